Context: an optimization exercise on an open-source flow, tuned for small area. The choices shown serve that exercise and are no tape-out recipe. At most, simulation tests tie the RTL to the original design; equivalence was not proved. Order is by start time. A run may have started before the one above it ended, and the first run may already hold edits. Some runs may be left out. An edit can pass the tests and still lose a function that they never use. For runs 1, 2 and 6, only the layout was checked, not whether the RTL still works. Power and IR drop assume default switching activity.

File: run.sh
#!/bin/bash
# synth_recipe.tcl (not shown) runs the flow's synth.tcl, then flattens the netlist and writes it again
# the make line also repeats each setting of config.mk as NAME=value (left out here)
make -C /OpenROAD-flow-scripts/flow DESIGN_CONFIG=/design/flow/config.mk WORK_HOME=/design/flow/orfs CLKGATE_MAP_FILE= SYNTH_SCRIPT=/design/flow/synth_recipe.tcl finish
File: config.mk
export PLATFORM = sky130hd
export DESIGN_NAME = riscv32b
export DESIGN_NICKNAME = riscv32b
export VERILOG_FILES = /design/flow/design.v
export SDC_FILE = /design/flow/constraint.sdc
export NUM_CORES = 8
export LEC_CHECK = 0
export CAP_MARGIN = 20
export CORE_MARGIN = 2
export CORE_UTILIZATION = 40
export SLEW_MARGIN = 20
File: constraint.sdc
create_clock -name core_clock -period 10.0 [get_ports {clk}]
set_input_delay 2.0000 -clock core_clock [delete_from_list [all_inputs] [get_ports {clk}]]
set_output_delay 2.0000 -clock core_clock [all_outputs]
set_load 0.01 [all_outputs]
File: design.v
module alu #(parameter WIDTH=32)(
input          [3:0]    alu_cntr,
input signed   [WIDTH-1:0]    a, b,
output         o_flag,
output         z_flag,
output reg     [WIDTH-1:0] alu_result);
wire [WIDTH-1:0] unsigned_in_a = $unsigned(a);
wire [WIDTH-1:0] unsigned_in_b = $unsigned(b);
reg slt_reg;
assign z_flag = (alu_result == 0)? 1'b1:1'b0;
assign o_flag = (alu_cntr[2:0] == 3'b100)? slt_reg : 1'b0;
always@(*)
begin
alu_result <= 0;
slt_reg <= 0;
case(alu_cntr[3])
1'b0:  
   begin
   if (alu_cntr[2:0] == 3'b100)
   begin
      alu_result <= unsigned_in_a - unsigned_in_b;
      slt_reg <= (unsigned_in_a < unsigned_in_b);  
   end
   end
1'b1:  
   begin 
   case(alu_cntr[2:0])
      3'b000:  alu_result <= a + b;
      3'b001: alu_result <= a & b;
      3'b010:  alu_result <= a ^ b;
      3'b011:  alu_result <= a | b;
      3'b100:  begin 
         alu_result <= a - b;
         slt_reg <= (a < b);
         end
      3'b101:  alu_result <= a << unsigned_in_b;
      3'b110:  alu_result <= a >> unsigned_in_b;
      3'b111:  alu_result <= a >>> unsigned_in_b;
      default: alu_result <= 0;
   endcase
   end
default: alu_result <= 0;
endcase
end
endmodule
module exe #(parameter WIDTH=32)(
input wire clk,
input wire rstn,
input wire exe_wait,
input wire [31:0] imm,
input wire [1:0]  alu_b,
input wire [1:0]  alu_a,
input wire [3:0]  alu_cntr,
input wire [31:0] reg_source1,reg_source2,
input wire [31:0] pc_id2exe,
input wire [2:0]  branch_cntr,
input wire [1:0]  memtoreg_id2exe,
input wire [2:0]  ld_cntr_id2exe,
input wire [1:0]  st_cntr_id2exe,
input wire        reg_write_id2exe,
input wire [4:0]  wr_addr_id2exe,
input wire [6:0]  opcode_id2exe,
output reg [31:0] alu_result,
output reg [1:0]  memtoreg_exe2lsu,
output reg [2:0]  ld_cntr_exe2lsu,
output reg [1:0]  st_cntr_exe2lsu,
output reg [31:0] reg_source2_exe2lsu,
output reg [4:0]  wr_addr_exe2lsu,
output reg [6:0]  opcode_exe2lsu,
output reg reg_write_exe2lsu,
output reg ov_flag, 
output reg pcbranch,
output z_flag
);
reg  stall1;
reg  stall2;
wire overflow;
wire [31:0] result;
always@(posedge clk or negedge rstn)
begin
if(~rstn) begin
   stall1 <= 0;
   stall2 <= 0;
   memtoreg_exe2lsu <= 0;
   ld_cntr_exe2lsu <=  0;
   st_cntr_exe2lsu <= 0;
   ov_flag <= 0;
   alu_result <= 0;
   reg_source2_exe2lsu <= 0;
   reg_write_exe2lsu <= 0;
   wr_addr_exe2lsu <= 0;
   opcode_exe2lsu <= 0;
   reg_write_exe2lsu <= 0;
end
else begin
if (exe_wait|stall1)
  begin
   reg_write_exe2lsu <= 0;
   st_cntr_exe2lsu <= 0;
   if (stall1!=1) stall1 <= 1;
   else
   begin 
      if (stall2!=1) stall2 <= 1;
      else
      begin
         stall1 <= 0;
         stall2 <= 0;
      end
   end   
  end
else
  begin
   stall1 <= 0;
   stall2 <= 0;
   memtoreg_exe2lsu <= memtoreg_id2exe;
   ld_cntr_exe2lsu <=  ld_cntr_id2exe;
   st_cntr_exe2lsu <= st_cntr_id2exe;
   ov_flag <= overflow;
   alu_result <= result;
   reg_source2_exe2lsu <= reg_source2;
   reg_write_exe2lsu <= reg_write_id2exe;
   wr_addr_exe2lsu <= wr_addr_id2exe;
   opcode_exe2lsu <= opcode_id2exe;
  end
end
end
reg [31:0]b;
always@(*)
begin
if (~rstn) b <= 0;
else begin
case(alu_b)
   2'b00: b <= reg_source2;
   2'b01: b <= reg_source2 & 32'h0000001F;
   2'b10: b <= imm;
   2'b11: b <= 32'h00000004;
   default: b <= reg_source2;
endcase
end
end
reg [31:0]a;
always@(*)
begin
if (~rstn) a <= 0;
else begin
case(alu_a)
   2'b01: a <= 32'h00000000;
   2'b10: a <= pc_id2exe;
   2'b11: a <= reg_source1;
   default: a <= reg_source1;
endcase 
end
end
alu #(   .WIDTH(WIDTH)
) 
alu_inst(   .alu_cntr(alu_cntr),
      .a(a),
      .b(b),
      .o_flag(overflow),
      .z_flag(z_flag),
      .alu_result(result)
);
always@(posedge clk or negedge rstn)
begin
if (~rstn) pcbranch <= 0;
else begin
   case(branch_cntr)
   3'b001:     pcbranch <= ({overflow,z_flag}==2'b01)? 1'b1:1'b0;  
   3'b010:     pcbranch <= (z_flag == 1'b0)? 1'b1:1'b0;      
   3'b011:     pcbranch <= ({overflow,z_flag} == 2'b10)? 1'b1:1'b0;   
   3'b100:     pcbranch <= (overflow ==1'b0)? 1'b1:1'b0;     
   default: pcbranch <= 1'b0; 
   endcase
end
end
endmodule
module idecode(
input wire clk,
input wire rstn,
input wire ide_wait,
input wire [31:0] instr,
input wire [31:0] pc_if2id,
input wire [4:0]  wr_addr,
input wire [6:0]  opcode,
output reg [1:0]  memtoreg_id2exe,
output reg [1:0]  st_cntr_id2exe,
output reg [2:0]  ld_cntr_id2exe,
output reg [1:0]  alu_a,
output reg [1:0]  alu_b,
output reg [3:0]  alu_cntr,
output reg [31:0] imm,
output reg [2:0]  branch_cntr,
output reg [31:0] pc_id2exe,
output reg [4:0]  wr_addr_id2exe,
output reg [6:0]  opcode_id2exe,
output reg reg_write,
output reg jal, jalr
);
wire [31:0]Uimm = {instr[31:12],{12{1'b0}}};
wire [31:0]Iimm = {{20{instr[31]}},instr[31:20]};
wire [31:0]SBimm = {{20{instr[31]}},instr[7],instr[30:25],instr[11:8],1'b0};
wire [31:0]UJimm = {{12{instr[31]}},instr[19:12],instr[20],instr[30:25],instr[24:21],1'b0};
wire [31:0]Simm = {{20{instr[31]}}, instr[31:25],instr[11:7]};
wire [31:0]Shiftimm = {{27{1'b0}},Iimm[4:0]};
always@(posedge clk or negedge rstn)
begin
if(~rstn) begin
{reg_write,memtoreg_id2exe,st_cntr_id2exe,ld_cntr_id2exe,alu_a,alu_b,alu_cntr,imm,branch_cntr,jal,jalr} <= 52'd0;
pc_id2exe <= 32'h0;
wr_addr_id2exe <= 5'h0;
opcode_id2exe <= 7'h0;
end
else begin
if (ide_wait=== 1)  
begin
   jal<=0;
   jalr<=0;
   branch_cntr <= 3'b000;
end
else begin
case(instr[6:0])
   7'b0000011:  
         begin 
         {reg_write,memtoreg_id2exe,alu_a,alu_b,branch_cntr,jal,jalr,alu_cntr} <= 16'b1111110000001000;
         st_cntr_id2exe <= 2'b00;
         case(instr[14:12])
            3'b010:  ld_cntr_id2exe <= 3'b000;
            3'b001: ld_cntr_id2exe <= 3'b001;
            3'b000: ld_cntr_id2exe <= 3'b010;
            3'b101:  ld_cntr_id2exe <= 3'b011;
            3'b100:  ld_cntr_id2exe <= 3'b100;
         endcase
         imm <= Iimm;
         end
   7'b0100011:  
         begin
         {reg_write,memtoreg_id2exe,alu_a,alu_b,branch_cntr,jal,jalr,alu_cntr} <= 16'b0001110000001000;
         ld_cntr_id2exe <= 3'b000;
         case(instr[14:12])
            3'b010: st_cntr_id2exe <= 2'b01;
            3'b001: st_cntr_id2exe <= 2'b10;
            3'b000: st_cntr_id2exe <= 2'b11;
            default: st_cntr_id2exe <= 2'b00; 
         endcase
         imm <= Simm;   
         end
   7'b0110111:  
         begin
         {reg_write,memtoreg_id2exe,alu_a,alu_b,branch_cntr,jal,jalr,alu_cntr} <= 16'b1010110000001000;
         st_cntr_id2exe <= 2'b00;
         ld_cntr_id2exe <= 3'b000;
         imm <= Uimm; 
         end
   7'b0010111:  
         begin
         {reg_write,memtoreg_id2exe,alu_a,alu_b,branch_cntr,jal,jalr,alu_cntr} <= 16'b1011010000001000;
         st_cntr_id2exe <= 2'b00;
         ld_cntr_id2exe <= 3'b000; 
         imm <= Uimm;
         end
   7'b0110011:  
         begin
         {reg_write,branch_cntr,jal,jalr} <= 6'b100000;
         st_cntr_id2exe <= 2'b00;
         ld_cntr_id2exe <= 3'b000;
         case(instr[14:12])
            3'b111:   
               begin
               {memtoreg_id2exe,alu_a,alu_b,alu_cntr} <= 10'b0111001001;
               end
            3'b110:   
               begin
               {memtoreg_id2exe,alu_a,alu_b,alu_cntr} <= 10'b0111001011;
               end
            3'b100:   
               begin
               {memtoreg_id2exe,alu_a,alu_b,alu_cntr} <= 10'b0111001010;
               end 
            3'b000:   
               begin
               {memtoreg_id2exe,alu_a,alu_b} <= 6'b011100;
               case(instr[30])
                  1'b1: alu_cntr <= 4'b1100;
                  default: alu_cntr <= 4'b1000;
               endcase
               end
            3'b010:   
               begin
               {memtoreg_id2exe,alu_a,alu_b,alu_cntr} <= 10'b1011001100;
               end
            3'b011:   
               begin
               {memtoreg_id2exe,alu_a,alu_b,alu_cntr} <= 10'b1011000100;
               end
            3'b001:   
               begin
               {memtoreg_id2exe,alu_a,alu_b,alu_cntr} <= 10'b0111011101;
               end
            3'b101:   
               begin
               {memtoreg_id2exe,alu_a,alu_b} <= 6'b011101;
               case(instr[30])
                  1'b0: alu_cntr <= 4'b1110;
                  default: alu_cntr <= 4'b1111;
               endcase
               end
            default:begin
               {memtoreg_id2exe,alu_a,alu_b,alu_cntr} <= 10'b0111001000;
               end
         endcase
         end
   7'b0010011:  
         begin
            {reg_write,branch_cntr,jal,jalr} <= 6'b100000;
            st_cntr_id2exe <= 2'b00;
            ld_cntr_id2exe <= 3'b000;
            case(instr[14:12])
            3'b111:   
               begin
               {memtoreg_id2exe,alu_a,alu_b,alu_cntr} <= 10'b0111101001;
               imm <= Iimm;
               end
            3'b110:   
               begin
               {memtoreg_id2exe,alu_a,alu_b,alu_cntr} <= 10'b0111101011;
               imm <= Iimm;
               end
            3'b100:   
               begin
               {memtoreg_id2exe,alu_a,alu_b,alu_cntr} <= 10'b0111101010;
               imm <= Iimm;
               end 
            3'b000:   
               begin
               {memtoreg_id2exe,alu_a,alu_b,alu_cntr} <= 10'b0111101000;
               imm <= Iimm;
               end
            3'b010:   
               begin
               {memtoreg_id2exe,alu_a,alu_b,alu_cntr} <= 10'b1011101100;
               imm <= Iimm;
               end
            3'b011:   
               begin
               {memtoreg_id2exe,alu_a,alu_b,alu_cntr} <= 10'b1011100100;
               imm <= Iimm;
               end
            3'b001:   
               begin
               {memtoreg_id2exe,alu_a,alu_b,alu_cntr} <= 10'b0111101101;
               imm <= Shiftimm;
               end
            3'b101:   
               begin
               {memtoreg_id2exe,alu_a,alu_b} <= 6'b011110;
               case(instr[30])
                  1'b0: alu_cntr <= 4'b1110;
                  default: alu_cntr <= 4'b1111;
               endcase
               imm <= Shiftimm;
               end
            default:begin
               {memtoreg_id2exe,alu_a,alu_b,alu_cntr} <= 10'b0111101000;
               imm <= Iimm;
               end
            endcase
         end
   7'b1100011:  
         begin
         {reg_write,memtoreg_id2exe,jal,jalr,alu_a,alu_b} <= 9'b001001100;
         st_cntr_id2exe <= 2'b00;
         ld_cntr_id2exe <= 3'b000;
         imm <= SBimm;
         case(instr[14:12])
            3'b000:   
               begin
               alu_cntr <= 4'b1100;
               branch_cntr <= 3'b001;
               end
            3'b001:   
               begin
               alu_cntr <= 4'b1100;
               branch_cntr <= 3'b010;
               end
            3'b100:  
               begin
               alu_cntr <= 4'b1100;
               branch_cntr <= 3'b011;
               end
            3'b101:  
               begin
               alu_cntr <= 4'b1100;
               branch_cntr <= 3'b100;
               end
            3'b110:  
               begin
               alu_cntr <= 4'b0100;
               branch_cntr <= 3'b011;
               end
            3'b111:   
               begin
               alu_cntr <= 4'b0100;
               branch_cntr <= 3'b100;
               end
         endcase
         end
   7'b1101111:  
         begin
         {reg_write,memtoreg_id2exe,alu_a,alu_b,branch_cntr,jal,jalr,alu_cntr} <= 16'b1011011000101000;
         st_cntr_id2exe <= 2'b00;
         ld_cntr_id2exe <= 3'b000; 
         imm <= UJimm;
         end
   7'b1100111:  
         begin
         {reg_write,memtoreg_id2exe,alu_a,alu_b,branch_cntr,jal,jalr,alu_cntr} <= 16'b1011011000111000;
         st_cntr_id2exe <= 2'b00;
         ld_cntr_id2exe <= 3'b000; 
         imm <= Iimm;
         end
   default: {reg_write,memtoreg_id2exe,st_cntr_id2exe,ld_cntr_id2exe,alu_a,alu_b,alu_cntr,imm,branch_cntr,jal,jalr} <= 52'd0;
endcase
pc_id2exe <= pc_if2id;
wr_addr_id2exe <= wr_addr;
opcode_id2exe <= opcode;
end
end  
end
endmodule
module ifetch(
input wire clk,
input wire rstn,
input wire [31:0] rs1,
input wire [31:0] imm,
input wire [31:0] instr_in,
input wire [31:0] bpu_addr,
input wire [2:0]  branch_cntr,
input wire bpu_branch,
input wire jal,jalr,pcbranch, 
output ide_wait,
output exe_wait,
output [31:0] pc_if2bpu,
output [31:0] instr_addr_o,
output reg [31:0] instr_reg,
output reg [31:0] pc_if2id
);
reg branch_encountered;
reg cpu_wait;
reg branch_predicted;
reg branch_predicted_d1;
reg branch_predicted_d2;
reg [31:0] pc_prev1,pc_prev2,pc_prev3;
wire branchcnt = branch_cntr[0]| branch_cntr[1]|branch_cntr[2];
wire pc_error = jal|jalr|(pcbranch^branch_predicted_d2)|(branchcnt^branch_predicted_d1)|branch_encountered; 
assign exe_wait = (pcbranch==0 & branch_predicted_d2==1)? 1'b1:1'b0; 
wire [31:0] t1;
wire [31:0] t2;
wire [31:0] t3;
wire [31:0] t4;
wire [31:0] pc_nxt;
reg  [31:0] pc;
reg [31:0] pc_next1;
assign instr_addr_o = pc;
assign ide_wait = pc_error|cpu_wait;
assign pc_if2bpu = pc;
assign t1 = (jalr===1)? rs1 : pc-8;
assign t2 = t1 + imm;
assign t3 = (jalr===1)? t2 &(32'hFFFFFFFE) : t2;
assign t4 = pc+4;
assign pc_nxt = (pcbranch==1 && branch_predicted_d2==0 )? pc_next1 : (jal===1)? t3:t4 ;
always@(posedge clk or negedge rstn)
begin
if (~rstn)  
begin
 pc <= 0;
 pc_if2id <= 0;
 pc_next1 <= 0;
 instr_reg <= 0;
 cpu_wait <= 0;
 branch_encountered <= 0;
 branch_predicted <= 0;
 branch_predicted_d1 <= 0;
 branch_predicted_d2 <= 0;
end
else
begin
   if(branchcnt !=0 && branch_predicted_d1==0)
   begin
   pc_next1 <= t2;
   branch_encountered<=1;
        end
   if(exe_wait==1)
   begin
      pc <= pc_prev3 + 4;
      branch_predicted <= 0;
      branch_predicted_d1 <= 0;
      branch_predicted_d2 <= 0;
   end
   else
   begin
      if (bpu_branch)
      begin
         pc <= bpu_addr;
         branch_predicted <= 1;
      end
      else if(pcbranch==0 && branch_encountered==1)
      begin
         pc<= t1;
            branch_encountered<=0;
      end
      else if (pcbranch ==1 && branch_encountered==1)
      begin
         branch_encountered<=0;
               pc<=pc_nxt;
         end
         else
      begin
            pc<= pc_nxt;
         branch_predicted <= 0;
      end
      branch_predicted_d1 <= branch_predicted;
      branch_predicted_d2 <= branch_predicted_d1;
   end
pc_prev1 <= pc;
pc_prev2 <= pc_prev1;
pc_prev3 <= pc_prev2;
if (pc_error !==1)
  begin
   instr_reg <= instr_in;
        pc_if2id <= pc;
   cpu_wait<= 0;
  end
else
   cpu_wait<=1;
end
end
endmodule
module lsu(
input clk,
input rstn,
input [31:0] alu_out_exe2lsu,
input [1:0]  memtoreg,
input [2:0]  ld_cntr,
input [1:0]  st_cntr,
input [31:0] datamem_rd_in,
input [31:0] datamem_wr_in,
input [4:0]   wr_addr_exe2lsu,
input alu_ov_flag_exe2lsu,
input reg_write_exe2lsu,
output reg [3:0]  dmem_wr,
output reg [31:0] reg_wrdata,
output reg [31:0] datamem_wr_o,
output reg [4:0]  wr_addr_lsu2reg,
output reg reg_write_lsu2reg,
output [31:0]   data_addr
);
assign data_addr = alu_out_exe2lsu;
wire [1:0]b_pos = alu_out_exe2lsu[1:0];
always@(*)
begin
if (~rstn) begin
reg_write_lsu2reg <= 0;
wr_addr_lsu2reg <= 0;
end
else begin
reg_write_lsu2reg <= reg_write_exe2lsu;
wr_addr_lsu2reg <= wr_addr_exe2lsu;
end
end
always@(*)
begin
if (~rstn) reg_wrdata <= 0;
else begin
case (memtoreg)
   2'b01:   reg_wrdata <= alu_out_exe2lsu;
   2'b10:   reg_wrdata <= {{30{1'b0}}, alu_ov_flag_exe2lsu};
   2'b11:   case(ld_cntr)
         3'b000:  reg_wrdata <= datamem_rd_in;
         3'b001:  reg_wrdata <= {{16{datamem_rd_in[15]}},datamem_rd_in[15:0]};
         3'b010: reg_wrdata <= {{24{datamem_rd_in[7]}},datamem_rd_in[7:0]};
         3'b011:  reg_wrdata <= {{16{1'b0}},datamem_rd_in[15:0]};
         3'b100:  reg_wrdata <= {{24{1'b0}},datamem_rd_in[7:0]};
         default: reg_wrdata <= datamem_rd_in;
         endcase
   default: reg_wrdata <= alu_out_exe2lsu;
endcase
end
end
always@(*)
begin
if (~rstn) dmem_wr <= 0;
else begin
case(st_cntr)
   2'b00:   dmem_wr <= 4'b0000;
   2'b01:   dmem_wr <= 4'b1111;
   2'b10:   case (b_pos)
      2'b00:   dmem_wr <= 4'b0011;
      2'b10:   dmem_wr <= 4'b1100;
      default: dmem_wr <= 4'b0011;
      endcase
   2'b11:   case (b_pos)
      2'b00:   dmem_wr <= 4'b0001;
      2'b01:   dmem_wr <= 4'b0010;
      2'b10:   dmem_wr <= 4'b0100;
      2'b11:   dmem_wr <= 4'b1000;
      default: dmem_wr <= 4'b0001;
      endcase
   default: dmem_wr <= 4'b0000;
endcase
end
end
always@(*)
begin
if (~rstn) datamem_wr_o <= 0;
else datamem_wr_o <= datamem_wr_in << (b_pos*8);
end
endmodule
module registers(
input clk,
input rstn,
input write,
input [4:0] rs1_addr,
input [4:0] rs2_addr,
input [4:0] w_addr,
input [31:0]  w_data,
output reg [31:0] rs1_out_id2exe,
output reg [31:0] rs2_out_id2exe
);
reg[31:0] reg_arr[0:31];
wire [31:0] rs1_out = reg_arr[rs1_addr]; 
wire [31:0] rs2_out = reg_arr[rs2_addr];
integer i;
always @(posedge clk)
begin
 rs1_out_id2exe <= rs1_out;
 rs2_out_id2exe <= rs2_out;
end
always @(posedge clk or negedge rstn)
begin
 if(~rstn)
   begin
     for(i = 0;i<32;i = i+1)
         reg_arr[i] <= 0;
   end
 else if(write)
    begin
	 i = 0;  
    if (w_addr != 0)
           reg_arr[w_addr] <= w_data;
         end
end
endmodule
module datahazard(
input wire clk,
input wire rstn,
input wire [4:0]  rs1_addr,
input wire [4:0]  rs2_addr,
input wire [4:0]  wr_addr_id2exe, 
input wire [4:0]  wr_addr_lsu2reg,
input wire        reg_wr1,
input wire        reg_wr2,
input wire [1:0]  St_cntr,
input wire [31:0] ALU_result,
input wire [31:0] memtoreg_data,
input wire [6:0]  opcode,
output reg [1:0]  rs1_hazard,
output reg [1:0]  rs2_hazard,
output reg [31:0] memtoreg_data_DH,
output reg store_load_hazard  
);
wire [1:0]  rs1_haz,rs2_haz;
reg  [1:0]  St_cntr_reg;
reg  [31:0] ALU_result_reg;
wire store_load_haz;
assign store_load_haz = ((|St_cntr_reg) & (ALU_result_reg == ALU_result) & (opcode == 7'b0000011));
assign rs1_haz = ((rs1_addr != 0) && (rs1_addr == wr_addr_id2exe) && reg_wr1) ? 2'b01 : (((rs1_addr != 0) && (rs1_addr == wr_addr_lsu2reg) && reg_wr2) == 1  ? 2'b10 : 2'b00) ;
assign rs2_haz = ((rs2_addr != 0) && (rs2_addr == wr_addr_id2exe) && reg_wr1) ? 2'b01 : (((rs2_addr != 0) && (rs2_addr == wr_addr_lsu2reg) && reg_wr2) == 1  ? 2'b10 : 2'b00) ;
always @(posedge clk or negedge rstn) begin
if (~rstn) begin
rs1_hazard <= 0;
rs2_hazard <= 0;
memtoreg_data_DH <= 0;
store_load_hazard <= 0;
St_cntr_reg <= 0;
ALU_result_reg <= 0;
end
else begin
rs1_hazard <= rs1_haz;
rs2_hazard <= rs2_haz;
memtoreg_data_DH <= memtoreg_data;
store_load_hazard <= store_load_haz;
St_cntr_reg <= St_cntr;
ALU_result_reg <= ALU_result;
end
end
endmodule
module forwarding(
input clk,
input rstn,
input wire [31:0] memtoreg_data,
input wire [31:0] memtoreg_data_d,
input wire [1:0]  rs1_hazard,
input wire [1:0]  rs2_hazard,
input wire [31:0] alu_result,
input wire [31:0] rs1,
input wire [31:0] rs2,
input wire        store_load_hazard,
input wire [31:0] store_value,
output reg [31:0] rs1_fwd2exe,
output reg [31:0] rs2_fwd2exe,
output reg [31:0] w_data
);
wire [1:0] rs1_haz, rs2_haz;
reg  [31:0] store_value_reg;
always @(*)
begin 
if (~rstn) begin 
   rs1_fwd2exe <= 0;
   rs2_fwd2exe <= 0;
   w_data <= 0;
end
else begin
case (rs1_hazard)
   2'b00: rs1_fwd2exe <= rs1;
   2'b01: rs1_fwd2exe <= alu_result;
   2'b10: rs1_fwd2exe <= memtoreg_data_d;
   default: rs1_fwd2exe <= 32'h00000000;
endcase  
case (rs2_hazard)
   2'b00: rs2_fwd2exe <= rs2;
   2'b01: rs2_fwd2exe <= alu_result;
   2'b10: rs2_fwd2exe <= memtoreg_data_d;
   default: rs2_fwd2exe <= 32'h00000000;
endcase  
case(store_load_hazard)
   1'b0: w_data <= memtoreg_data; 
   1'b1: w_data <= store_value_reg; 
   default: w_data <= 32'h00000000;
endcase
end
end
always @(posedge clk or negedge rstn)
begin
if(~rstn) begin
store_value_reg <= 32'h00000000;
end
else begin
store_value_reg <= store_value;
end
end
endmodule
module BranchHistoryRegister #(parameter REGSIZE=2)(
input  clk,
input  rstn,
input  bhr_en,
input  bhr_in,
output reg [REGSIZE-1:0] bhr_out 
);
always@(posedge clk or negedge rstn)
begin
if(~rstn)
  bhr_out <= 0;
else 
  begin
    if(bhr_en)
       bhr_out <= {bhr_in, bhr_out[REGSIZE-1:1]};
    else
       bhr_out <= bhr_out;
  end
end
endmodule
module PatternHistoryTable #(parameter REGSIZE=2)(
input wire clk,
input wire rstn,
input wire en,
input wire pcbranch,
input wire [REGSIZE-1:0] pattern_addr,
output [1:0]count
);
reg [1:0] hist_table [2**REGSIZE-1:0];
integer i;
assign count = hist_table[pattern_addr];
always@(posedge clk or negedge rstn) 
begin
  if(~rstn)
  begin
    for(i = 0;i<2**REGSIZE;i = i+1) 
   hist_table[i]<=2'b01;
  end
  else
  begin
  i=0;  
    if(en)
    begin
      if (pcbranch==1)
      begin
        if(hist_table[pattern_addr] ==2'b00 || hist_table[pattern_addr] ==2'b01|| hist_table[pattern_addr]==2'b10)
      hist_table[pattern_addr] <= hist_table[pattern_addr] + 2'b01;
      end
      else if (pcbranch==0)
      begin
        if(hist_table[pattern_addr] ==2'b01 || hist_table[pattern_addr] ==2'b10 || hist_table[pattern_addr]==2'b11)
      hist_table[pattern_addr] <= hist_table[pattern_addr] - 2'b01;
      end
     end
  end
end
endmodule
module BranchTargetBuffer #(parameter BLOCKSIZE = 4)(
input       clk,
input       rstn,
input [31:0]pc,
input [31:0]pc_id2exe,
input [31:0]imm,
input        en,
output       hit,
output reg[31:0]addr_out
);
reg [31:0] pc_arr[0:BLOCKSIZE-1];
reg [31:0] addr_arr[0:BLOCKSIZE-1];
reg hit_reg;
integer i;
integer j;
reg [1:0] wr_pos; 
assign hit = hit_reg & rstn;
always@(*)
begin
   hit_reg = 0;
   addr_out = 32'b0;  
   for(j = 0;j<BLOCKSIZE;j = j+1)
   begin
      if(pc == pc_arr[j])
           begin
         addr_out = addr_arr[j];
              hit_reg = 1;
           end            
   end
end
always@(posedge clk or negedge rstn) 
begin
   if(~rstn)
   begin
          wr_pos <= 0;    
          for(i = 0;i<BLOCKSIZE;i = i+1)
          begin
             pc_arr[i] <= 32'b00000000;
             addr_arr[i] <= 32'b00000000;
          end
        end
   else
   begin
	   i=0;  
      if(en)
      begin
        pc_arr[wr_pos] <= pc_id2exe;
        addr_arr[wr_pos] <= pc_id2exe+imm;
        wr_pos <= wr_pos + 1'b1;
      end 
   end
end
endmodule
module BranchPrediction (
input wire clk,
input wire rstn,
input wire pcbranch,
input wire [31:0] pc,
input wire [31:0] pc_id2exe,
input wire [31:0] imm,
input wire [2:0]  branch_cntr,
output br_taken_reg,
output [31:0] target_address_reg
);
parameter BLOCKSIZE = 4;
parameter REGSIZE   = 2;
wire hit;
reg  hit_d1;
reg  hit_d2;
wire [31:0] addr_out;
wire [REGSIZE-1:0] bhr_out;
wire [1:0] count;
wire bp_reg_wr;
reg  branch_cntr_d;
wire br_taken;
wire [31:0] target_address;
wire btb_wr;
assign br_taken = (hit & count[1]);
assign br_taken_reg = br_taken;
assign target_address_reg = target_address;
always@(posedge clk or negedge rstn)
begin
  if(~rstn)
  begin
    hit_d1 <= 0;
    hit_d2 <= 0;
    branch_cntr_d <= 0 ;
  end
  else
  begin
   hit_d1 <= hit;
   hit_d2 <= hit_d1;
   branch_cntr_d <= (|branch_cntr) ;  
  end 
end
assign btb_wr = (~hit_d2  & (|branch_cntr));
assign bp_reg_wr = branch_cntr_d;
BranchTargetBuffer #( .BLOCKSIZE(BLOCKSIZE) ) 
btb(
.clk       (clk),
.rstn      (rstn),
.pc        (pc),
.pc_id2exe (pc_id2exe),
.imm       (imm),
.en        (btb_wr),
.hit       (hit),
.addr_out  (target_address) 
);
BranchHistoryRegister #( .REGSIZE(REGSIZE) ) 
bhr(
.clk     (clk),
.rstn    (rstn),
.bhr_en  (bp_reg_wr),
.bhr_in  (pcbranch),
.bhr_out (bhr_out)
);
PatternHistoryTable #( .REGSIZE(REGSIZE) ) 
pht(
.clk          (clk),
.rstn         (rstn),
.en           (bp_reg_wr),
.pcbranch     (pcbranch),
.pattern_addr (bhr_out),
.count        (count)        
);
endmodule
module riscv32b(
input clk,
input rstn,
input  [31:0] instr_in,
input  [31:0] data_in,
output [31:0] data_addr,
output [3:0]  datamem_wr,
output [31:0] instr_addr,
output [7:0]  data_out0,
output [7:0]  data_out1,
output [7:0]  data_out2,
output [7:0]  data_out3
);
wire [31:0]instr;
wire [6:0] opcode = instr[6:0];
wire [6:0] opcode_id2exe;
wire [6:0] opcode_exe2lsu;
wire [4:0] rs1_addr = instr[19:15];
wire [4:0] rs2_addr = instr[24:20];
wire [4:0] wr_addr = instr[11:7];
wire [4:0] wr_addr_id2exe;
wire [4:0] wr_addr_exe2lsu;
wire [4:0] wr_addr_lsu2reg;
wire [31:0]data_out;
assign data_out0 = data_out[7:0];
assign data_out1 = data_out[15:8];
assign data_out2 = data_out[23:16];
assign data_out3 = data_out[31:24];
wire [31:0] memtoreg_data;
wire [31:0] rs1;
wire [31:0] rs2;
wire [31:0] rs2_exe2lsu;
wire reg_wr1, reg_wr2;
wire reg_wr;
wire [31:0] alu_result;
wire alu_ov_flag;
wire alu_z_flag;
wire [31:0] imm_data;
wire pcbranch;
wire [31:0] pc;
wire [31:0] pc_if2id;
wire [31:0] pc_id2exe;
wire ide_wait;
wire exe_wait;
wire jal;
wire jalr;
wire [1:0] mem_to_reg;
wire [1:0] mem_to_reg2;
wire [1:0] st_cntr;
wire [2:0] ld_cntr;
wire [1:0] st_cntr2;
wire [2:0] ld_cntr2;
wire [1:0] alu_a;
wire [1:0] alu_b;
wire [3:0] alu_cntr;
wire [2:0] branch_cntr;
wire br_taken;
wire [31:0]target_addr;
wire [31:0] w_data;
wire [1:0]  rs1_hazard;
wire [1:0]  rs2_hazard;
wire [31:0] rs1_fwd2exe;
wire [31:0] rs2_fwd2exe;
wire [31:0] result;
wire [31:0] memtoreg_data_DH;
wire store_load_hazard;
registers regset(
.clk            (clk),
.rstn           (rstn),
.write          (reg_wr2),
.rs1_addr       (rs1_addr),
.rs2_addr       (rs2_addr),
.w_addr         (wr_addr_lsu2reg),
.w_data         (w_data),
.rs1_out_id2exe (rs1),
.rs2_out_id2exe (rs2)
);
ifetch fetchunit(
.clk           (clk),
.rstn          (rstn),
.instr_addr_o  (instr_addr),
.rs1           (rs1),
.imm           (imm_data),
.jal           (jal),
.jalr          (jalr),
.pcbranch      (pcbranch),
.instr_in      (instr_in),
.instr_reg     (instr),
.ide_wait      (ide_wait),
.exe_wait      (exe_wait),
.pc_if2id      (pc_if2id),
.pc_if2bpu     (pc),
.branch_cntr   (branch_cntr),
.bpu_branch    (br_taken),
.bpu_addr      (target_addr)
);
idecode decodeunit(
.clk            (clk),
.rstn           (rstn),
.ide_wait       (ide_wait),
.instr          (instr),
.pc_if2id       (pc_if2id),
.wr_addr        (wr_addr),
.reg_write      (reg_wr),
.memtoreg_id2exe(mem_to_reg),
.opcode         (opcode),
.st_cntr_id2exe (st_cntr),
.ld_cntr_id2exe (ld_cntr),
.alu_a          (alu_a),
.alu_b          (alu_b),
.alu_cntr       (alu_cntr),
.imm            (imm_data),
.branch_cntr    (branch_cntr),
.jal            (jal),
.jalr           (jalr),
.pc_id2exe      (pc_id2exe),
.wr_addr_id2exe (wr_addr_id2exe),
.opcode_id2exe  (opcode_id2exe)
);
exe   exeunit(
.clk        (clk),
.rstn       (rstn),
.opcode_id2exe       (opcode_id2exe),
.opcode_exe2lsu      (opcode_exe2lsu),
.exe_wait            (exe_wait),
.imm                 (imm_data),
.alu_b               (alu_b),
.alu_a               (alu_a),
.alu_cntr            (alu_cntr),
.reg_source1         (rs1_fwd2exe),
.reg_source2         (rs2_fwd2exe),
.pc_id2exe           (pc_id2exe),
.branch_cntr         (branch_cntr),
.memtoreg_id2exe     (mem_to_reg),
.ld_cntr_id2exe      (ld_cntr),
.st_cntr_id2exe      (st_cntr),
.reg_write_id2exe    (reg_wr),
.wr_addr_id2exe      (wr_addr_id2exe),
.alu_result          (alu_result),
.ov_flag             (alu_ov_flag),
.z_flag              (alu_z_flag),
.pcbranch            (pcbranch),
.memtoreg_exe2lsu    (mem_to_reg2),
.ld_cntr_exe2lsu     (ld_cntr2),
.st_cntr_exe2lsu     (st_cntr2),
.reg_source2_exe2lsu (rs2_exe2lsu),
.reg_write_exe2lsu   (reg_wr1),
.wr_addr_exe2lsu     (wr_addr_exe2lsu)
);
lsu lsuunit(
.clk        (clk),
.rstn	    (rstn),
.alu_out_exe2lsu     (alu_result),
.alu_ov_flag_exe2lsu (alu_ov_flag),
.data_addr           (data_addr),
.memtoreg            (mem_to_reg2),
.dmem_wr             (datamem_wr),
.reg_wrdata          (memtoreg_data),
.ld_cntr             (ld_cntr2),
.st_cntr             (st_cntr2),
.datamem_wr_in       (rs2_exe2lsu),
.datamem_wr_o        (data_out),
.datamem_rd_in       (data_in),
.reg_write_exe2lsu   (reg_wr1),
.reg_write_lsu2reg   (reg_wr2),
.wr_addr_exe2lsu     (wr_addr_exe2lsu),
.wr_addr_lsu2reg     (wr_addr_lsu2reg)
);
datahazard datahardunit(
.clk               (clk),
.rstn              (rstn),
.rs1_addr          (rs1_addr),
.rs2_addr          (rs2_addr),
.wr_addr_id2exe    (wr_addr_id2exe),
.wr_addr_lsu2reg   (wr_addr_lsu2reg),
.reg_wr1           (reg_wr),
.reg_wr2           (reg_wr2),
.St_cntr           (st_cntr2),
.ALU_result        (alu_result),
.opcode            (opcode_exe2lsu),
.rs1_hazard        (rs1_hazard),
.rs2_hazard        (rs2_hazard),
.memtoreg_data     (memtoreg_data),
.memtoreg_data_DH  (memtoreg_data_DH),
.store_load_hazard (store_load_hazard)
);
forwarding forwardingunit(
.clk               (clk),
.rstn              (rstn),
.memtoreg_data     (memtoreg_data),
.memtoreg_data_d   (memtoreg_data_DH),
.rs1_hazard        (rs1_hazard),
.rs2_hazard        (rs2_hazard),
.alu_result        (alu_result),
.rs1               (rs1),
.rs2               (rs2),
.store_load_hazard (store_load_hazard),
.store_value       (rs2_exe2lsu),
.w_data            (w_data),
.rs1_fwd2exe       (rs1_fwd2exe),
.rs2_fwd2exe       (rs2_fwd2exe)
);
BranchPrediction bpu(
.clk                (clk),
.rstn               (rstn),
.pcbranch           (pcbranch),
.pc                 (pc),
.pc_id2exe          (pc_id2exe),
.imm                (imm_data),
.branch_cntr        (branch_cntr),
.br_taken_reg       (br_taken),
.target_address_reg (target_addr)
);
endmodule
==> flow_summary.json, run 1 <==
{
  "largest_register_ffs": 992,
  "grt_pass1_wl_mm": 718,
  "post-route-drc-count": 0,
  "vdd_drop_max_mv": 0.171,
  "final.min_clock_period_ns": 7.95,
  "clockBufferDepth": 3,
  "ys_seq_area_share_pct": 47.3,
  "maxCapViolations": 0,
  "clkLatencyLatePin_ns": 0.91,
  "hp-class": "flip-flop to flip-flop",
  "cts_resized": 0,
  "n_fill_cell": 23400,
  "synth_fa_ha_area_share_pct": 2.27,
  "hold_viol_final": 0,
  "portBuffers": 165,
  "synth.top_cell.area_share_pct": 43.0,
  "die_h_um": 499,
  "p_sw_uw": 11500,
  "io_pins": 166,
  "seqPwrFrac_pct": 36.5,
  "antenna_found_initial": 42,
  "cts_tree": "built",
  "cp_data_required_time_ns": 10.73,
  "numClockSinks": 1844,
  "postCtsHoldBufs": 0,
  "async_flop_share_pct": 91.3,
  "final-seq-area_um2": 46300,
  "fp.dieW_um": 499,
  "slew_headroom_pct": 12.4,
  "grt_pass1_vias": 89200,
  "p_sw_share_pct": 42.2,
  "powerDensity_nw_per_um2": 246,
  "die_area_um2": 249000,
  "grt_max_degree": 178,
  "fp.coreArea_um2": 243000,
  "p_leak_uw": 0.0475,
  "synthSimpleGateAreaFrac_pct": 16.6,
  "synth_top_family_by_area": "compound AO/OA/AOI/OAI gates",
  "ys.flop_type": "dfrtp_1",
  "htreeDepth": 4,
  "synth_edf_count": 96,
  "internal_power_uw": 15700,
  "wl_per_cell_um": 36.9,
  "top_regs": "regset.reg_arr (992), bpu.btb.addr_arr (128), bpu.btb.pc_arr (128)",
  "place_congestion": 1.01,
  "slew_violations": 0,
  "synth_cells": 10900,
  "rows": 181,
  "post_cts.repair.setup_buffers": 0,
  "end_kind": "flip-flop",
  "tightest_slew_ns": 1.31,
  "startpoint_type": "flip-flop",
  "fin_nets": 10900,
  "place_hpwl_mm": 330,
  "place_ws_ns": 1.61,
  "synth_compound_area_share_pct": 23.1,
  "synth-seq-cells": 1844,
  "post_synth.cell_area_avg_um2": 8.96,
  "synth_area_leader_cell": "dfrtp_1",
  "drt_first_pass_iters": 15,
  "worstSetupPathType": "flip-flop to flip-flop",
  "setup_slack_ns": 2.05,
  "synth.area.top_cells": "dfrtp_1 43%, nand2_1 8.9%, o21ai_0 7.2%",
  "p_comb_share_pct": 33.9,
  "initial_core_util_pct": 40.2,
  "clock-skew-final_ns": 0.0935,
  "drive_gt1_share_pct": 9.03,
  "synth.yosys.warnings": 16,
  "drt_iter0_markers": 16100,
  "cts_made_buffers": 199,
  "area_delta_synth_final_pct": 12.8,
  "cts-root-buf": "clkbuf_16",
  "fmax_mhz": 126,
  "crit_family": "compound AO/OA/AOI/OAI gates",
  "top_register": "regset.reg_arr",
  "cp_slowest_cell": "ha_1",
  "dpl-instance-area_um2": 103000,
  "cts.clk_slew.worst_paths_ns": 0.07,
  "cp_max_fo": 35,
  "muxShareOfSynthArea_pct": 3.36,
  "slowest_delay_ns": 0.71,
  "fin_area_um2": 110000,
  "ant_nets": 0,
  "avgViaCountPerCell": 6.77,
  "fin_crit_sh_pct": 79.5,
  "synth_cell_type_count": 105,
  "track_usage_pct": 40.7,
  "setup_tns_ns": 0,
  "status": "complete, no violations",
  "multi_input_area_um2": 48000,
  "clockPowerShare_pct": 29.6,
  "rsz0062_at_grt": "no",
  "synth_area_um2": 97800,
  "wirelength_mm": 521,
  "gr-total-overflow": 0,
  "path_cells": "ha_1, buf_4, nor2b_1, a22o_1, o21ai_1, inv_1, ha_1, nor2_1, a221oi_1, a21oi_1, o31ai_1, o211ai_1, a311oi_1, or2_2, o21ai_0, o41ai_1, o221a_2, o21ai_0, nor4_1, a21oi_1, nand3b_1",
  "setup_viol": 0,
  "synth-xor-area-share_pct": 3.08,
  "vias": 95400,
  "critPathArrivalTime_ns": 8.68,
  "syn-num-nets": 11200,
  "crit_buf_inv": 2
}
[worst paths after layout]
check	to	startpoint	cells past startpoint	slack, ns
setup / recovery	exeunit.pcbranch	decodeunit.alu_a[1]	21	2.05
hold / removal	bpu.hit_d2	bpu.hit_d1	0	0.36
setup reg to reg	exeunit.pcbranch	decodeunit.alu_a[1]	21	2.05
hold reg to reg	bpu.hit_d2	bpu.hit_d1	0	0.36
max in group asynchronous	regset.reg_arr[5][23]	rstn	5	5.07
min in group asynchronous	exeunit.wr_addr_exe2lsu[3]	rstn	1	1.11
[cell usage in the layout, fill, tap and decap left out, types with 142 or more instances in the layout]
master	n
nand2_1	2274
xnor2_1	201
clkdlybuf4s50_1	164
nand4_1	169
xor2_1	142
o21ai_0	1407
nand3_1	252
mux2i_1	173
o211ai_1	165
a21oi_1	293
dfrtp_1	1670
inv_1	176
ha_1	167
nor2_1	344
a22oi_1	542
a221oi_1	194
a22o_1	236
buf_4	307
clkbuf_16	203
[routing by layer]
layer / part of all wire (%) / global-route usage (%) / wire [µm]
met5: 0.029 / 0.502 / 149
met2: 42 / 58.6 / 217000
met1: 38 / 51.4 / 195000
met4: 8.6 / 28.6 / 44800
met3: 12 / 13.2 / 63500
[power groups by stage]
stage / logic (µW) / clock network, µW / registers [µW]
2_1_floorplan: 4930 / 0 / 9180
3_3_place_gp: 8770 / 0 / 9950
3_5_place_dp: 8790 / 0 / 9980
4_1_cts: 8830 / 8060 / 9840
5_1_grt: 9500 / 8350 / 9940
6_report: 9210 / 8030 / 9900
[cells by family after synthesis]
logic type	Yosys count
compound gates	3440
xor+xnor	344
fa+ha+maj	175
buf+inv	1094
flops	1844
mux	308
simple gates	3716
[cell usage after synthesis, drive strengths merged, types with 142 or more instances]
master	count
nand2	2314
dfrtp	1680
o21ai	1424
clkbuf	797
a22oi	542
nor2	406
a21oi	294
nand3	253
a22o	236
xnor2	202
a221oi	194
inv	178
mux2i	173
ha	170
nand4	169
o211ai	165
xor2	142
[area by class of cell]
class                           count  share of cell area (%)
Antenna cell                       26                  0.0590
Clock buffer                      263                    5.08
Clock inverter                    114                    1.35
Inverter                          180                   0.612
Multi-Input combinational cell   7983                    43.5
Sequential cell                  1844                    42.0
Tap cell                         3202                    3.63
Timing Repair Buffer              482                    3.77
[per-stage QoR]
step                hold slack [ns]  utilization, %  total power (µW)  cells
global route                  0.368            45.3             27800  14100
finish                        0.359            45.4             27100  14100
floorplan                     0.331               -             14100  10900
CTS                           0.357            45.3             26700  14100
detailed placement            0.343            42.4             18800  13700
global placement              0.338            42.4             18700  13700
==> run 2, diff against run 1 <==
==> design.v (replaced) <==
module riscv32b(
input clk,
input rstn,
input  [31:0] instr_in,
input  [31:0] data_in,
output [31:0] data_addr,
output [3:0]  datamem_wr,
output [31:0] instr_addr,
output [7:0]  data_out0,
output [7:0]  data_out1,
output [7:0]  data_out2,
output [7:0]  data_out3
);
reg [31:0] pc;
reg [31:0] instr_reg;
reg [31:0] pc_if2id;
reg [31:0] pc_next1;
reg [31:0] pc_prev1, pc_prev2, pc_prev3;
reg cpu_wait, branch_encountered, branch_predicted, branch_predicted_d1, branch_predicted_d2;
reg        jal, jalr;
reg [2:0]  branch_cntr;
reg [31:0] pc_id2exe;
reg        reg_write;
reg [1:0]  memtoreg_id2exe;
reg [1:0]  st_cntr_id2exe;
reg [2:0]  ld_cntr_id2exe;
reg [1:0]  alu_a, alu_b;
reg [3:0]  alu_cntr;
reg [31:0] imm;
reg [4:0]  wr_addr_id2exe;
reg        isload_id2exe;
reg [31:0] rs1_q;
reg [4:0]  rs2a_q;
reg        stall1, stall2;
reg [1:0]  memtoreg_exe2lsu;
reg [2:0]  ld_cntr_exe2lsu;
reg [1:0]  st_cntr_exe2lsu;
reg        ov_flag;
reg [31:0] alu_result;
reg [31:0] rs2_exe2lsu;
reg        reg_write_exe2lsu;
reg [4:0]  wr_addr_exe2lsu;
reg        isload_exe2lsu;
reg        pcbranch;
reg [1:0]  rs1_hazard, rs2_hazard;
reg [31:0] memtoreg_data_DH;
reg        sl_pre;
reg        store_load_hazard;
reg [31:0] store_value_reg;
reg        hit_d1, hit_d2, branch_cntr_d;
reg [1:0]  bhr;
reg [1:0]  pht0, pht1, pht2, pht3;
reg [31:0] btb_tag0, btb_tag1, btb_tag2, btb_tag3;
reg [11:0] btb_off0, btb_off1, btb_off2, btb_off3;
reg [1:0]  wr_pos;
reg [31:0] rf [1:31];
wire [4:0] rs1_addr = instr_reg[19:15];
wire [4:0] rs2_addr = instr_reg[24:20];
reg        hit;
reg [11:0] hit_off;
always @(*) begin
   hit = 1'b0;
   hit_off = 12'd0;
   if (pc == btb_tag0) begin hit = 1'b1; hit_off = btb_off0; end
   if (pc == btb_tag1) begin hit = 1'b1; hit_off = btb_off1; end
   if (pc == btb_tag2) begin hit = 1'b1; hit_off = btb_off2; end
   if (pc == btb_tag3) begin hit = 1'b1; hit_off = btb_off3; end
end
wire [31:0] bpu_addr = pc + {{19{hit_off[11]}}, hit_off, 1'b0};
wire [1:0]  count = (bhr == 2'd0) ? pht0 : (bhr == 2'd1) ? pht1 : (bhr == 2'd2) ? pht2 : pht3;
wire        bpu_branch = hit & count[1];
wire branchcnt = |branch_cntr;
wire pc_error  = jal | jalr | (pcbranch ^ branch_predicted_d2) | (branchcnt ^ branch_predicted_d1) | branch_encountered;
wire exe_wait  = ~pcbranch & branch_predicted_d2;
wire ide_wait  = pc_error | cpu_wait;
wire [31:0] t1 = jalr ? rs1_q : pc - 32'd8;
wire [31:0] t2 = t1 + imm;
wire [31:0] t3 = jalr ? {t2[31:1], 1'b0} : t2;
wire [31:0] t4 = pc + 32'd4;
wire [31:0] pc_nxt = (pcbranch & ~branch_predicted_d2) ? pc_next1 : jal ? t3 : t4;
assign instr_addr = pc;
always @(posedge clk or negedge rstn) begin
   if (~rstn) begin
      pc <= 0;
      pc_next1 <= 0;
      instr_reg <= 0;
      cpu_wait <= 0;
      branch_encountered <= 0;
      branch_predicted <= 0;
      branch_predicted_d1 <= 0;
      branch_predicted_d2 <= 0;
   end else begin
      if (branchcnt && !branch_predicted_d1) begin
         pc_next1 <= t2;
         branch_encountered <= 1'b1;
      end
      if (exe_wait) begin
         pc <= pc_prev3 + 32'd4;
         branch_predicted <= 1'b0;
         branch_predicted_d1 <= 1'b0;
         branch_predicted_d2 <= 1'b0;
      end else begin
         if (bpu_branch) begin
            pc <= bpu_addr;
            branch_predicted <= 1'b1;
         end else if (!pcbranch && branch_encountered) begin
            pc <= t1;
            branch_encountered <= 1'b0;
         end else if (pcbranch && branch_encountered) begin
            branch_encountered <= 1'b0;
            pc <= pc_nxt;
         end else begin
            pc <= pc_nxt;
            branch_predicted <= 1'b0;
         end
         branch_predicted_d1 <= branch_predicted;
         branch_predicted_d2 <= branch_predicted_d1;
      end
      if (!pc_error) instr_reg <= instr_in;
      cpu_wait <= pc_error;
   end
end
always @(posedge clk) begin
   pc_prev1 <= pc;
   pc_prev2 <= pc_prev1;
   pc_prev3 <= pc_prev2;
   if (!pc_error) pc_if2id <= pc;
end
wire [31:0] Uimm  = {instr_reg[31:12], 12'b0};
wire [31:0] Iimm  = {{20{instr_reg[31]}}, instr_reg[31:20]};
wire [31:0] SBimm = {{20{instr_reg[31]}}, instr_reg[7], instr_reg[30:25], instr_reg[11:8], 1'b0};
wire [31:0] UJimm = {{12{instr_reg[31]}}, instr_reg[19:12], instr_reg[20], instr_reg[30:25], instr_reg[24:21], 1'b0};
wire [31:0] Simm  = {{20{instr_reg[31]}}, instr_reg[31:25], instr_reg[11:7]};
wire [31:0] Shiftimm = {27'b0, instr_reg[24:20]};
always @(posedge clk or negedge rstn) begin
   if (~rstn) begin
      jal <= 0;
      jalr <= 0;
      branch_cntr <= 0;
      pc_id2exe <= 0;
   end else if (ide_wait) begin
      jal <= 0;
      jalr <= 0;
      branch_cntr <= 0;
   end else begin
      pc_id2exe <= pc_if2id;
      case (instr_reg[6:0])
         7'b1100011: begin
            jal <= 0; jalr <= 0;
            case (instr_reg[14:12])
               3'b000: branch_cntr <= 3'b001;
               3'b001: branch_cntr <= 3'b010;
               3'b100: branch_cntr <= 3'b011;
               3'b101: branch_cntr <= 3'b100;
               3'b110: branch_cntr <= 3'b011;
               3'b111: branch_cntr <= 3'b100;
               default: ;
            endcase
         end
         7'b1101111: begin jal <= 1; jalr <= 0; branch_cntr <= 0; end
         7'b1100111: begin jal <= 1; jalr <= 1; branch_cntr <= 0; end
         default:    begin jal <= 0; jalr <= 0; branch_cntr <= 0; end
      endcase
   end
end
always @(posedge clk) begin
   if (!ide_wait) begin
      wr_addr_id2exe <= instr_reg[11:7];
      isload_id2exe  <= (instr_reg[6:0] == 7'b0000011);
      case (instr_reg[6:0])
      7'b0000011: begin
         {reg_write,memtoreg_id2exe,alu_a,alu_b,alu_cntr} <= 11'b11111101000;
         st_cntr_id2exe <= 2'b00;
         case (instr_reg[14:12])
            3'b010: ld_cntr_id2exe <= 3'b000;
            3'b001: ld_cntr_id2exe <= 3'b001;
            3'b000: ld_cntr_id2exe <= 3'b010;
            3'b101: ld_cntr_id2exe <= 3'b011;
            3'b100: ld_cntr_id2exe <= 3'b100;
            default: ;
         endcase
         imm <= Iimm;
      end
      7'b0100011: begin
         {reg_write,memtoreg_id2exe,alu_a,alu_b,alu_cntr} <= 11'b00011101000;
         ld_cntr_id2exe <= 3'b000;
         case (instr_reg[14:12])
            3'b010: st_cntr_id2exe <= 2'b01;
            3'b001: st_cntr_id2exe <= 2'b10;
            3'b000: st_cntr_id2exe <= 2'b11;
            default: st_cntr_id2exe <= 2'b00;
         endcase
         imm <= Simm;
      end
      7'b0110111: begin
         {reg_write,memtoreg_id2exe,alu_a,alu_b,alu_cntr} <= 11'b10101101000;
         st_cntr_id2exe <= 2'b00;
         ld_cntr_id2exe <= 3'b000;
         imm <= Uimm;
      end
      7'b0010111: begin
         {reg_write,memtoreg_id2exe,alu_a,alu_b,alu_cntr} <= 11'b10110101000;
         st_cntr_id2exe <= 2'b00;
         ld_cntr_id2exe <= 3'b000;
         imm <= Uimm;
      end
      7'b0110011: begin
         reg_write <= 1'b1;
         st_cntr_id2exe <= 2'b00;
         ld_cntr_id2exe <= 3'b000;
         case (instr_reg[14:12])
            3'b111: {memtoreg_id2exe,alu_a,alu_b,alu_cntr} <= 10'b0111001001;
            3'b110: {memtoreg_id2exe,alu_a,alu_b,alu_cntr} <= 10'b0111001011;
            3'b100: {memtoreg_id2exe,alu_a,alu_b,alu_cntr} <= 10'b0111001010;
            3'b000: {memtoreg_id2exe,alu_a,alu_b,alu_cntr} <= instr_reg[30] ? 10'b0111001100 : 10'b0111001000;
            3'b010: {memtoreg_id2exe,alu_a,alu_b,alu_cntr} <= 10'b1011001100;
            3'b011: {memtoreg_id2exe,alu_a,alu_b,alu_cntr} <= 10'b1011000100;
            3'b001: {memtoreg_id2exe,alu_a,alu_b,alu_cntr} <= 10'b0111011101;
            default: {memtoreg_id2exe,alu_a,alu_b,alu_cntr} <= instr_reg[30] ? 10'b0111011111 : 10'b0111011110;
         endcase
      end
      7'b0010011: begin
         reg_write <= 1'b1;
         st_cntr_id2exe <= 2'b00;
         ld_cntr_id2exe <= 3'b000;
         case (instr_reg[14:12])
            3'b111: begin {memtoreg_id2exe,alu_a,alu_b,alu_cntr} <= 10'b0111101001; imm <= Iimm; end
            3'b110: begin {memtoreg_id2exe,alu_a,alu_b,alu_cntr} <= 10'b0111101011; imm <= Iimm; end
            3'b100: begin {memtoreg_id2exe,alu_a,alu_b,alu_cntr} <= 10'b0111101010; imm <= Iimm; end
            3'b000: begin {memtoreg_id2exe,alu_a,alu_b,alu_cntr} <= 10'b0111101000; imm <= Iimm; end
            3'b010: begin {memtoreg_id2exe,alu_a,alu_b,alu_cntr} <= 10'b1011101100; imm <= Iimm; end
            3'b011: begin {memtoreg_id2exe,alu_a,alu_b,alu_cntr} <= 10'b1011100100; imm <= Iimm; end
            3'b001: begin {memtoreg_id2exe,alu_a,alu_b,alu_cntr} <= 10'b0111101101; imm <= Shiftimm; end
            default: begin
               {memtoreg_id2exe,alu_a,alu_b,alu_cntr} <= instr_reg[30] ? 10'b0111101111 : 10'b0111101110;
               imm <= Shiftimm;
            end
         endcase
      end
      7'b1100011: begin
         {reg_write,memtoreg_id2exe,alu_a,alu_b} <= 7'b0011100;
         st_cntr_id2exe <= 2'b00;
         ld_cntr_id2exe <= 3'b000;
         imm <= SBimm;
         case (instr_reg[14:12])
            3'b000, 3'b001, 3'b100, 3'b101: alu_cntr <= 4'b1100;
            3'b110, 3'b111: alu_cntr <= 4'b0100;
            default: ;
         endcase
      end
      7'b1101111: begin
         {reg_write,memtoreg_id2exe,alu_a,alu_b,alu_cntr} <= 11'b10110111000;
         st_cntr_id2exe <= 2'b00;
         ld_cntr_id2exe <= 3'b000;
         imm <= UJimm;
      end
      7'b1100111: begin
         {reg_write,memtoreg_id2exe,alu_a,alu_b,alu_cntr} <= 11'b10110111000;
         st_cntr_id2exe <= 2'b00;
         ld_cntr_id2exe <= 3'b000;
         imm <= Iimm;
      end
      default: begin
         {reg_write,memtoreg_id2exe,st_cntr_id2exe,ld_cntr_id2exe,alu_a,alu_b,alu_cntr} <= 16'd0;
         imm <= 32'd0;
      end
      endcase
   end
end
wire [31:0] rf_rd1 = (rs1_addr == 5'd0) ? 32'd0 : rf[rs1_addr];
wire [31:0] rf_rd2 = (rs2a_q == 5'd0) ? 32'd0 : rf[rs2a_q];
always @(posedge clk) begin
   rs1_q  <= rstn ? rf_rd1 : 32'd0;
   rs2a_q <= rs2_addr;
end
wire [31:0] rs1_fwd = rs1_hazard[0] ? alu_result : rs1_hazard[1] ? memtoreg_data_DH : rs1_q;
wire [31:0] rs2_fwd = rs2_hazard[0] ? alu_result : rs2_hazard[1] ? memtoreg_data_DH : rf_rd2;
reg [31:0] opa, opb;
always @(*) begin
   case (alu_a)
      2'b01: opa = 32'd0;
      2'b10: opa = pc_id2exe;
      default: opa = rs1_fwd;
   endcase
   case (alu_b)
      2'b00: opb = rs2_fwd;
      2'b01: opb = {27'd0, rs2_fwd[4:0]};
      2'b10: opb = imm;
      default: opb = 32'd4;
   endcase
end
wire        is_sub = alu_cntr[2];
wire [32:0] sum    = {1'b0, opa} + {1'b0, opb ^ {32{is_sub}}} + {32'd0, is_sub};
wire        lt_u   = ~sum[32];
wire        lt_s   = (opa[31] == opb[31]) ? sum[31] : opa[31];
wire        slt    = alu_cntr[3] ? lt_s : lt_u;
wire        sh_left = ~alu_cntr[1];
wire        sh_fill = alu_cntr[0] & alu_cntr[1] & opa[31];
wire        sh_big  = |opb[31:5];
reg  [31:0] opa_rev;
integer k;
always @(*) for (k = 0; k < 32; k = k + 1) opa_rev[k] = opa[31-k];
wire [31:0] sh_in  = sh_left ? opa_rev : opa;
wire [63:0] sh_ext = {{32{sh_fill}}, sh_in} >> opb[4:0];
wire [31:0] sh_r   = sh_big ? {32{sh_fill}} : sh_ext[31:0];
reg  [31:0] sh_rev;
always @(*) for (k = 0; k < 32; k = k + 1) sh_rev[k] = sh_r[31-k];
wire [31:0] sh_out = sh_left ? sh_rev : sh_r;
reg [31:0] result;
always @(*) begin
   case (alu_cntr)
      4'b0100, 4'b1000, 4'b1100: result = sum[31:0];
      4'b1001: result = opa & opb;
      4'b1010: result = opa ^ opb;
      4'b1011: result = opa | opb;
      4'b1101, 4'b1110, 4'b1111: result = sh_out;
      default: result = 32'd0;
   endcase
end
wire overflow = (alu_cntr[2:0] == 3'b100) ? slt : 1'b0;
wire z_flag   = (result == 32'd0);
wire stall = exe_wait | stall1;
always @(posedge clk or negedge rstn) begin
   if (~rstn) begin
      stall1 <= 0;
      stall2 <= 0;
      memtoreg_exe2lsu <= 0;
      ld_cntr_exe2lsu <= 0;
      st_cntr_exe2lsu <= 0;
      ov_flag <= 0;
      alu_result <= 0;
      rs2_exe2lsu <= 0;
      reg_write_exe2lsu <= 0;
      wr_addr_exe2lsu <= 0;
      isload_exe2lsu <= 0;
      pcbranch <= 0;
   end else begin
      if (stall) begin
         reg_write_exe2lsu <= 0;
         st_cntr_exe2lsu <= 0;
         if (!stall1) stall1 <= 1;
         else if (!stall2) stall2 <= 1;
         else begin
            stall1 <= 0;
            stall2 <= 0;
         end
      end else begin
         stall1 <= 0;
         stall2 <= 0;
         memtoreg_exe2lsu <= memtoreg_id2exe;
         ld_cntr_exe2lsu <= ld_cntr_id2exe;
         st_cntr_exe2lsu <= st_cntr_id2exe;
         ov_flag <= overflow;
         alu_result <= result;
         rs2_exe2lsu <= rs2_fwd;
         reg_write_exe2lsu <= reg_write;
         wr_addr_exe2lsu <= wr_addr_id2exe;
         isload_exe2lsu <= isload_id2exe;
      end
      case (branch_cntr)
         3'b001: pcbranch <= ~overflow & z_flag;
         3'b010: pcbranch <= ~z_flag;
         3'b011: pcbranch <= overflow & ~z_flag;
         3'b100: pcbranch <= ~overflow;
         default: pcbranch <= 1'b0;
      endcase
   end
end
assign data_addr = alu_result;
wire [1:0] b_pos = alu_result[1:0];
reg [31:0] memtoreg_data;
always @(*) begin
   case (memtoreg_exe2lsu)
      2'b10: memtoreg_data = {31'd0, ov_flag};
      2'b11: case (ld_cntr_exe2lsu)
                3'b001: memtoreg_data = {{16{data_in[15]}}, data_in[15:0]};
                3'b010: memtoreg_data = {{24{data_in[7]}}, data_in[7:0]};
                3'b011: memtoreg_data = {16'd0, data_in[15:0]};
                3'b100: memtoreg_data = {24'd0, data_in[7:0]};
                default: memtoreg_data = data_in;
             endcase
      default: memtoreg_data = alu_result;
   endcase
end
reg [3:0] dmem_wr;
always @(*) begin
   case (st_cntr_exe2lsu)
      2'b01: dmem_wr = 4'b1111;
      2'b10: dmem_wr = (b_pos == 2'b10) ? 4'b1100 : 4'b0011;
      2'b11: dmem_wr = 4'b0001 << b_pos;
      default: dmem_wr = 4'b0000;
   endcase
end
assign datamem_wr = dmem_wr;
wire [31:0] data_out = rs2_exe2lsu << {b_pos, 3'b000};
assign data_out0 = data_out[7:0];
assign data_out1 = data_out[15:8];
assign data_out2 = data_out[23:16];
assign data_out3 = data_out[31:24];
wire [1:0] rs1_haz = ((rs1_addr != 0) && (rs1_addr == wr_addr_id2exe) && reg_write) ? 2'b01 :
                     ((rs1_addr != 0) && (rs1_addr == wr_addr_exe2lsu) && reg_write_exe2lsu) ? 2'b10 : 2'b00;
wire [1:0] rs2_haz = ((rs2_addr != 0) && (rs2_addr == wr_addr_id2exe) && reg_write) ? 2'b01 :
                     ((rs2_addr != 0) && (rs2_addr == wr_addr_exe2lsu) && reg_write_exe2lsu) ? 2'b10 : 2'b00;
wire sl_eq   = stall | (alu_result == result);
wire sl_load = stall ? isload_exe2lsu : isload_id2exe;
always @(posedge clk or negedge rstn) begin
   if (~rstn) begin
      rs1_hazard <= 0;
      rs2_hazard <= 0;
      store_load_hazard <= 0;
   end else begin
      rs1_hazard <= rs1_haz;
      rs2_hazard <= rs2_haz;
      store_load_hazard <= sl_pre;
   end
end
always @(posedge clk) begin
   sl_pre <= (|st_cntr_exe2lsu) & sl_eq & sl_load;
   memtoreg_data_DH <= memtoreg_data;
   store_value_reg <= rs2_exe2lsu;
end
wire [31:0] w_data = store_load_hazard ? store_value_reg : memtoreg_data;
wire        rf_we  = reg_write_exe2lsu & (wr_addr_exe2lsu != 5'd0);
genvar gi;
generate
   for (gi = 1; gi < 32; gi = gi + 1) begin : g_rf
      always @(posedge clk)
         if (~rstn | (rf_we & (wr_addr_exe2lsu == gi))) rf[gi] <= w_data;
   end
endgenerate
wire btb_wr = ~hit_d2 & branchcnt;
wire [11:0] btb_off_in = rstn ? imm[12:1] : 12'd0;
always @(posedge clk or negedge rstn) begin
   if (~rstn) begin
      hit_d1 <= 0;
      bhr <= 0;
      pht0 <= 2'b01; pht1 <= 2'b01; pht2 <= 2'b01; pht3 <= 2'b01;
      wr_pos <= 0;
   end else begin
      hit_d1 <= hit;
      if (btb_wr) wr_pos <= wr_pos + 2'd1;
      if (branch_cntr_d) begin
         bhr <= {pcbranch, bhr[1]};
         case (bhr)
            2'd0: if (pcbranch) begin if (pht0 != 2'b11) pht0 <= pht0 + 2'b01; end else begin if (pht0 != 2'b00) pht0 <= pht0 - 2'b01; end
            2'd1: if (pcbranch) begin if (pht1 != 2'b11) pht1 <= pht1 + 2'b01; end else begin if (pht1 != 2'b00) pht1 <= pht1 - 2'b01; end
            2'd2: if (pcbranch) begin if (pht2 != 2'b11) pht2 <= pht2 + 2'b01; end else begin if (pht2 != 2'b00) pht2 <= pht2 - 2'b01; end
            default: if (pcbranch) begin if (pht3 != 2'b11) pht3 <= pht3 + 2'b01; end else begin if (pht3 != 2'b00) pht3 <= pht3 - 2'b01; end
         endcase
      end
   end
end
always @(posedge clk) begin
   hit_d2 <= hit_d1;
   branch_cntr_d <= branchcnt;
   if (~rstn | (btb_wr & (wr_pos == 2'd0))) begin btb_tag0 <= pc_id2exe; btb_off0 <= btb_off_in; end
   if (~rstn | (btb_wr & (wr_pos == 2'd1))) begin btb_tag1 <= pc_id2exe; btb_off1 <= btb_off_in; end
   if (~rstn | (btb_wr & (wr_pos == 2'd2))) begin btb_tag2 <= pc_id2exe; btb_off2 <= btb_off_in; end
   if (~rstn | (btb_wr & (wr_pos == 2'd3))) begin btb_tag3 <= pc_id2exe; btb_off3 <= btb_off_in; end
end
endmodule
==> flow_summary.json, run 2 <==
{
  "status": "complete, no violations",
  "portBuffers": 165,
  "synth_cell_type_count": 112,
  "final.min_clock_period_ns": 9.74,
  "post_cts.repair.setup_buffers": 0,
  "hp-class": "flip-flop to flip-flop",
  "clkLatencyLatePin_ns": 0.89,
  "largest_register_ffs": 992,
  "drt_iter0_markers": 13600,
  "drt_first_pass_iters": 13,
  "critPathArrivalTime_ns": 10.46,
  "mostFrequentLayoutCells": "1254 x edfxtp_1, 661 x nand2_1, 407 x a22oi_1, 336 x o21ai_0, 306 x nor2_1",
  "maxCapViolations": 0,
  "fp.dieW_um": 460,
  "io_pins": 166,
  "synth-seq-cells": 1692,
  "cts-root-buf": "clkbuf_16",
  "vias": 72200,
  "tightest_slew_ns": 1.27,
  "cp_data_required_time_ns": 10.72,
  "slew_violations": 0,
  "final_util_pct": 46.2,
  "ant_nets": 0,
  "synth_area_um2": 83100,
  "clock-skew-final_ns": 0.0904,
  "die_h_um": 460,
  "synth.top_cell.area_share_pct": 45.3,
  "grt_pass1_vias": 67200,
  "end_kind": "flip-flop",
  "post-route-drc-count": 0,
  "syn-num-nets": 7529,
  "synth.area.top_cells": "edfxtp_1 45%, dfrtp_1 7.0%, dfxtp_1 4.8%",
  "grt_pass1_wl_mm": 573,
  "ys_seq_area_share_pct": 57.3,
  "top_register": "rf",
  "initial_core_util_pct": 40.2,
  "dpl-instance-area_um2": 89100,
  "ys.flop_type": "edfxtp_1",
  "layout_commonest_cell": "edfxtp_1",
  "setup_viol": 0,
  "slew_headroom_pct": 15.4,
  "p_total_uw": 33900,
  "antenna_found_initial": 23,
  "track_usage_pct": 39.3,
  "die_area_um2": 211000,
  "synth_area_leader_cell": "edfxtp_1",
  "vdd_drop_max_mv": 0.265,
  "cts_resized": 0,
  "rsz0062_at_grt": "no",
  "cp_slowest_cell": "and3_2",
  "slowest_delay_ns": 1.04,
  "synth.yosys.warnings": 34,
  "instances_no_fill": 10300,
  "wirelength_mm": 428,
  "postCtsHoldBufs": 0,
  "fin_crit_sh_pct": 97.4,
  "cts_made_buffers": 180,
  "htreeDepth": 4,
  "numClockSinks": 1692,
  "p_leak_uw": 0.0359,
  "powerDensity_nw_per_um2": 355,
  "wl_per_cell_um": 41.6,
  "fin_area_um2": 95700,
  "cts_tree": "built",
  "fmax_mhz": 103,
  "place_congestion": 1.04,
  "clockBufferDepth": 3,
  "avgViaCountPerCell": 7.02,
  "startpoint_type": "flip-flop",
  "fp.coreArea_um2": 207000,
  "gr-total-overflow": 0,
  "setup_tns_ns": 0,
  "hold_viol_final": 0,
  "place_hpwl_mm": 286,
  "synth_cells": 7292,
  "area_delta_synth_final_pct": 15.2,
  "synth_edf_count": 1254,
  "n_fill_cell": 18700,
  "worstSetupPathType": "flip-flop to flip-flop",
  "cts.clk_slew.worst_paths_ns": 0.06,
  "rows": 167,
  "drive_gt1_share_pct": 12.1,
  "grt_max_degree": 133,
  "synthMostInstantiatedCell": "edfxtp_1",
  "cp_max_fo": 38,
  "async_flop_share_pct": 14.1,
  "fin_nets": 7646,
  "post_synth.cell_area_avg_um2": 11.4,
  "placed_cells": 9929,
  "synthTopCellsByCount": "1254 x edfxtp_1, 665 x nand2_1, 407 x a22oi_1"
}
[run 2: changes by cell type after synthesis, moves of 63 or more]
cell	previous run	this run
o211ai_1	165	41
dfrtp_1	1680	234
nand2_1	2313	665
edfxtp_1	96	1254
a22o_1	236	173
dfxtp_1	64	200
a2111oi_0	10	79
a22oi_1	542	407
o21ai_0	1409	368
and3_1	39	306
mux2i_1	173	106
clkbuf_1	797	400
[run 2: routing by layer]
metal	routed length, µm	track usage, %	vias to the layer above
met3	54500	12.4	1845
met4	39900	28.8	28
met5	466	0.850	-
met2	181000	58.1	6362
met1	152000	48.3	35500
li1	-	-	28400
[run 2: final cells by class]
type,instances,area (µm²),area share (%)
tap,2704,3380,3.54
multi-input combinational,4918,33700,35.2
antenna,11,27.5,0.0288
clock inverter,119,1530,1.60
clock buffer,218,4940,5.16
sequential,1692,47600,49.8
inverter,175,657,0.687
timing repair buffer,442,3800,3.97
[run 2: report_power, final]
group / total (µW) / internal (µW) / switching (µW)
Sequential: 12200 / 9890 / 2280
Combinational: 14500 / 4450 / 10000
Clock: 7300 / 4170 / 3130
Total: 33900 / 18500 / 15400
[run 2: worst paths after layout]
path / start / slack (ns) / cells past startpoint / end
worst max-delay path: rs2a_q[3] / 0.26 / 28 / sl_pre
worst min-delay path: pc_prev1[21] / 0.30 / 0 / pc_prev2[21]
worst max register to register: rs2a_q[3] / 0.26 / 28 / sl_pre
worst min register to register: pc_prev1[21] / 0.30 / 0 / pc_prev2[21]
max in group asynchronous: rstn / 6.80 / 3 / store_load_hazard
min in group asynchronous: rstn / 1.17 / 1 / bhr[1]
[run 2: logic make-up after synthesis]
logic type | Yosys count | synth area share [%]
fa+ha+maj | 171 | 2.60
compound gates | 2012 | 17.2
mux | 211 | 2.80
flops | 1692 | 57.3
simple gates | 2162 | 13.0
xor+xnor | 362 | 3.82
buf+inv | 682 | 3.25
[run 2: through the flow]
stage          hold slack [ns]  setup WS, ns
2_1_floorplan            0.310          2.79
3_3_place_gp             0.310         0.347
3_5_place_dp             0.312         0.772
4_1_cts                  0.302         0.643
5_1_grt                  0.316        0.0458
6_report                 0.300         0.255
[run 2: worst max-delay path, delay by kind of cell (launching register included)]
kind	cells	cell delay (ns)
XOR/XNOR	2	0.27
adder cells (fa/ha/maj)	1	0.45
flip-flops	1	0.86
buffers and inverters	2	0.41
AO/OA/AOI/OAI	16	5.58
AND/OR/NAND/NOR	7	1.99
==> run 3, diff against run 2 <==
--- a/design.v
+++ b/design.v
@@ -17,3 +17,3 @@
 reg [31:0] pc_next1;
-reg [31:0] pc_prev1, pc_prev2, pc_prev3;
+reg [31:0] pc_prev1, pc_prev2, pc_prev3;    
 reg cpu_wait, branch_encountered, branch_predicted, branch_predicted_d1, branch_predicted_d2;
@@ -32,3 +32,3 @@
 reg [31:0] rs1_q;
-reg [4:0]  rs2a_q;
+reg [31:0] rs2_q;
 reg        stall1, stall2;
@@ -97,3 +97,3 @@
       if (exe_wait) begin
-         pc <= pc_prev3 + 32'd4;
+         pc <= pc_prev3;
          branch_predicted <= 1'b0;
@@ -123,3 +123,3 @@
 always @(posedge clk) begin
-   pc_prev1 <= pc;
+   pc_prev1 <= t4;
    pc_prev2 <= pc_prev1;
@@ -270,9 +270,9 @@
 wire [31:0] rf_rd1 = (rs1_addr == 5'd0) ? 32'd0 : rf[rs1_addr];
-wire [31:0] rf_rd2 = (rs2a_q == 5'd0) ? 32'd0 : rf[rs2a_q];
+wire [31:0] rf_rd2 = (rs2_addr == 5'd0) ? 32'd0 : rf[rs2_addr];
 always @(posedge clk) begin
    rs1_q  <= rstn ? rf_rd1 : 32'd0;
-   rs2a_q <= rs2_addr;
+   rs2_q  <= rstn ? rf_rd2 : 32'd0;
 end
 wire [31:0] rs1_fwd = rs1_hazard[0] ? alu_result : rs1_hazard[1] ? memtoreg_data_DH : rs1_q;
-wire [31:0] rs2_fwd = rs2_hazard[0] ? alu_result : rs2_hazard[1] ? memtoreg_data_DH : rf_rd2;
+wire [31:0] rs2_fwd = rs2_hazard[0] ? alu_result : rs2_hazard[1] ? memtoreg_data_DH : rs2_q;
 reg [31:0] opa, opb;
==> flow_summary.json, run 3 <==
{
  "synthMostInstantiatedCell": "edfxtp_1",
  "initial_core_util_pct": 40.2,
  "grt_pass1_wl_mm": 551,
  "largest_register_ffs": 992,
  "cp_slowest_cell": "a311oi_1",
  "critPathArrivalTime_ns": 7.97,
  "wl_per_cell_um": 41.0,
  "place_hpwl_mm": 262,
  "synth.top_cell.area_share_pct": 45.3,
  "postCtsHoldBufs": 0,
  "end_kind": "flip-flop",
  "synth_cells": 7036,
  "synth.area.top_cells": "edfxtp_1 45%, dfrtp_1 7.0%, dfxtp_1 5.5%",
  "ys.flop_type": "edfxtp_1",
  "rsz0062_at_grt": "no",
  "cp_max_fo": 54,
  "post-route-drc-count": 0,
  "setup_slack_ns": 2.83,
  "vdd_drop_max_mv": 0.222,
  "async_flop_share_pct": 13.8,
  "synth_edf_count": 1254,
  "fmax_mhz": 139,
  "gr-total-overflow": 0,
  "cts.clk_slew.worst_paths_ns": 0.06,
  "vias": 70500,
  "post_synth.cell_area_avg_um2": 11.8,
  "cts_resized": 0,
  "wirelength_mm": 410,
  "syn-num-nets": 7272,
  "worstSetupPathType": "flip-flop to flip-flop",
  "fp.coreArea_um2": 207000,
  "instances_no_fill": 9998,
  "numClockSinks": 1719,
  "drt_iter0_markers": 13800,
  "slew_headroom_pct": 14.8,
  "min-delay-start": "pc_prev2[28]",
  "slew_violations": 0,
  "synth.yosys.warnings": 34,
  "synth_cell_type_count": 109,
  "area_delta_synth_final_pct": 14.6,
  "startpoint_type": "flip-flop",
  "synth_area_leader_cell": "edfxtp_1",
  "ff2ff_setup_slack_ns": 2.83,
  "post_cts.repair.setup_buffers": 0,
  "synthTopCellsByCount": "1254 x edfxtp_1, 467 x nand2_1, 428 x nor2_1",
  "hp-class": "flip-flop to flip-flop",
  "grt_max_degree": 81,
  "maxCapViolations": 0,
  "powerDensity_nw_per_um2": 326,
  "fp.dieW_um": 460,
  "ant_nets": 0,
  "track_usage_pct": 37.6,
  "clock-skew-final_ns": 0.0616,
  "fin_crit_sh_pct": 71.7,
  "p_leak_uw": 0.0351,
  "io_pins": 166,
  "status": "complete, no violations",
  "path_cells": "ha_1, buf_4, nand2b_1, buf_4, o21ai_0, ha_1, a21oi_1, o211ai_1, or3_1, a311oi_1, or2_1, o311a_1, nor4_1, nor4_1, xnor2_1, o21ai_1, mux2i_1, nand4_1, or4b_2, nand3_1",
  "layout_commonest_cell": "edfxtp_1",
  "hold_slack_ns": 0.292,
  "drt_first_pass_iters": 14,
  "avgViaCountPerCell": 7.05,
  "synth_area_um2": 83200,
  "clkLatencyLatePin_ns": 0.89,
  "htreeDepth": 4,
  "fin_nets": 7356,
  "slowest_delay_ns": 0.79,
  "grt_pass1_vias": 66600,
  "crit_start": "alu_a[1]",
  "die_area_um2": 212000,
  "setup_viol": 0,
  "final.min_clock_period_ns": 7.17,
  "antenna_found_initial": 23,
  "hold_viol_final": 0,
  "ys_seq_area_share_pct": 57.9,
  "top_register": "rf",
  "place_ws_ns": 2.93,
  "cts_tree": "built",
  "cts-root-buf": "clkbuf_16",
  "drive_gt1_share_pct": 12.3,
  "setup_tns_ns": 0,
  "r2r-start": "alu_a[1]",
  "rows": 167,
  "clockBufferDepth": 3,
  "mostFrequentLayoutCells": "1254 x edfxtp_1, 460 x nand2_1, 363 x nor2_1, 339 x a22oi_1, 316 x o21ai_0",
  "cts_made_buffers": 182,
  "synth-seq-cells": 1719,
  "placed_cells": 9637,
  "die_h_um": 460,
  "place_congestion": 1.04,
  "cp_data_required_time_ns": 10.79,
  "final_util_pct": 46.1,
  "portBuffers": 165,
  "tightest_slew_ns": 1.27
}
[run 3: cell count changes after synthesis, sizes merged, moves of 29 or more]
cell / before / now
a22oi: 407 / 340
nand3: 191 / 155
a22o: 173 / 264
a221oi: 174 / 308
and3: 306 / 21
a2111oi: 86 / 5
a21o: 45 / 74
nor2: 371 / 430
nand2: 666 / 467
mux2: 98 / 174
[run 3: final timing paths]
path,cells past startpoint,endpoint
worst max-delay path,20,pcbranch
worst min-delay path,0,pc_prev3[28]
worst max register to register,20,pcbranch
worst min register to register,0,pc_prev3[28]
max in group asynchronous,3,alu_result[0]
min in group asynchronous,1,pht2[1]
[run 3: kinds of logic after synthesis]
group | share of synthesized area [%]
compound gates | 19.1
simple gates | 9.74
xor+xnor | 3.55
mux | 3.92
fa+ha+maj | 2.58
flops | 57.9
buf+inv | 3.18
[run 3: per-layer routing]
| layer | wire length [µm] | vias up | GRT usage (%) | part of all wire [%] |
|---|---|---|---|---|
| met3 | 55700 | 1939 | 12.9 | 14 |
| li1 | - | 27700 | - | - |
| met2 | 172000 | 6414 | 55.2 | 42 |
| met5 | 112 | - | 0.161 | 0.027 |
| met4 | 39900 | 10 | 29.5 | 9.7 |
| met1 | 142000 | 34400 | 45.2 | 35 |
[run 3: stage by stage]
step,total power [µW],cell area [µm²]
final,31000,95300
after global routing,31800,95300
after CTS,30400,95100
after detailed placement,23300,88800
after floorplan,17500,83200
after global placement,23300,88800
[run 3: where the power goes]
| group | internal, µW | switching, µW | leakage, µW | total, µW |
|---|---|---|---|---|
| logic | 3650 | 8470 | 0.0141 | 12100 |
| registers | 9850 | 1860 | 0.0179 | 11700 |
| clock network | 4160 | 3040 | 0.00309 | 7200 |
[run 3: worst max-delay path: cells and delay by family, from the launching register on]
kind	cells	cell delay (ns)
adders and majority gates	2	0.72
DFF	1	0.36
buffers and inverters	2	0.80
xor gates and xnor gates	1	0.24
AOI/OAI and AO/OA	6	1.95
muxes	1	0.14
and+or+nand+nor	8	2.85
[run 3: cell type report]
cell class / count / area [µm²]
Clock inverter: 110 / 1400
Multi-Input combinational cell: 4657 / 33300
Sequential cell: 1719 / 48200
Inverter: 166 / 623
Tap cell: 2704 / 3380
Fill cell: 18700 / 112000
Clock buffer: 232 / 4950
Timing Repair Buffer: 394 / 3420
Antenna cell: 16 / 40.0
==> run 4, diff against run 3 <==
==> flow/run.sh (new file) <==
#!/bin/bash
# Own layout flow: the standard synthesis unchanged, then the standard ORFS
# layout with three changes that only affect cell area:
#  - port buffers are buf_1 cells (every port still gets its own buffer);
#  - the clock tree is built from clkbuf_8 cells without dummy load cells;
#  - after global routing, cells off the critical paths are downsized
#    (repair_timing -recover_power).
# Each tool's output goes to a log file in this folder.
set -euo pipefail
bash standard.sh synth > synth.log 2>&1
bash standard.sh \
  BUFFER_PORTS_ARGS="-buffer_cell sky130_fd_sc_hd__buf_1" \
  CTS_ARGS="-sink_clustering_enable -repair_clock_nets -dont_use_dummy_load -buf_list sky130_fd_sc_hd__clkbuf_8 -sink_clustering_size 18 -sink_clustering_max_diameter 50" \
  RECOVER_POWER=100 \
  finish > layout.log 2>&1
==> standard.sh (new file) <==
#!/bin/bash
# synth_recipe.tcl (not shown) runs the flow's synth.tcl, then flattens the netlist and writes it again
# the make line also repeats each setting of config.mk as NAME=value (left out here)
make -C /OpenROAD-flow-scripts/flow DESIGN_CONFIG=/design/flow/config.mk WORK_HOME=/design/flow/orfs CLKGATE_MAP_FILE= SYNTH_SCRIPT=/design/flow/synth_recipe.tcl "${@:-finish}"
removed: run.sh
==> flow_summary.json, run 4 <==
{
  "drt_first_pass_iters": 11,
  "layout_commonest_cell": "edfxtp_1",
  "wl_per_cell_um": 41.3,
  "fin_nets": 7362,
  "clock-skew-final_ns": 0.158,
  "vias": 70200,
  "hp-class": "flip-flop to flip-flop",
  "slew_headroom_pct": -211,
  "cts_resized": 0,
  "fp.coreArea_um2": 207000,
  "p_comb_share_pct": 43.1,
  "htreeDepth": 4,
  "synth.top_cell.area_share_pct": 45.3,
  "drt_iter0_markers": 14600,
  "io_pins": 166,
  "numClockSinks": 1719,
  "p_leak_uw": 0.0327,
  "ys_seq_area_share_pct": 57.9,
  "maxCapViolations": 54,
  "synthTopCellsByCount": "1254 x edfxtp_1, 467 x nand2_1, 428 x nor2_1",
  "seqPwrFrac_pct": 42.6,
  "top_register": "rf",
  "synth.area.top_cells": "edfxtp_1 45%, dfrtp_1 7.0%, dfxtp_1 5.5%",
  "postCtsHoldBufs": 0,
  "post-route-drc-count": 0,
  "final.min_clock_period_ns": 8.42,
  "n_fill_cell": 19300,
  "ys.flop_type": "edfxtp_1",
  "synth-xor-area-share_pct": 3.55,
  "drive_gt1_share_pct": 9.42,
  "ff2ff_setup_slack_ns": 1.58,
  "cp_data_required_time_ns": 10.79,
  "area_delta_synth_final_pct": 8.25,
  "synth_compound_area_share_pct": 19.1,
  "r2r-start": "alu_result[1]",
  "grt_pass1_wl_mm": 546,
  "hold-path-cell-count": 0,
  "wirelength_mm": 407,
  "min-delay-start": "pc_prev2[7]",
  "synth_top_family_by_area": "compound AO/OA/AOI/OAI gates",
  "internal_power_uw": 14800,
  "p_sw_share_pct": 46.1,
  "setup_tns_ns": 0,
  "final_util_pct": 43.5,
  "synth.yosys.warnings": 34,
  "place_congestion": 1.02,
  "rows": 167,
  "fmax_mhz": 119,
  "cts_tree": "built",
  "portBuffers": 165,
  "cts-root-buf": "clkbuf_8",
  "async_flop_share_pct": 13.8,
  "synth_edf_count": 1254,
  "track_usage_pct": 37.3,
  "antenna_found_initial": 34,
  "gr-total-overflow": 0,
  "clkLatencyLatePin_ns": 1.03,
  "end_kind": "flip-flop",
  "synth_fa_ha_area_share_pct": 2.58,
  "hold_viol_final": 0,
  "multi_input_area_um2": 33300,
  "initial_core_util_pct": 40.2,
  "hold_end": "pc_prev3[7]",
  "synth_area_um2": 83200,
  "synth_cell_type_count": 109,
  "critPathArrivalTime_ns": 9.21,
  "mostFrequentLayoutCells": "1254 x edfxtp_1, 462 x nand2_1, 367 x nor2_1, 339 x a22oi_1, 318 x o21ai_0",
  "die_area_um2": 212000,
  "ant_nets": 0,
  "fp.dieW_um": 460,
  "syn-num-nets": 7272,
  "r2r_end": "pcbranch",
  "synthSimpleGateAreaFrac_pct": 9.74,
  "so_faults": "capacitance limit, slew limit",
  "synthMostInstantiatedCell": "edfxtp_1",
  "powerDensity_nw_per_um2": 306,
  "fin_crit_sh_pct": 84.2,
  "muxShareOfSynthArea_pct": 3.92,
  "grt_max_degree": 128,
  "avgViaCountPerCell": 7.13,
  "startpoint_type": "flip-flop",
  "worstSetupPathType": "flip-flop to flip-flop",
  "r2r_cells": 20,
  "clockPowerShare_pct": 14.3,
  "synth_area_leader_cell": "edfxtp_1",
  "slew_violations": 2080,
  "place_hpwl_mm": 261,
  "vdd_drop_max_mv": 0.177,
  "synth_cells": 7036,
  "cp_max_fo": 42,
  "setup_viol": 0,
  "clockBufferDepth": 3,
  "cts_made_buffers": 175,
  "cts.clk_slew.worst_paths_ns": 0.11,
  "largest_register_ffs": 992,
  "status": "finished with violations",
  "die_h_um": 460,
  "post_cts.repair.setup_buffers": 0,
  "synth-seq-cells": 1719,
  "tightest_slew_ns": 4.67,
  "final-seq-area_um2": 48200,
  "post_synth.cell_area_avg_um2": 11.8,
  "rsz0062_at_grt": "no",
  "p_sw_uw": 12700,
  "grt_pass1_vias": 65400
}
## run 4: cell families after synthesis
group / count (synthesis)
DFF: 1719
adders and majority gates: 170
xor gates and xnor gates: 337
muxes: 291
and+or+nand+nor: 1686
buffers and inverters: 660
AOI/OAI and AO/OA: 2173
## run 4: power groups by stage
stage | clock network, µW | registers, µW | logic [µW]
after floorplan | 0 | 10700 | 6780
after global placement | 0 | 11700 | 11300
after detailed placement | 0 | 11700 | 11300
after CTS | 3940 | 11600 | 11300
after global routing | 4190 | 11800 | 12200
final | 3930 | 11700 | 11800
## run 4: layout make-up
| class | instances | area share, % |
|---|---|---|
| sequential | 1719 | 53.5 |
| inverter | 166 | 0.692 |
| multi-input combinational | 4657 | 36.9 |
| tap | 2704 | 3.76 |
| timing repair buffer | 407 | 2.37 |
| clock buffer | 175 | 2.68 |
| antenna | 22 | 0.0612 |
## run 4: critical path: stages (launching register included)
cell	delay, ns
dfrtp_2	0.33
clkbuf_1	1.95
nor3b_1	0.23
a221oi_4	0.31
buf_4	0.49
inv_1	0.14
xnor2_1	0.20
fa_1	0.47
a21oi_1	0.25
nor2_1	0.10
o311a_1	0.39
nand2b_1	0.19
xnor2_1	0.35
o221ai_1	0.19
a211oi_1	0.49
nand3_1	0.20
or4_1	0.57
or4_1	0.55
nor2_1	0.51
or4b_2	0.24
nand3_1	0.09
## run 4: metrics by stage
| stage | setup slack [ns] | hold WS, ns | area, µm² | power, µW | std cells |
|---|---|---|---|---|---|
| floorplan | 4.49 | 0.310 | 83200 | 17500 | 7036 |
| global placement | 2.70 | 0.310 | 87800 | 23000 | 9649 |
| detailed placement | 2.67 | 0.312 | 87800 | 23000 | 9649 |
| CTS | 2.61 | 0.255 | 90300 | 26800 | 9824 |
| global route | 1.26 | 0.252 | 90000 | 28200 | 9832 |
| finish | 1.58 | 0.254 | 90000 | 27500 | 9850 |
## run 4: worst max-delay path by stage
stage | to | start | cells after the start | slack (ns)
after floorplan | pcbranch | alu_b[1] | 24 | 4.49
after global placement | pcbranch | alu_b[1] | 18 | 2.70
after detailed placement | pcbranch | alu_b[1] | 18 | 2.67
after CTS | pcbranch | alu_b[1] | 18 | 2.61
after global routing | rf[1][9] | rstn | 4 | 1.26
final | pcbranch | alu_result[1] | 20 | 1.58
## run 4: routing by layer
metal	vias up	wire length, µm	GRT usage [%]
met4	32	38300	27.2
li1	27500	-	-
met3	1959	55300	13.1
met1	34300	141000	45.0
met5	-	589	0.161
met2	6415	172000	55.0
==> run 5, diff against run 4 <==
--- a/design.v
+++ b/design.v
@@ -56,2 +56,51 @@
 reg [31:0] rf [1:31];
+function [31:0] inc4;
+   input [31:0] x;
+   integer i; reg c;
+   begin
+      c = 1'b1;
+      inc4[1:0] = x[1:0];
+      for (i = 2; i < 32; i = i + 1) begin
+         inc4[i] = x[i] ^ c;
+         c = c & x[i];
+      end
+   end
+endfunction
+function [31:0] dec8;
+   input [31:0] x;
+   integer i; reg b;
+   begin
+      b = 1'b1;
+      dec8[2:0] = x[2:0];
+      for (i = 3; i < 32; i = i + 1) begin
+         dec8[i] = x[i] ^ b;
+         b = b & ~x[i];
+      end
+   end
+endfunction
+function [32:0] bkadd;
+   input [31:0] x, y;
+   input cin;
+   integer i, l;
+   reg [31:0] p, G, P;
+   begin
+      p = x ^ y;
+      G = x & y;
+      P = p;
+      G[0] = G[0] | (P[0] & cin);
+      for (l = 0; l < 5; l = l + 1)
+         for (i = 0; i < 32; i = i + 1)
+            if ((i % (2 << l)) == ((2 << l) - 1)) begin
+               G[i] = G[i] | (P[i] & G[i - (1 << l)]);
+               P[i] = P[i] & P[i - (1 << l)];
+            end
+      for (l = 3; l >= 0; l = l - 1)
+         for (i = 0; i < 32; i = i + 1)
+            if ((i >= (3 << l) - 1) && ((i % (2 << l)) == ((1 << l) - 1))) begin
+               G[i] = G[i] | (P[i] & G[i - (1 << l)]);
+               P[i] = P[i] & P[i - (1 << l)];
+            end
+      bkadd = {G[31], p ^ {G[30:0], cin}};
+   end
+endfunction
 wire [4:0] rs1_addr = instr_reg[19:15];
@@ -68,3 +117,9 @@
 end
-wire [31:0] bpu_addr = pc + {{19{hit_off[11]}}, hit_off, 1'b0};
+wire [13:0] bpu_lo = {1'b0, pc[12:0]} + {1'b0, hit_off, 1'b0};
+wire [31:0] pc_hi_inc4 = inc4({11'd0, pc[31:13], 2'b00});
+wire [31:0] pc_hi_dec4 = dec8({10'd0, pc[31:13], 3'b000});
+wire [18:0] pc_hi_inc = pc_hi_inc4[20:2];
+wire [18:0] pc_hi_dec = pc_hi_dec4[21:3];
+wire [18:0] bpu_hi = (bpu_lo[13] & ~hit_off[11]) ? pc_hi_inc : (~bpu_lo[13] & hit_off[11]) ? pc_hi_dec : pc[31:13];
+wire [31:0] bpu_addr = {bpu_hi, bpu_lo[12:0]};
 wire [1:0]  count = (bhr == 2'd0) ? pht0 : (bhr == 2'd1) ? pht1 : (bhr == 2'd2) ? pht2 : pht3;
@@ -292,3 +347,3 @@
 wire        is_sub = alu_cntr[2];
-wire [32:0] sum    = {1'b0, opa} + {1'b0, opb ^ {32{is_sub}}} + {32'd0, is_sub};
+wire [32:0] sum    = bkadd(opa, opb ^ {32{is_sub}}, is_sub);
 wire        lt_u   = ~sum[32];
==> flow/run.sh (replaced) <==
#!/bin/bash
# Own layout flow: the standard synthesis unchanged, then the standard ORFS
# layout with two changes that only affect cell area:
#  - port buffers are buf_1 cells (every port still gets its own buffer);
#  - the clock tree is built from clkbuf_8 cells, in clusters of at most 18
#    sinks within 50 um, without dummy load cells.
# Each tool's output goes to a log file in this folder.
set -euo pipefail
bash standard.sh synth > synth.log 2>&1
bash standard.sh \
  BUFFER_PORTS_ARGS="-buffer_cell sky130_fd_sc_hd__buf_1" \
  CTS_ARGS="-sink_clustering_enable -repair_clock_nets -dont_use_dummy_load -buf_list sky130_fd_sc_hd__clkbuf_8 -sink_clustering_size 18 -sink_clustering_max_diameter 50" \
  finish > layout.log 2>&1
==> flow_summary.json, run 5 <==
{
  "place_congestion": 1.02,
  "avgViaCountPerCell": 6.99,
  "area_delta_synth_final_pct": 8.44,
  "hp-class": "flip-flop to flip-flop",
  "async_flop_share_pct": 13.8,
  "cp_data_required_time_ns": 10.81,
  "fin_nets": 7187,
  "wirelength_mm": 387,
  "slew_headroom_pct": 6.98,
  "grt_pass1_vias": 63600,
  "final_util_pct": 43.8,
  "wl_per_cell_um": 40.2,
  "largest_register_ffs": 992,
  "hold_viol_final": 0,
  "drt_first_pass_iters": 10,
  "grt_max_degree": 96,
  "setup_tns_ns": 0,
  "p_leak_uw": 0.0322,
  "slew_violations": 0,
  "wl_met1_mm": 133,
  "setup_slack_ns": 1.73,
  "maxCapViolations": 0,
  "syn-num-nets": 7124,
  "clockBufferDepth": 3,
  "track_usage_pct": 35.8,
  "drt_iter0_markers": 13600,
  "place_hpwl_mm": 242,
  "dr_wl_met3_mm": 52.1,
  "die_h_um": 456,
  "ant_nets": 0,
  "vdd_drop_max_mv": 0.178,
  "numClockSinks": 1719,
  "ys.flop_type": "edfxtp_1",
  "post_synth.cell_area_avg_um2": 11.9,
  "fp.coreArea_um2": 203000,
  "synth_cell_type_count": 101,
  "fp.dieW_um": 456,
  "n_fill_cell": 18700,
  "die_area_um2": 208000,
  "final.min_clock_period_ns": 8.27,
  "cts_resized": 0,
  "post_cts.repair.setup_buffers": 0,
  "cts_made_buffers": 167,
  "htreeDepth": 4,
  "ys_seq_area_share_pct": 58.9,
  "fmax_mhz": 121,
  "r2r_cells": 26,
  "highest_layer": "met5",
  "portBuffers": 165,
  "layout_commonest_cell": "edfxtp_1",
  "top_register": "rf",
  "cts-root-buf": "clkbuf_8",
  "critPathArrivalTime_ns": 9.08,
  "mostFrequentLayoutCells": "1254 x edfxtp_1, 560 x nand2_1, 372 x a22oi_1, 368 x nor2_1, 294 x o21ai_0",
  "hold-path-cell-count": 0,
  "drive_gt1_share_pct": 10.2,
  "setup_viol": 0,
  "wl_met2_mm": 166,
  "synth.yosys.warnings": 34,
  "synth_edf_count": 1254,
  "synth.area.top_cells": "edfxtp_1 46%, dfrtp_1 7.2%, dfxtp_1 5.6%",
  "synthMostInstantiatedCell": "edfxtp_1",
  "cts_tree": "built",
  "rows": 165,
  "gr-total-overflow": 0,
  "antenna_found_initial": 20,
  "cp_max_fo": 26,
  "end_kind": "flip-flop",
  "postCtsHoldBufs": 0,
  "synth_area_leader_cell": "edfxtp_1",
  "synth_area_um2": 81800,
  "synth_cells": 6891,
  "status": "complete, no violations",
  "clkLatencyLatePin_ns": 1.02,
  "fin_area_um2": 88700,
  "clock-skew-final_ns": 0.198,
  "tightest_slew_ns": 1.38,
  "synth.top_cell.area_share_pct": 46.0,
  "post-route-drc-count": 0,
  "startpoint_type": "flip-flop",
  "io_pins": 166,
  "initial_core_util_pct": 40.3,
  "vias": 67400,
  "fin_crit_sh_pct": 82.7,
  "rsz0062_at_grt": "no",
  "synth-seq-cells": 1719,
  "cts.clk_slew.worst_paths_ns": 0.09,
  "worstSetupPathType": "flip-flop to flip-flop",
  "powerDensity_nw_per_um2": 297,
  "grt_pass1_wl_mm": 521,
  "synthTopCellsByCount": "1254 x edfxtp_1, 566 x nand2_1, 432 x nor2_1",
  "dpl-instance-area_um2": 86300,
  "place_ws_ns": 2.03
}
-- run 5: cell types whose count changed after synthesis, moves of 20 or more --
cell      before  now
nand2_1      467  566
nor3_1       148  116
o21ai_0      350  323
a21oi_1      307  287
a221oi_1     297  261
mux2_2       167  125
a22oi_1      339  372
o22ai_1       46   70
a32oi_1       25    5
a21o_1        73   41
-- run 5: where the power goes --
part	total [µW]	internal (µW)	leakage [µW]	switching (µW)
clock	3840	1480	0.00120	2360
combinational	10700	3100	0.0131	7560
sequential	11800	9970	0.0179	1860
total	26300	14600	0.0322	11800
-- run 5: kinds of logic (layout without fill, tap and decap cells) --
logic type	count (synthesis)	in the layout	synth area share (%)
simple gates	1745	1745	10.0
other cells	0	14	0
xor+xnor	337	337	3.61
mux	284	284	4.09
compound gates	1986	1986	17.5
buf+inv	653	714	3.17
flops	1719	1719	58.9
fa+ha+maj	167	167	2.72
-- run 5: final timing paths --
| path | endpoint | startpoint | slack [ns] |
|---|---|---|---|
| setup / recovery | pcbranch | alu_b[1] | 1.73 |
| hold / removal | pc_prev2[1] | pc_prev1[1] | 0.31 |
| setup reg to reg | pcbranch | alu_b[1] | 1.73 |
| hold reg to reg | pc_prev2[1] | pc_prev1[1] | 0.31 |
| max in group asynchronous | wr_addr_exe2lsu[3] | rstn | 7.43 |
| min in group asynchronous | pc[10] | rstn | 1.14 |
-- run 5: final cells by class --
cell class                 count  area, µm²  area share, %
inverter                     171        654          0.738
multi-input combinational   4519      32000           36.1
antenna                       14       35.0         0.0395
timing repair buffer         376       2220           2.50
clock buffer                 167       2300           2.59
sequential                  1719      48200           54.3
tap                         2672       3340           3.77
-- run 5: critical path, stage by stage (launching register included) --
cell      delay (ns)
edfxtp_1        0.42
inv_1           0.24
or2_0           0.65
nand2_8         0.28
clkinv_8        0.23
o21ai_0         0.16
fa_1            0.51
a211oi_1        0.31
o21bai_1        0.22
o41ai_1         0.70
a31oi_1         0.23
o31ai_1         0.52
o21a_1          0.32
nor2_1          0.07
nor3_1          0.35
o21a_1          0.23
fa_1            0.17
nor2_1          0.05
a221oi_1        0.23
o21ai_0         0.18
a31oi_1         0.18
o211ai_1        0.26
nor4_1          0.34
nand4b_1        0.13
or4_1           0.62
or3_1           0.38
nand4_1         0.09
-- run 5: layer usage --
| metal | GRT usage [%] | up-vias |
|---|---|---|
| li1 | - | 26700 |
| met3 | 12.2 | 1767 |
| met4 | 26.0 | 12 |
| met1 | 42.7 | 32900 |
| met2 | 53.9 | 6060 |
| met5 | 0.482 | - |
-- run 5: metrics by stage --
step	std cells	total power (µW)	hold WS, ns
floorplan	6891	16900	0.310
global placement	9455	21900	0.310
detailed placement	9455	22000	0.312
CTS	9622	25700	0.319
global route	9629	27100	0.316
finish	9638	26300	0.314
==> run 6, diff against run 5 <==
--- a/design.v
+++ b/design.v
@@ -370,3 +370,4 @@
       4'b1011: result = opa | opb;
-      4'b1101, 4'b1110, 4'b1111: result = sh_out;
+      4'b1101: result = sh_rev;
+      4'b1110, 4'b1111: result = sh_r;
       default: result = 32'd0;
==> flow/run.sh (replaced) <==
#!/bin/bash
# Own flow.
# Synthesis: the standard flow's synthesis script and ORFS's synthesis, unchanged except
# for the ABC script that maps the combinational logic: it maps for area with
# the delay constraint relaxed and without ABC's buffering and resizing
# (flow/abc_area.script). Registers are mapped before ABC, as in the standard
# synthesis, so they keep their names and cell types.
# Layout: the standard ORFS layout, except that port buffers are buf_1 cells
# (every port still gets its own buffer) and the clock tree is built from
# clkbuf_8 cells, in clusters of at most 18 sinks within 50 um, without dummy
# load cells. Timing repair then fixes whatever the relaxed mapping left.
# Each tool's output goes to a log file in this folder.
set -euo pipefail
W=$PWD
rm -rf "$W/scripts_abc"
cp -r "$FLOW_HOME/scripts" "$W/scripts_abc"
cp "$W/flow/abc_area.script" "$W/scripts_abc/abc_speed.script"
bash standard.sh SCRIPTS_DIR="$W/scripts_abc" synth > synth.log 2>&1
bash standard.sh \
  BUFFER_PORTS_ARGS="-buffer_cell sky130_fd_sc_hd__buf_1" \
  CTS_ARGS="-sink_clustering_enable -repair_clock_nets -dont_use_dummy_load -buf_list sky130_fd_sc_hd__clkbuf_8 -sink_clustering_size 18 -sink_clustering_max_diameter 50" \
  finish > layout.log 2>&1
==> flow/abc_area.script (new file) <==
&get -n
&st
&dch
&nf -p -R 1000 -C 32 -F 8 -A 4
&put
topo
stime -c
==> flow_summary.json, run 6 <==
{
  "synth.area.top_cells": "edfxtp_1 49%, dfrtp_1 7.6%, dfxtp_1 5.9%",
  "clockBufferDepth": 3,
  "final_util_pct": 44.7,
  "cp_slowest_cell": "dfrtp_2",
  "synth.top_cell.area_share_pct": 49.2,
  "ant_nets": 0,
  "grt_pass1_vias": 56300,
  "hold_viol_final": 0,
  "wirelength_mm": 301,
  "fin_crit_sh_pct": 88.5,
  "post_cts.repair.setup_buffers": 0,
  "status": "complete, no violations",
  "cp_max_fo": 55,
  "cp_data_required_time_ns": 10.75,
  "worstSetupPathType": "flip-flop to flip-flop",
  "numClockSinks": 1719,
  "synth_cell_type_count": 68,
  "hp-class": "flip-flop to flip-flop",
  "ys.flop_type": "edfxtp_1",
  "grt_max_degree": 96,
  "wl_per_cell_um": 33.7,
  "top_register": "rf",
  "top_usage_layer": "met2",
  "synth_area_um2": 76600,
  "async_flop_share_pct": 13.8,
  "cts_made_buffers": 160,
  "htreeDepth": 4,
  "antenna_found_initial": 15,
  "cts-root-buf": "clkbuf_8",
  "io_pins": 166,
  "setup_tns_ns": 0,
  "multi_input_area_um2": 28800,
  "synth_edf_count": 1254,
  "mostFrequentLayoutCells": "1254 x edfxtp_1, 436 x a222oi_1, 434 x nor2_1, 426 x nand2_1, 369 x a21oi_1",
  "grt_use_met3_pct": 7.93,
  "setup_viol": 0,
  "fp.dieW_um": 442,
  "track_usage_pct": 30.0,
  "cts_tree": "built",
  "ys_seq_area_share_pct": 62.9,
  "final.min_clock_period_ns": 8.85,
  "syn-num-nets": 6103,
  "area_delta_synth_final_pct": 11.1,
  "fin_nets": 6644,
  "initial_core_util_pct": 40.3,
  "p_leak_uw": 0.0301,
  "synth_area_leader_cell": "edfxtp_1",
  "die_area_um2": 195000,
  "rows": 160,
  "portBuffers": 165,
  "grtUsageMet2_pct": 46.5,
  "clkLatencyLatePin_ns": 1.01,
  "place_hpwl_mm": 204,
  "slew_headroom_pct": 11.6,
  "synthTopCellsByCount": "1254 x edfxtp_1, 449 x nor2_1, 436 x a222oi_1",
  "layout_commonest_cell": "edfxtp_1",
  "drt_iter0_markers": 11300,
  "post-route-drc-count": 0,
  "vias": 59200,
  "ff2ff_setup_slack_ns": 1.15,
  "post_synth.cell_area_avg_um2": 13.0,
  "placed_cells": 8758,
  "tightest_slew_ns": 1.31,
  "fmax_mhz": 113,
  "cts_resized": 0,
  "slowest_delay_ns": 0.99,
  "n_fill_cell": 17300,
  "met1_usage_pct": 38.4,
  "synthMostInstantiatedCell": "edfxtp_1",
  "maxCapViolations": 0,
  "critPathArrivalTime_ns": 9.60,
  "cts.clk_slew.worst_paths_ns": 0.09,
  "grt_pass1_wl_mm": 420,
  "instances_no_fill": 8924,
  "startpoint_type": "flip-flop",
  "synth.yosys.warnings": 34,
  "end_kind": "flip-flop",
  "drive_gt1_share_pct": 8.25,
  "drt_first_pass_iters": 11,
  "vdd_drop_max_mv": 0.149,
  "final-seq-area_um2": 48200,
  "slew_violations": 0,
  "gr-total-overflow": 0,
  "largest_register_ffs": 992,
  "place_congestion": 1.09,
  "clock-skew-final_ns": 0.158,
  "synth_cells": 5870,
  "powerDensity_nw_per_um2": 282,
  "synth-seq-cells": 1719,
  "avgViaCountPerCell": 6.63,
  "fp.coreArea_um2": 190000,
  "die_h_um": 442,
  "rsz0062_at_grt": "no",
  "postCtsHoldBufs": 0
}
==> run 6: power breakdown <==
| group | switching (µW) | leakage, µW | internal [µW] |
|---|---|---|---|
| clock network | 2290 | 0.00115 | 1420 |
| registers | 1670 | 0.0178 | 9750 |
| logic | 6110 | 0.0111 | 2780 |
==> run 6: stage by stage <==
stage	hold slack (ns)	worst slack, ns	area [µm²]	total power (µW)
CTS	0.289	1.44	85000	23700
global route	0.294	0.875	85100	25000
detailed placement	0.312	1.54	82800	20100
finish	0.293	1.15	85100	24000
global placement	0.310	1.53	82800	20000
floorplan	0.310	0.749	76600	15900
==> run 6: logic make-up after synthesis <==
logic type	count (synthesis)	synth area share [%]
AO/OA/AOI/OAI	1727	16.6
XOR/XNOR	338	3.87
buffers and inverters	138	0.686
adder cells (fa/ha/maj)	167	2.90
flip-flops	1719	62.9
AND/OR/NAND/NOR	1544	9.74
multiplexers	237	3.32
==> run 6: area by class of cell <==
cell class / instances / area share [%]
inverter: 136 / 0.600
multi-input combinational: 4013 / 33.8
antenna: 4 / 0.0118
sequential: 1719 / 56.6
tap: 2511 / 3.69
timing repair buffer: 381 / 2.65
clock buffer: 160 / 2.59
==> run 6: final timing paths <==
kind                                    start  cells past startpoint           end
worst max-delay path            rs2_hazard[0]                     31      pcbranch
worst min-delay path             pc_prev1[24]                      0  pc_prev2[24]
worst max register to register  rs2_hazard[0]                     31      pcbranch
worst min register to register   pc_prev1[24]                      0  pc_prev2[24]
max in group asynchronous                rstn                      3          jalr
min in group asynchronous                rstn                      1        pc[23]
==> run 6: metal layers <==
metal / wire length (µm) / share of wire, %
met1: 112000 / 37
met2: 135000 / 45
met3: 35000 / 12
met4: 18300 / 6.1
met5: 47 / 0.016
==> run 6: critical path, delay by kind of cell (launching register included) <==
kind | cells | cell delay, ns
AOI/OAI and AO/OA | 13 | 3.10
xor gates and xnor gates | 1 | 0.14
adders and majority gates | 2 | 1.06
buffers and inverters | 3 | 0.83
DFF | 1 | 0.99
and+or+nand+nor | 12 | 2.53
==> run 7, diff against run 6 <==
--- a/design.v
+++ b/design.v
@@ -347,3 +347,6 @@
 wire        is_sub = alu_cntr[2];
-wire [32:0] sum    = bkadd(opa, opb ^ {32{is_sub}}, is_sub);
+wire [31:0] alu_y  = opb ^ {32{is_sub}};
+wire [31:0] alu_p  = opa ^ alu_y;     
+wire [31:0] alu_g  = opa & alu_y;     
+wire [32:0] sum    = bkadd(opa, alu_y, is_sub);
 wire        lt_u   = ~sum[32];
@@ -367,5 +370,5 @@
       4'b0100, 4'b1000, 4'b1100: result = sum[31:0];
-      4'b1001: result = opa & opb;
-      4'b1010: result = opa ^ opb;
-      4'b1011: result = opa | opb;
+      4'b1001: result = alu_g;
+      4'b1010: result = alu_p;
+      4'b1011: result = alu_p | alu_g;
       4'b1101: result = sh_rev;
--- a/flow/run.sh
+++ b/flow/run.sh
@@ -2,7 +2,12 @@
 # Own flow.
-# Synthesis: the standard flow's synthesis script and ORFS's synthesis, unchanged except
-# for the ABC script that maps the combinational logic: it maps for area with
-# the delay constraint relaxed and without ABC's buffering and resizing
-# (flow/abc_area.script). Registers are mapped before ABC, as in the standard
-# synthesis, so they keep their names and cell types.
+# Synthesis: the standard flow's synthesis script and ORFS's synthesis with three changes
+# that only concern the combinational logic:
+#  - ABC maps for area with the delay constraint relaxed and without ABC's
+#    buffering and resizing (flow/abc_area.script);
+#  - adders are not pre-mapped to half/full adder cells (ADDER_MAP_FILE empty),
+#    ABC maps them with the rest of the logic;
+#  - Yosys's default carry-lookahead mapping is used instead of the
+#    Kogge-Stone one (SYNTH_OPERATIONS_ARGS set).
+# Registers are mapped before ABC exactly as in the standard synthesis, so they
+# keep their names and cell types.
 # Layout: the standard ORFS layout, except that port buffers are buf_1 cells
@@ -17,3 +22,3 @@
 cp "$W/flow/abc_area.script" "$W/scripts_abc/abc_speed.script"
-bash standard.sh SCRIPTS_DIR="$W/scripts_abc" synth > synth.log 2>&1
+bash standard.sh SCRIPTS_DIR="$W/scripts_abc" ADDER_MAP_FILE= SYNTH_OPERATIONS_ARGS=-nofsm synth > synth.log 2>&1
 bash standard.sh \
==> flow_summary.json, run 7 <==
{
  "status": "complete, no violations",
  "rows": 158,
  "post_cts.repair.setup_buffers": 0,
  "die_area_um2": 191000,
  "fp.coreArea_um2": 186000,
  "synth-xor-area-share_pct": 4.12,
  "async_flop_share_pct": 13.8,
  "setup_tns_ns": 0,
  "setup_viol": 0,
  "end_kind": "flip-flop",
  "synth.yosys.warnings": 34,
  "p_comb_share_pct": 35.3,
  "wirelength_mm": 318,
  "gr-total-overflow": 0,
  "synth_area_leader_cell": "edfxtp_1",
  "multi_input_area_um2": 27500,
  "synth_edf_count": 1254,
  "antenna_found_initial": 27,
  "post_synth.cell_area_avg_um2": 12.8,
  "fin_nets": 6488,
  "top_register": "rf",
  "synth_fa_ha_area_share_pct": 0.147,
  "post-route-drc-count": 0,
  "track_usage_pct": 32.3,
  "clockBufferDepth": 3,
  "worstSetupPathType": "flip-flop to flip-flop",
  "vias": 60200,
  "p_sw_share_pct": 41.4,
  "p_sw_uw": 9850,
  "drt_first_pass_iters": 13,
  "cts_made_buffers": 158,
  "hp-class": "flip-flop to flip-flop",
  "numClockSinks": 1719,
  "grt_max_degree": 80,
  "area_delta_synth_final_pct": 11.6,
  "rsz0062_at_grt": "no",
  "drive_gt1_share_pct": 8.68,
  "avgViaCountPerCell": 6.75,
  "largest_register_ffs": 992,
  "cp_slowest_cell": "o311ai_0",
  "maxCapViolations": 0,
  "final.min_clock_period_ns": 7.84,
  "clockPowerShare_pct": 15.5,
  "synth-seq-cells": 1719,
  "ys.flop_type": "edfxtp_1",
  "n_fill_cell": 17000,
  "critPathArrivalTime_ns": 8.68,
  "cp_data_required_time_ns": 10.84,
  "synth_cells": 5857,
  "fmax_mhz": 128,
  "portBuffers": 165,
  "wl_per_cell_um": 35.7,
  "synthTopCellsByCount": "1254 x edfxtp_1, 552 x nand2_1, 439 x nor2_1",
  "slew_violations": 0,
  "cts.clk_slew.worst_paths_ns": 0.08,
  "synthMostInstantiatedCell": "edfxtp_1",
  "initial_core_util_pct": 40.4,
  "grt_pass1_vias": 56800,
  "slowest_delay_ns": 0.72,
  "startpoint_type": "flip-flop",
  "die_h_um": 437,
  "placed_cells": 8738,
  "synthSimpleGateAreaFrac_pct": 10.5,
  "seqPwrFrac_pct": 49.2,
  "mostFrequentLayoutCells": "1254 x edfxtp_1, 549 x nand2_1, 423 x nor2_1, 416 x a222oi_1, 347 x a21oi_1",
  "internal_power_uw": 14000,
  "syn-num-nets": 5923,
  "synth_area_um2": 75000,
  "cts_tree": "built",
  "cts-root-buf": "clkbuf_8",
  "synth_top_family_by_area": "compound AO/OA/AOI/OAI gates",
  "cp_max_fo": 14,
  "postCtsHoldBufs": 0,
  "synth.area.top_cells": "edfxtp_1 50%, dfrtp_1 7.8%, dfxtp_1 6.1%",
  "fp.dieW_um": 437,
  "instances_no_fill": 8915,
  "fin_crit_sh_pct": 78.4,
  "htreeDepth": 4,
  "synth_compound_area_share_pct": 17.3,
  "vdd_drop_max_mv": 0.243,
  "ys_seq_area_share_pct": 64.2,
  "p_leak_uw": 0.0291,
  "clock-skew-final_ns": 0.124,
  "place_hpwl_mm": 206,
  "tightest_slew_ns": 1.19,
  "place_congestion": 0.997,
  "powerDensity_nw_per_um2": 284,
  "cts_resized": 0,
  "muxShareOfSynthArea_pct": 3.40,
  "synth_cell_type_count": 65,
  "final-seq-area_um2": 48200,
  "synth.top_cell.area_share_pct": 50.2,
  "slew_headroom_pct": 19.5,
  "drt_iter0_markers": 11800,
  "io_pins": 166,
  "clkLatencyLatePin_ns": 1.00,
  "grt_pass1_wl_mm": 437,
  "hold_viol_final": 0,
  "layout_commonest_cell": "edfxtp_1",
  "ant_nets": 0
}
==> run 7: cell types whose count changed after synthesis, moves of 21 or more <==
cell / delta
nand2_1: +122
ha_1: -149
o22ai_1: +69
o21ai_0: +77
mux2i_1: +22
a221oi_1: -44
clkinv_1: -76
a21oi_1: -21
nor2b_1: +33
==> run 7: logic make-up (layout without fill, tap and decap cells) <==
logic type / count (synthesis) / count (layout)
AND/OR/NAND/NOR: 1667 / 1667
AO/OA/AOI/OAI: 1805 / 1805
other: 0 / 15
buffers and inverters: 62 / 625
multiplexers: 240 / 240
XOR/XNOR: 353 / 353
flip-flops: 1719 / 1719
adder cells (fa/ha/maj): 11 / 11
==> run 7: path summary, 6_finish.rpt <==
kind                       slack [ns]  cells after the start        endpoint          start
max                              2.16                     30          sl_pre  rs2_hazard[1]
min                              0.30                      0    pc_prev2[26]   pc_prev1[26]
max reg2reg                      2.16                     30          sl_pre  rs2_hazard[1]
min reg2reg                      0.30                      0    pc_prev2[26]   pc_prev1[26]
max in group asynchronous        6.06                      4  rs2_exe2lsu[3]           rstn
min in group asynchronous        1.10                      1          pc[31]           rstn
==> run 7: metrics by stage <==
| stage | hold slack [ns] | instance area (µm²) | setup slack, ns | power, µW | utilization [%] |
|---|---|---|---|---|---|
| CTS | 0.295 | 83600 | 2.23 | 23500 | 45.0 |
| global route | 0.306 | 83700 | 1.31 | 24700 | 45.0 |
| global placement | 0.310 | 81400 | 2.38 | 19800 | 43.8 |
| finish | 0.303 | 83700 | 2.16 | 23800 | 45.0 |
| floorplan | 0.310 | 75000 | 0.749 | 15900 | - |
| detailed placement | 0.312 | 81400 | 2.33 | 19900 | 43.8 |
==> run 7: final cells by class <==
| type | instances | area share, % |
|---|---|---|
| multi-input cells | 4076 | 32.9 |
| flip-flops and latches | 1719 | 57.5 |
| clock buffers | 158 | 2.60 |
| diodes | 15 | 0.0448 |
| well taps | 2480 | 3.71 |
| repair buffers | 407 | 2.96 |
| inverters | 60 | 0.269 |
==> run 7: critical path, delay by kind of cell, from the launching register on <==
kind	cells	cell delay (ns)
compound gates	16	4.42
simple gates	8	1.58
flops	1	0.63
xor+xnor	3	0.53
buf+inv	2	0.35
mux	1	0.24
==> run 7: power groups by stage <==
| stage | registers [µW] | clock network [µW] | logic, µW |
|---|---|---|---|
| 2_1_floorplan | 11100 | 0 | 4840 |
| 3_3_place_gp | 11700 | 0 | 8100 |
| 3_5_place_dp | 11800 | 0 | 8120 |
| 4_1_cts | 11600 | 3740 | 8150 |
| 5_1_grt | 11800 | 3980 | 8900 |
| 6_report | 11700 | 3700 | 8400 |
==> run 7: per-layer routing <==
metal  routed length (µm)  track usage [%]  vias to the layer above
met5                  151            0.227                        -
met4                23500             20.4                       14
met3                38900             8.66                      991
met2               142000             49.8                     4518
met1               113000             40.2                    29700
li1                     -                -                    25000
==> run 8, diff against run 7 <==
--- a/design.v
+++ b/design.v
@@ -13,6 +13,7 @@
 );
-reg [31:0] pc;
+reg [31:1] pc_r;
+wire [31:0] pc = {pc_r, 1'b0};
 reg [31:0] instr_reg;
 reg [31:0] pc_if2id;
-reg [31:0] pc_next1;
+reg [31:1] pc_next1;
 reg [31:0] pc_prev1, pc_prev2, pc_prev3;    
@@ -134,3 +135,3 @@
 wire [31:0] t4 = pc + 32'd4;
-wire [31:0] pc_nxt = (pcbranch & ~branch_predicted_d2) ? pc_next1 : jal ? t3 : t4;
+wire [31:0] pc_nxt = (pcbranch & ~branch_predicted_d2) ? {pc_next1, 1'b0} : jal ? t3 : t4;
 assign instr_addr = pc;
@@ -138,4 +139,3 @@
    if (~rstn) begin
-      pc <= 0;
-      pc_next1 <= 0;
+      pc_r <= 0;
       instr_reg <= 0;
@@ -147,8 +147,6 @@
    end else begin
-      if (branchcnt && !branch_predicted_d1) begin
-         pc_next1 <= t2;
+      if (branchcnt && !branch_predicted_d1)
          branch_encountered <= 1'b1;
-      end
       if (exe_wait) begin
-         pc <= pc_prev3;
+         pc_r <= pc_prev3[31:1];
          branch_predicted <= 1'b0;
@@ -158,6 +156,6 @@
          if (bpu_branch) begin
-            pc <= bpu_addr;
+            pc_r <= bpu_addr[31:1];
             branch_predicted <= 1'b1;
          end else if (!pcbranch && branch_encountered) begin
-            pc <= t1;
+            pc_r <= t1[31:1];
             branch_encountered <= 1'b0;
@@ -165,5 +163,5 @@
             branch_encountered <= 1'b0;
-            pc <= pc_nxt;
+            pc_r <= pc_nxt[31:1];
          end else begin
-            pc <= pc_nxt;
+            pc_r <= pc_nxt[31:1];
             branch_predicted <= 1'b0;
@@ -178,2 +176,3 @@
 always @(posedge clk) begin
+   if (branchcnt && !branch_predicted_d1) pc_next1 <= t2[31:1];
    pc_prev1 <= t4;
--- a/config.mk
+++ b/config.mk
@@ -9,3 +9,3 @@
 export CORE_MARGIN = 2
-export CORE_UTILIZATION = 40
+export CORE_UTILIZATION = 55
 export SLEW_MARGIN = 20
==> flow_summary.json, run 8 <==
{
  "fin_nets": 6442,
  "synth.yosys.warnings": 34,
  "cp_slowest_cell": "o21a_1",
  "numClockSinks": 1708,
  "synth_edf_count": 1280,
  "ys.flop_type": "edfxtp_1",
  "worstSetupPathType": "flip-flop to flip-flop",
  "placed_cells": 8000,
  "cp_max_fo": 28,
  "synth_cells": 5866,
  "synthMostInstantiatedCell": "edfxtp_1",
  "synth.top_cell.area_share_pct": 51.4,
  "post_cts.repair.setup_buffers": 0,
  "synth-seq-cells": 1708,
  "gr-total-overflow": 0,
  "vias": 59100,
  "grt_use_met3_pct": 9.70,
  "final_util_pct": 60.8,
  "fmax_mhz": 129,
  "r2r_cells": 26,
  "initial_core_util_pct": 55.3,
  "wl_per_cell_um": 35.5,
  "clockBufferDepth": 3,
  "synth_cell_type_count": 65,
  "track_usage_pct": 40.8,
  "postCtsHoldBufs": 0,
  "slew_headroom_pct": 11.0,
  "tightest_slew_ns": 1.32,
  "path_depth": 26,
  "instances_no_fill": 8158,
  "setup_tns_ns": 0,
  "vdd_drop_max_mv": 0.152,
  "dpl-instance-area_um2": 79900,
  "slew_violations": 0,
  "met1_usage_pct": 53.6,
  "crit_buf_inv": 1,
  "grt_max_degree": 124,
  "fp.coreArea_um2": 135000,
  "die_h_um": 373,
  "rows": 135,
  "wirelength_mm": 289,
  "cts_resized": 0,
  "drt_first_pass_iters": 13,
  "layout_commonest_cell": "edfxtp_1",
  "hold_slack_ns": 0.274,
  "hold-path-cell-count": 0,
  "cp_data_required_time_ns": 10.80,
  "slowest_delay_ns": 0.83,
  "muxShareOfSynthArea_pct": 3.27,
  "die_area_um2": 139000,
  "synth_top_family_by_area": "compound AO/OA/AOI/OAI gates",
  "largest_register_ffs": 992,
  "post_synth.cell_area_avg_um2": 12.7,
  "multi_input_area_um2": 27300,
  "cts_made_buffers": 151,
  "hold_viol_final": 0,
  "hp-class": "flip-flop to flip-flop",
  "final-seq-area_um2": 48000,
  "clkLatencyLatePin_ns": 0.98,
  "cts.clk_slew.worst_paths_ns": 0.08,
  "powerDensity_nw_per_um2": 289,
  "grt_pass1_wl_mm": 406,
  "synth_compound_area_share_pct": 16.8,
  "status": "complete, no violations",
  "portBuffers": 164,
  "synth.area.top_cells": "edfxtp_1 51%, dfrtp_1 6.7%, dfxtp_1 6.0%",
  "final.min_clock_period_ns": 7.75,
  "syn-num-nets": 5932,
  "ant_nets": 0,
  "fin_area_um2": 82100,
  "synth-xor-area-share_pct": 4.07,
  "synthSimpleGateAreaFrac_pct": 10.9,
  "startpoint_type": "flip-flop",
  "top_usage_layer": "met2",
  "synth_fa_ha_area_share_pct": 0.228,
  "antenna_found_initial": 16,
  "ys_seq_area_share_pct": 64.3,
  "htreeDepth": 4,
  "n_fill_cell": 10800,
  "clock-skew-final_ns": 0.137,
  "async_flop_share_pct": 11.9,
  "post-route-drc-count": 0,
  "end_kind": "flip-flop",
  "area_delta_synth_final_pct": 9.91,
  "grt_pass1_vias": 55300,
  "grtUsageMet2_pct": 62.1,
  "place_hpwl_mm": 190,
  "mostFrequentLayoutCells": "1280 x edfxtp_1, 610 x nand2_1, 445 x nor2_1, 414 x a222oi_1, 315 x a21oi_1",
  "fin_crit_sh_pct": 77.5,
  "maxCapViolations": 0,
  "rsz0062_at_grt": "no",
  "critPathArrivalTime_ns": 8.56,
  "synth_area_um2": 74700,
  "crit_family": "compound AO/OA/AOI/OAI gates",
  "synthTopCellsByCount": "1280 x edfxtp_1, 612 x nand2_1, 461 x nor2_1",
  "drt_iter0_markers": 11700,
  "cts-root-buf": "clkbuf_8",
  "place_congestion": 1.01,
  "p_leak_uw": 0.0286,
  "synth_area_leader_cell": "edfxtp_1",
  "cts_tree": "built",
  "io_pins": 166,
  "fp.dieW_um": 373,
  "top_register": "rf",
  "avgViaCountPerCell": 7.25,
  "setup_viol": 0,
  "drive_gt1_share_pct": 7.81
}
-- run 8: cell types whose count changed after synthesis, sizes merged, moves of 12 or more --
cell	previous run	this run
xor2	164	128
clkinv	60	81
edfxtp	1254	1280
o221ai	22	10
nor2	439	461
nand2	552	612
o21ai	355	317
xnor2	189	219
or3	5	17
dfrtp	234	200
a21oi	350	318
-- run 8: per-stage QoR --
stage               setup slack, ns  power, µW
floorplan                     0.921      16100
global placement               2.33      19900
detailed placement             2.23      20000
CTS                            2.19      23400
global route                   1.58      24700
finish                         2.25      23800
-- run 8: logic make-up after synthesis --
group	after synthesis
multiplexers	231
AND/OR/NAND/NOR	1748
flip-flops	1708
XOR/XNOR	347
adder cells (fa/ha/maj)	17
other	1
AO/OA/AOI/OAI	1731
buffers and inverters	83
-- run 8: routing by layer --
| metal | up-vias | routed length (µm) |
|---|---|---|
| met5 | - | 106 |
| met4 | 16 | 19600 |
| met3 | 885 | 35600 |
| met2 | 4455 | 129000 |
| met1 | 29000 | 105000 |
| li1 | 24800 | - |
-- run 8: power by group --
group	total (µW)	switching, µW	internal, µW	leakage, µW
Sequential	11800	1850	9940	0.0175
Clock	3550	2210	1350	0.00109
Combinational	8430	5760	2670	0.00994
Total	23800	9820	14000	0.0286
-- run 8: worst paths after layout --
kind	start	to	slack [ns]
max	rs2_hazard[1]	pcbranch	2.25
min	pc_prev1[1]	pc_prev2[1]	0.27
max reg2reg	rs2_hazard[1]	pcbranch	2.25
min reg2reg	pc_prev1[1]	pc_prev2[1]	0.27
max in group asynchronous	rstn	alu_result[11]	7.37
min in group asynchronous	rstn	bhr[0]	1.06
-- run 8: cell type report --
class	instances	share of cell area (%)
sequential	1708	58.5
multi-input combinational	4075	33.3
tap	1781	2.71
timing repair buffer	359	2.63
clock buffer	151	2.53
inverter	81	0.370
antenna	3	0.00914

-- re-timing with driven ports --
No port has a modelled driver above. Below, the same layouts with a new extraction and two added sets of constraints.
Step 1 sets driving cells, clkbuf_16 on the clock port and buf_2 on the other inputs (assumed; they add their load-dependent delay and slew).
Step 2 also shifts input and output timing later by t, the mid clock arrival at the registers, as if the neighbouring blocks saw the same clock.
Slacks: no drivers / after step 1 / after step 2; pairs: no drivers / after step 1.
run	shift t [ns]	setup slack, ns	worst hold slack (ns)	worst slew at a driven data input, ns	cell pins on the clock port's net
run 1	0.966	2.053 / 2.053 / 1.227	0.359 / 0.359 / 0.359	0.31	1
run 2	0.932	0.255 / 0.255 / 0.255	0.300 / 0.300 / 0.300	0.06	1
run 3	0.931	2.828 / 2.828 / 2.828	0.292 / 0.292 / 0.292	0.05	1
run 4	1.040	1.578 / 1.578 / 0.583	0.254 / 0.254 / 0.254	0.05	1
run 5	1.020	1.732 / 1.732 / 1.732	0.314 / 0.314 / 0.314	0.05	1
run 6	1.006	1.149 / 1.149 / 1.149	0.293 / 0.293 / 0.293	0.10	1
run 7	1.018	2.160 / 2.160 / 2.160	0.303 / 0.303 / 0.303	0.06	1
run 8	0.986	2.248 / 2.248 / 2.248	0.274 / 0.274 / 0.274	0.04	1
The setup slack of run 4, which loses most, moves by 0.000 ns with the drivers and by -0.995 ns with both steps.
